What follows belongs to an exercise in optimizing a design on an open flow for small area; a production flow would make more cautious choices.
Where RTL was checked, it was by simulation tests only, not by an equivalence proof against the original.
Order is by start time. A run may have started before the one above it ended, and the first run may already hold edits.
Some runs may be left out. An edit can pass the tests and still lose a function that they never use.
For run 2, only the layout was checked, not whether the RTL still works.

$ cat flow/design.v
module decode (input [31:0] instruction, output reg [5:0] op_code, output reg [5:0] func_code, output reg [4:0] rs, output reg [4:0] rt, output reg [4:0] rd, output reg [4:0] shamt, output reg [15:0] address);
    always @ (*) begin
        op_code = instruction [31:26];
        func_code = instruction [5:0];
        shamt = instruction [10:6];
        address = instruction [15:0];
        rs = instruction [25:21];
        rt = instruction [20:16];
        if (op_code == 0) begin  
            rd = instruction [15:11];
        end
        else begin  
            rd = instruction [20:16];
        end
    end
endmodule
module CPU (input clk, input rst, input [31:0] instr, output reg [4:0] pc, output reg [31:0] out);
    reg [31:0] data_memory [31:0];
    wire [5:0] op_code;
    wire [5:0] func_code;
    wire [4:0] rs;
    wire [4:0] rt;
    wire [4:0] rd;
    wire [4:0] shamt;
    wire [15:0] address;
    wire [31:0] op1;
    wire [31:0] op2;
    wire [31:0] cur;
    wire [31:0] maddr;
    wire m_in;
    wire [31:0] mval;
    reg [31:0] ans;
    reg [4:0] next_pc;
    reg jal_we;
    reg sw_we;
    integer i;
    decode d (instr, op_code, func_code, rs, rt, rd, shamt, address);
    assign op1 = data_memory[rs];
    assign op2 = data_memory[rt];
    assign cur = data_memory[rd];
    assign maddr = op1 + address;
    assign m_in = (maddr[31:5] == 27'd0);
    assign mval = m_in ? data_memory[maddr[4:0]] : 32'd0;
    always @ (*) begin
        ans = cur;
        next_pc = pc;
        jal_we = 1'b0;
        sw_we = 1'b0;
        if (op_code == 6'd0) begin  
            case(func_code)
                6'd1: ans = op1 + op2;  
                6'd2: ans = op1 - op2;  
                6'd3: ans = op1 + op2;  
                6'd4: ans = op1 - op2;  
                6'd5: ans = op1 & op2;  
                6'd6: ans = op1 | op2;  
                6'd9: ans = (op1<op2) ? 1 : 0;  
                default: ;
            endcase
            next_pc = pc + 5'b1;
        end
        if (op_code != 6'd0 && op_code != 6'd1) begin
            case(op_code)
                6'd2: begin ans = op1 + address; next_pc = pc + 5'b1; end  
                6'd3: begin ans = op1 + address; next_pc = pc + 5'b1; end  
                6'd4: begin ans = op1 & address; next_pc = pc + 5'b1; end  
                6'd5: begin ans = op1 | address; next_pc = pc + 5'b1; end  
                6'd6: begin ans = op1 << address; next_pc = pc + 5'b1; end  
                6'd7: begin ans = op1 >> address; next_pc = pc + 5'b1; end  
                6'd9: begin ans = mval; next_pc = pc + 5'b1; end  
                6'd8: begin ans = mval; sw_we = m_in; next_pc = pc + 5'b1; end  
                6'd10: next_pc = (op1 < op2) ? address[4:0] : pc + 5'b1;  
                6'd11: next_pc = (op1 != op2) ? address[4:0] : pc + 5'b1;  
                6'd12: next_pc = (op1 == op2) ? address[4:0] : pc + 5'b1;  
                6'd13: next_pc = (op1 > op2) ? address[4:0] : pc + 5'b1;  
                6'd14: next_pc = (op1 >= op2) ? address[4:0] : pc + 5'b1;  
                6'd15: next_pc = (op1 <= op2) ? address[4:0] : pc + 5'b1;  
                6'd16: begin ans = (op1 < address) ? 1 : 0; next_pc = pc + 5'b1; end  
                default: ;
            endcase
        end
        if (op_code == 6'd1) begin
            case(op1)
                32'd1: next_pc = address[4:0];  
                32'd2: begin jal_we = 1'b1; next_pc = address[4:0]; end  
                32'd3: next_pc = data_memory[22][4:0];  
                default: ;
            endcase
        end
    end
    always @ (posedge clk) begin
        if (rst) begin
            pc <= 5'd0;
            out <= 32'd0;
            for (i = 0; i < 32; i = i + 1) data_memory[i] <= 32'd0;
            data_memory[0] <= 32'd78;  
            data_memory[1] <= 32'd456;
            data_memory[2] <= 32'd1;
            data_memory[3] <= 32'd89;
            data_memory[4] <= 32'd13;
            data_memory[5] <= 32'd56;
            data_memory[6] <= 32'd267;
            data_memory[7] <= 32'd102;
            data_memory[8] <= 32'd3;
            data_memory[9] <= 32'd51;  
            data_memory[11] <= 32'd9;  
            data_memory[14] <= 32'd10;  
        end
        else begin
            pc <= next_pc;
            out <= ans;
            if (jal_we) data_memory[21] <= {27'd0, pc} + 32'd1;
            if (sw_we) data_memory[maddr[4:0]] <= cur;
            data_memory[rd] <= ans;
        end
    end
endmodule
$ cat flow/run.sh
#!/bin/bash
# synth_recipe.tcl (not shown) runs the flow's synth.tcl, then flattens the netlist and writes it again
# the make line also repeats each setting of config.mk as NAME=value (left out here)
make -C /OpenROAD-flow-scripts/flow DESIGN_CONFIG=/design/flow/config.mk WORK_HOME=/design/flow/orfs CLKGATE_MAP_FILE= SYNTH_SCRIPT=/design/flow/synth_recipe.tcl finish
$ cat flow/config.mk
export PLATFORM = sky130hd
export DESIGN_NAME = CPU
export DESIGN_NICKNAME = CPU
export VERILOG_FILES = /design/flow/design.v
export SDC_FILE = /design/flow/constraint.sdc
export NUM_CORES = 8
export LEC_CHECK = 0
export CAP_MARGIN = 20
export CORE_MARGIN = 2
export CORE_UTILIZATION = 40
export SLEW_MARGIN = 20
$ cat flow/constraint.sdc
create_clock -name core_clock -period 20.0 [get_ports {clk}]
set_input_delay 4.0000 -clock core_clock [delete_from_list [all_inputs] [get_ports {clk}]]
set_output_delay 4.0000 -clock core_clock [all_outputs]
set_load 0.01 [all_outputs]
==> summary.txt, run 1 <==
R2R Path Start - data_memory[22][0]
IO Port Bufs - 70
Vias/cell - 8.76
Die X - 470 um
CTS tree - yes
post-synthesis sequential area ratio - 0.363
measured slew at the worst slew-check pin - 1.37 ns
Startpoint Class - input pin
worst-path cell with the longest stage delay - nand3_2
final core utilization - 0.449
layout cells sized above 1 - 0.218
HP Start - pc[1]
# clock sinks - 1,061
routed length per instance - 58.0 um
Layout area overhead - 11.4%
Clk pin slew, worst setup/hold paths - 0.07 ns
Post-synth ARST share - 0
Num CTS Buffers - 132
FF-to-FF End - data_memory[27][26]
Slew headroom - 0.0632
top_reg_cell synth - edfxtp_1
die area - 0.221 mm^2
most frequent cells in the layout - 1,024 x edfxtp_1, 959 x o22ai_1, 759 x nand2_1
CTS Buffer Depth - 3
Syn Area/Cell - 10.8 um^2
number of global-route vias before repair - 86,000
post-CTS setup buffers - 0
WHS Path Cells - 3
top post-synthesis cells by area - edfxtp_1 35%, mux4_2 19%, o22ai_1 6.9%
slowest cell delay on critical path - 1.19 ns
Die H - 470 um
Worst path most repeated cell - buf_4
Core Area - 0.215 mm^2
synth unique cells - 98
HP Class - reg -> reg
Slew Limit Fails - 0
hold endpoint - pc[1]
total grt overflow - 0
crit share post-route - 0.729
worst path cell trace - buf_8 -> buf_12 -> buf_4 -> mux2i_1 -> a22oi_1 -> a21oi_1 -> nor4_4 -> buf_4 -> inv_1 -> ha_1 -> o21ai_0 -> nand2b_1 -> o211ai_1 -> a31oi_1 -> nand4b_1 -> nor4_2 -> mux2i_1 -> o2111ai_2 -> buf_4 -> nor4_4 -> nand3_2 -> buf_4 -> o22ai_1
Syn Inst Count - 8,000
FF-to-FF setup slack - 9.40 ns
Max Fclk - 68.6 MHz
First-pass DRT Iterations - 9
GRT Overall Usage - 0.549
Mapped Nets - 8,197
CP required - 20.67 ns
R2R cell count - 22
post-DP HPWL - 408,000 um
# nets final - 7,928
Antenna Nets Post-Route - 0
GPL Wtd Cong - 1.08
vias after detailed routing - 94,600
Initial Util - 0.403
Setup Crit Path Kind - in -> reg
first-pass GRT wire length - 814,000 um
Setup-failing EPs final - 0
post-synth top area cell - edfxtp_1
worst skew pair latency - 0.88 ns
WP data arrival - 15.25 ns
post-route setup TNS - 0 ns
EDFF count, synth - 1,024
endpoints failing hold - 0
largest net degree at the start of global routing - 103
Seq cells post-synth - 1,061
skew final - 0.0466 ns
leading cell type in the layout, fill and taps excluded - edfxtp_1
synth warn - 2
synthesized area - 0.0867 mm^2
Post-CTS Resized - 0
top cell type's share of synthesized area - 0.355
status - timing/DRC/antenna clean
DR iter-0 viols - 20,000
residual DRC count - 0
H-tree Lvls - 4
I/O pins - 71
clock root buffer - clkbuf_16
Crit Path Max Fanout - 71
Hold-fix buffers, CTS - 0
row count - 170
initial antenna violation count - 82
fill count - 20,000
Tmin final - 14.58 ns
drt total wl - 626,000 um
unrepaired setup endpoints after global routing - false
Max Cap Viol - 0
CP Capture Type - register
==> cells by family after synthesis <==
logic type | count (synthesis) | synth area share
AND/OR/NAND/NOR | 1850 | 0.0995
adder cells (fa/ha/maj) | 163 | 0.0238
AO/OA/AOI/OAI | 2474 | 0.199
flip-flops | 1061 | 0.363
multiplexers | 1319 | 0.258
buffers and inverters | 1097 | 0.0527
XOR/XNOR | 36 | 0.00364
==> final cells by class <==
cell class,instances,area [um^2],area share
Inverter,132,495,0.00513
Clock buffer,158,3560,0.0369
Timing Repair Buffer,562,4590,0.0475
Sequential cell,1061,31500,0.326
Antenna cell,119,298,0.00308
Clock inverter,82,821,0.00850
Multi-Input combinational cell,5842,51800,0.536
Tap cell,2838,3550,0.0368
==> sequential cells by signal (all words and copies together) (netlist names) <==
| register | cells |
|---|---|
| data_memory | 1024 |
| out | 32 |
| pc | 5 |
==> critical path: cells and delay by family <==
family                     cells  cell delay [ns]
and+or+nand+nor                6             4.13
buffers and inverters          7             3.44
AOI/OAI and AO/OA              7             2.13
muxes                          2             0.86
adders and majority gates      1             0.44
==> layer usage <==
layer / up-vias / global-route usage / routed length [um]
li1: 32600 / - / -
met1: 46600 / 0.593 / 193000
met2: 11700 / 0.736 / 246000
met3: 3669 / 0.327 / 112000
met4: 53 / 0.510 / 73800
met5: - / 0.0389 / 1430
==> stage by stage <==
| stage | cells | setup WS, ns | hold slack [ns] | area (um^2) |
|---|---|---|---|---|
| after floorplan | 8000 | 6.82 | 0.583 | 86700 |
| after global placement | 10400 | 5.35 | 0.736 | 91700 |
| after detailed placement | 10400 | 5.32 | 0.750 | 91800 |
| after CTS | 10700 | 6.16 | 0.766 | 96200 |
| after global routing | 10700 | 5.74 | 0.813 | 96400 |
| final | 10800 | 5.42 | 0.767 | 96600 |
==> cells in the mapped netlist (22+ instances only) <==
library cell,count
o22ai_1,960
nand4_1,73
inv_1,123
nor2_1,340
and3_1,72
edfxtp_1,1024
o211ai_1,85
a211oi_1,77
nor2b_1,22
mux4_2,731
or3_1,29
o221ai_1,40
buf_4,35
dfxtp_1,37
nand3_1,210
mux2i_1,570
a221oi_1,42
o32ai_1,73
xnor2_1,24
a21o_1,30
o311ai_0,22
buf_2,162
nor4_1,43
a21oi_1,232
nand2_1,790
or4_1,26
clkbuf_1,640
a22oi_1,168
o2bb2ai_1,66
a32oi_1,166
buf_1,112
nor3_1,116
or2_2,22
o31ai_1,24
a2111oi_0,41
ha_1,160
o21ai_0,153
a31oi_1,48
o2111ai_1,28
==> how the worst max path moves through the flow <==
stage	start	end	cells past startpoint
3_5_place_dp	instr[22]	data_memory[27][25]	23
5_1_grt	instr[22]	data_memory[27][27]	23
3_3_place_gp	instr[22]	data_memory[27][31]	23
6_report	instr[22]	data_memory[27][26]	23
4_1_cts	instr[22]	data_memory[27][26]	23
2_1_floorplan	instr[22]	data_memory[1][0]	27
Power of run 1 is not shown: the default activity estimate is doubtful for this run.
==> run 2, diff against run 1 <==
==> flow/design.v (replaced) <==
module decode (input [4:0] a, output [31:0] y);
    assign y = 32'd1 << a;
endmodule
module aoi222 (input a1, a2, b1, b2, c1, c2, output y);
    assign y = ~((a1 & a2) | (b1 & b2) | (c1 & c2));
endmodule
module aoi22 (input a1, a2, b1, b2, output y);
    assign y = ~((a1 & a2) | (b1 & b2));
endmodule
module rbit (input [31:0] s, input [31:0] d, output y);
    wire [10:0] t;
    genvar g;
    generate for (g = 0; g < 10; g = g + 1) begin : a
        aoi222 u (s[3*g], d[3*g], s[3*g+1], d[3*g+1], s[3*g+2], d[3*g+2], t[g]);
    end endgenerate
    aoi22 u10 (s[30], d[30], s[31], d[31], t[10]);
    assign y = ~&t;
endmodule
module stbit (input sa, a, sb, b, h, q, output d);
    assign d = (sa & a) | (sb & b) | (h & q);
endmodule
module fa (input a, b, ci, output s, co);
    assign s = a ^ b ^ ci;
    assign co = (a & b) | (ci & (a ^ b));
endmodule
module ha (input a, b, output s, co);
    assign s = a ^ b;
    assign co = a & b;
endmodule
module incseg #(parameter N = 11) (input [N-1:0] a, input [N-1:0] b, input ci, output [N-1:0] s, output co);
    wire [N:0] h;
    wire [N-1:0] s0;
    wire [N:0] p;
    ha u0 (a[0], b[0], s0[0], h[1]);
    genvar g;
    generate for (g = 1; g < N; g = g + 1) begin : r
        fa u (a[g], b[g], h[g], s0[g], h[g+1]);
    end endgenerate
    assign p[0] = 1'b1;
    generate for (g = 0; g < N; g = g + 1) begin : inc
        assign p[g+1] = p[g] & s0[g];
        assign s[g] = s0[g] ^ (ci & p[g]);
    end endgenerate
    assign co = h[N] | (ci & p[N]);
endmodule
module add32 (input [31:0] a, input [31:0] b, input ci, output [31:0] s, output co);
    wire [11:0] c;
    wire c22;
    assign c[0] = ci;
    genvar g;
    generate for (g = 0; g < 11; g = g + 1) begin : lo
        fa u (a[g], b[g], c[g], s[g], c[g+1]);
    end endgenerate
    incseg #(11) m1 (a[21:11], b[21:11], c[11], s[21:11], c22);
    incseg #(10) m2 (a[31:22], b[31:22], c22, s[31:22], co);
endmodule
module shr32 (input [31:0] a, input [4:0] n, output [31:0] y);
    assign y = a >> n;
endmodule
module CPU (input clk, input rst, input [31:0] instr, output reg [4:0] pc, output reg [31:0] out);
    reg [1023:0] m;
    wire [5:0]  op   = instr[31:26];
    wire [5:0]  func = instr[5:0];
    wire [4:0]  rs   = instr[25:21];
    wire [4:0]  rt   = instr[20:16];
    wire [15:0] imm  = instr[15:0];
    wire        is_r = (op == 6'd0);
    wire [4:0]  rd   = is_r ? instr[15:11] : rt;
    wire r_add = (func == 6'd1) | (func == 6'd3);
    wire r_sub = (func == 6'd2) | (func == 6'd4);
    wire r_and = (func == 6'd5);
    wire r_or  = (func == 6'd6);
    wire r_slt = (func == 6'd9);
    wire r_ok  = r_add | r_sub | r_and | r_or | r_slt;
    wire i_add = (op == 6'd2) | (op == 6'd3);
    wire i_and = (op == 6'd4);
    wire i_or  = (op == 6'd5);
    wire i_sll = (op == 6'd6);
    wire i_srl = (op == 6'd7);
    wire i_sw  = (op == 6'd8);
    wire i_lw  = (op == 6'd9);
    wire i_br  = (op[5:4] == 2'b00) & (op[3:1] == 3'b101 || op[3:2] == 2'b11);  
    wire i_slt = (op == 6'd16);
    wire i_j   = (op == 6'd1);
    wire [4:0] pb = (is_r & ~r_ok) ? instr[15:11] : rt;
    wire [31:0] sel_a, sel_b, sel_rd, sel_c;
    decode da (rs, sel_a);
    decode db (pb, sel_b);
    decode dd (rd, sel_rd);
    wire [31:0] op1, rb, mval;
    genvar b, k, i;
    generate
        for (b = 0; b < 32; b = b + 1) begin : rp
            wire [31:0] d;
            for (k = 0; k < 32; k = k + 1) begin : c
                assign d[k] = m[32*k + b];
            end
            rbit ua (sel_a, d, op1[b]);
            rbit ub (sel_b, d, rb[b]);
            rbit uc (sel_c, d, mval[b]);
        end
    endgenerate
    wire use_imm = i_add | i_and | i_or | i_sw | i_lw | i_slt;
    wire [31:0] x = use_imm ? {16'd0, imm} : rb;
    wire sub = (is_r & (r_sub | r_slt)) | i_slt | i_br;
    wire [31:0] sum;
    wire co;
    add32 ad (op1, x ^ {32{sub}}, sub, sum, co);
    wire lt = ~co;                   
    wire eq = (sum == 32'd0);        
    wire m_in = (sum[31:5] == 27'd0);
    decode dc (sum[4:0], sel_c);
    wire [31:0] op1_r, sh, sh_r;
    generate for (k = 0; k < 32; k = k + 1) begin : rv
        assign op1_r[k] = op1[31-k];
        assign sh_r[k] = sh[31-k];
    end endgenerate
    shr32 sr (i_sll ? op1_r : op1, imm[4:0], sh);
    wire sh_ok = (imm[15:5] == 11'd0);
    wire s_sum = (is_r & (r_add | r_sub)) | i_add;
    wire s_and = (is_r & r_and) | i_and;
    wire s_or  = (is_r & r_or) | i_or;
    wire s_slt = (is_r & r_slt) | i_slt;
    wire s_mem = (i_sw | i_lw) & m_in;
    wire s_cur = ~(s_sum | s_and | s_or | s_slt | i_sw | i_lw | i_sll | i_srl);
    wire [31:0] ans = ({32{s_sum}} & sum)
                    | ({32{s_and}} & (op1 & x))
                    | ({32{s_or}}  & (op1 | x))
                    | ({32{s_cur}} & x)
                    | {31'd0, s_slt & lt}
                    | ({32{i_sll & sh_ok}} & sh_r)
                    | ({32{i_srl & sh_ok}} & sh)
                    | ({32{s_mem}} & mval);
    wire [4:0] pc1 = pc + 5'd1;
    reg take;
    always @(*) begin
        case (op[2:0])
            3'd2: take = lt;           
            3'd3: take = ~eq;          
            3'd4: take = eq;           
            3'd5: take = ~lt & ~eq;    
            3'd6: take = ~lt;          
            default: take = lt | eq;   
        endcase
    end
    wire op1_lo = (op1[31:2] == 30'd0);
    wire j1 = op1_lo & (op1[1:0] == 2'd1);
    wire j2 = op1_lo & (op1[1:0] == 2'd2);
    wire j3 = op1_lo & (op1[1:0] == 2'd3);
    wire stay = (op > 6'd16) | (i_j & ~(j1 | j2 | j3));
    wire to_imm = (i_br & take) | (i_j & (j1 | j2));
    wire [4:0] next_pc = stay ? pc : to_imm ? imm[4:0] : (i_j & j3) ? m[32*22 +: 5] : pc1;
    wire [31:0] s_a = sel_rd | {32{rst}};
    wire [31:0] s_b = sel_c & {32{i_sw & m_in & ~rst}};
    wire s_j = i_j & j2 & ~rst & ~sel_rd[21];
    wire [31:0] a_z = ans & {32{~rst}};
    wire [31:0] a_o = ans | {32{rst}};
    wire [5:0] pcn = {1'b0, pc} + 6'd1;
    function [31:0] init_val(input integer w);
        case (w)
            0: init_val = 32'd78;   1: init_val = 32'd456; 2: init_val = 32'd1;
            3: init_val = 32'd89;   4: init_val = 32'd13;  5: init_val = 32'd56;
            6: init_val = 32'd267;  7: init_val = 32'd102; 8: init_val = 32'd3;
            9: init_val = 32'd51;   11: init_val = 32'd9;  14: init_val = 32'd10;
            default: init_val = 32'd0;
        endcase
    endfunction
    generate
        for (i = 0; i < 32; i = i + 1) begin : w
            wire [31:0] av = (a_z & ~init_val(i)) | (a_o & init_val(i));
            wire hold = ~(s_a[i] | s_b[i] | (i == 21 ? s_j : 1'b0));
            wire [31:0] jv = (i == 21) ? ({32{s_j}} & {26'd0, pcn}) : 32'd0;
            wire [31:0] nx;
            for (k = 0; k < 32; k = k + 1) begin : bt
                stbit u (s_a[i], av[k], s_b[i], rb[k], hold, m[32*i + k], nx[k]);
            end
            always @(posedge clk)
                m[32*i +: 32] <= nx | jv;
        end
    endgenerate
    always @(posedge clk) begin
        pc <= rst ? 5'd0 : next_pc;
        out <= a_z;
    end
endmodule
==> flow/config.mk (replaced) <==
export PLATFORM = sky130hd
export DESIGN_NAME = CPU
export DESIGN_NICKNAME = CPU
export VERILOG_FILES = /design/flow/design.v
export SDC_FILE = /design/flow/constraint.sdc
export NUM_CORES = 8
export LEC_CHECK = 0
export CAP_MARGIN = 0
export CELL_PAD_IN_SITES_DETAIL_PLACEMENT = 1
export CELL_PAD_IN_SITES_GLOBAL_PLACEMENT = 2
export CORE_MARGIN = 2
export CORE_UTILIZATION = 30
export PLACE_DENSITY = 0.35
export SLEW_MARGIN = 0
export SYNTH_HIERARCHICAL = 1
export SYNTH_MINIMUM_KEEP_SIZE = 0
==> run 2 against run 1 <==
- clock-buffer cell count grew 60
- highest routed layer unchanged
- register-to-register slack got worse by 1.1 ns
- sequential share of layout area decreased by 1.6 points
- final cell count fell by 18%
- largest cell class unchanged
- die area fell by 14%
- synthesized area decreased by 35%
==> summary.txt, run 2 <==
Crit Path Max Fanout - 33
die area - 0.191 mm^2
Max Fclk - 53.7 MHz
Post-synth ARST share - 0
WHS Path Cells - 2
synth warn - 7
vias after detailed routing - 71,500
largest net degree at the start of global routing - 51
synthesized area - 0.0561 mm^2
hold_ws - 0.540 ns
Slew Limit Fails - 0
CP Capture Type - register
max FFs per register - 1,024
First-pass DRT Iterations - 17
Tmin final - 18.62 ns
top post-synthesis cells by area - dfxtp_1 38%, a222oi_1 36%, inv_1 6.9%
synth unique cells - 81
measured slew at the worst slew-check pin - 1.43 ns
final core utilization - 0.369
DR iter-0 viols - 21,000
Seq cells post-synth - 1,061
Post-CTS Resized - 0
skew final - 0.0355 ns
Die H - 437 um
drt total wl - 474,000 um
status - timing/DRC/antenna clean
crit share post-route - 0.931
GRT Overall Usage - 0.472
# clock sinks - 1,061
Hold-fix buffers, CTS - 0
Syn Area/Cell - 9.91 um^2
# nets final - 6,191
worst-path cell with the longest stage delay - a41oi_1
post-DP HPWL - 308,000 um
Die X - 437 um
top-count cell post-synth - a222oi_1
IO Port Bufs - 70
I/O pins - 71
Largest Register - m
Slew headroom - 0.0466
Setup Crit Path Kind - in -> reg
post-synthesis sequential area ratio - 0.378
Mapped Nets - 5,733
Clk pin slew, worst setup/hold paths - 0.06 ns
WP data arrival - 19.35 ns
H-tree Lvls - 4
initial antenna violation count - 121
Core Area - 0.186 mm^2
fin area - 0.0685 mm^2
first-pass GRT wire length - 619,000 um
residual DRC count - 0
Setup-failing EPs final - 0
number of global-route vias before repair - 66,100
EDFF count, synth - 0
row count - 158
Startpoint Class - input pin
unrepaired setup endpoints after global routing - false
top cell type's share of synthesized area - 0.378
layout cells sized above 1 - 0.161
slowest cell delay on critical path - 1.05 ns
CTS tree - yes
Vias/cell - 8.13
Syn Inst Count - 5,664
post-route setup TNS - 0 ns
post-CTS setup buffers - 0
R2R cell count - 31
top_reg_cell synth - dfxtp_1
GPL Wtd Cong - 1.01
synth cell count leaders - 1,991 x a222oi_1, 1,061 x dfxtp_1, 1,033 x inv_1, 227 x nor2_1, 200 x nand4_1
worst skew pair latency - 0.86 ns
Worst path most repeated cell - fa_1
Initial Util - 0.302
Num CTS Buffers - 141
leading cell type in the layout, fill and taps excluded - a222oi_1
Placed Area - 0.0635 mm^2
Antenna Nets Post-Route - 0
Layout area overhead - 21.9%
endpoints failing hold - 0
most frequent cells in the layout - 1,991 x a222oi_1, 1,061 x dfxtp_1, 1,033 x inv_1
HP Class - reg -> reg
biggest regs - m x1024, out x32, pc x5
clock root buffer - clkbuf_16
Max Cap Viol - 0
post-synth top area cell - dfxtp_1
CTS Buffer Depth - 3
total grt overflow - 0
CP required - 20.72 ns
routed length per instance - 53.9 um
run 2: cell types whose count changed after synthesis, sizes merged, moves of 726 or more:
cell    change
mux4      -726
edfxtp   -1024
dfxtp    +1024
a222oi   +1989
inv       +907
o22ai     -952
run 2: cell families after synthesis:
family	Yosys count	share of synthesized area
flops	1061	0.378
simple gates	932	0.0905
buf+inv	1121	0.0768
fa+ha+maj	35	0.0118
xor+xnor	57	0.00889
compound gates	2334	0.408
mux	124	0.0254
run 2: Yosys stat by module, one instance, submodules excluded, a selection:
module,copies in the design,area [um^2]
CPU,1,25200
shr32,1,1840
rbit,96,23.8
fa,30,20.0
stbit,1024,13.8
ha,2,12.5
aoi22,96,12.5
aoi222,960,10.0
run 2: path summary, 6_finish.rpt:
| kind | from | end | slack, ns |
|---|---|---|---|
| setup / recovery | instr[27] | m[328] | 1.38 |
| hold / removal | m[716] | m[716] | 0.54 |
| setup reg to reg | m[97] | m[328] | 8.35 |
| hold reg to reg | m[716] | m[716] | 0.54 |
run 2: layout make-up:
cell class	count	area [um^2]
Fill cell	20600	117000
Multi-Input combinational cell	3482	32000
Sequential cell	1061	21200
Clock buffer	218	4330
Inverter	1033	3880
Timing Repair Buffer	403	3180
Tap cell	2480	3100
Clock inverter	29	438
Antenna cell	94	235
run 2: worst max-delay path, delay by kind of cell:
family	cells	cell delay [ns]
muxes	2	0.78
xor gates and xnor gates	2	0.29
adders and majority gates	11	4.31
and+or+nand+nor	14	4.76
buffers and inverters	6	2.70
AOI/OAI and AO/OA	4	2.34
run 2: layer usage:
metal  vias up  track usage  wire (um)
li1      26700            -          -
met1     36600        0.572     171000
met2      6550        0.656     190000
met3      1607        0.192      71300
met4        82        0.369      41900
met5         -       0.0116        578
run 2: per-stage QoR:
step                      std cells  setup WS [ns]
final                          8800           1.38
after global routing           8756           1.18
after CTS                      8706           2.05
after detailed placement       8459           1.24
after global placement         8459           1.41
after floorplan                5664           2.49
Power of run 2 is not shown: the default activity estimate is doubtful for this run.
==> run 3, diff against run 2 <==
--- a/flow/design.v
+++ b/flow/design.v
@@ -1,20 +1,35 @@
 module decode (input [4:0] a, output [31:0] y);
     assign y = 32'd1 << a;
 endmodule
+module aoi22 (input a1, a2, b1, b2, output y);
+    assign y = ~((a1 & a2) | (b1 & b2));
+endmodule
 module aoi222 (input a1, a2, b1, b2, c1, c2, output y);
     assign y = ~((a1 & a2) | (b1 & b2) | (c1 & c2));
 endmodule
-module aoi22 (input a1, a2, b1, b2, output y);
-    assign y = ~((a1 & a2) | (b1 & b2));
+module nand4m (input a, b, c, d, output y);
+    assign y = ~(a & b & c & d);
+endmodule
+module nand3m (input a, b, c, output y);
+    assign y = ~(a & b & c);
+endmodule
+module fin2 (input t8, t9, a1, a2, b1, b2, output y);
+    assign y = ~(t8 & t9) | (a1 & a2) | (b1 & b2);
+endmodule
+module or3m (input a, b, c, output y);
+    assign y = a | b | c;
 endmodule
 module rbit (input [31:0] s, input [31:0] d, output y);
-    wire [10:0] t;
+    wire [9:0] t;
+    wire [2:0] n;
     genvar g;
     generate for (g = 0; g < 10; g = g + 1) begin : a
         aoi222 u (s[3*g], d[3*g], s[3*g+1], d[3*g+1], s[3*g+2], d[3*g+2], t[g]);
     end endgenerate
-    aoi22 u10 (s[30], d[30], s[31], d[31], t[10]);
-    assign y = ~&t;
+    nand4m n0 (t[0], t[1], t[2], t[3], n[0]);
+    nand4m n1 (t[4], t[5], t[6], t[7], n[1]);
+    fin2 n2 (t[8], t[9], s[30], d[30], s[31], d[31], n[2]);
+    or3m o (n[0], n[1], n[2], y);
 endmodule
 module stbit (input sa, a, sb, b, h, q, output d);
     assign d = (sa & a) | (sb & b) | (h & q);
==> flow/flow/run.sh (new file) <==
#!/bin/bash
# The standard ORFS layout (standard.sh), with two changes passed to ORFS as variables:
#  - clock tree synthesis without dummy loads, with clkbuf_8 sink buffers and larger clusters
#  - input/output port buffers of type buf_2
# Every tool's output goes to make_finish.log here; ORFS's own per-step logs are under orfs/logs.
set -euo pipefail
export CTS_ARGS="-sink_clustering_enable -repair_clock_nets -dont_use_dummy_load -buf_list sky130_fd_sc_hd__clkbuf_8 -sink_clustering_size 20 -sink_clustering_max_diameter 70"
export BUFFER_PORTS_ARGS="-buffer_cell sky130_fd_sc_hd__buf_2"
bash standard.sh finish > make_finish.log 2>&1
==> flow/standard.sh (new file) <==
#!/bin/bash
# synth_recipe.tcl (not shown) runs the flow's synth.tcl, then flattens the netlist and writes it again
# the make line also repeats each setting of config.mk as NAME=value (left out here)
make -C /OpenROAD-flow-scripts/flow DESIGN_CONFIG=/design/flow/config.mk WORK_HOME=/design/flow/orfs CLKGATE_MAP_FILE= SYNTH_SCRIPT=/design/flow/synth_recipe.tcl "${@:-finish}"
removed: flow/run.sh
==> run 3 against run 2 <==
- now fails the layout checks on max-capacitance violations, max-slew violations
- clock-buffer cell count down 102
- clock skew up 0.11 ns
- worst setup slack better by 1.2 ns
- sequential share of layout area up 1.9 points
- synthesized cell count unchanged
- critical path type unchanged
- critical endpoint is now m[473]
==> summary.txt, run 3 <==
status - failed layout checks
failed layout checks - max-capacitance violations, max-slew violations
Num CTS Buffers - 116
Antenna Nets Post-Route - 0
GPL Wtd Cong - 0.969
Startpoint Class - input pin
Clk pin slew, worst setup/hold paths - 0.08 ns
IO Port Bufs - 70
endpoints failing hold - 0
# nets final - 6,164
top post-synthesis cells by area - dfxtp_1 38%, a222oi_1 36%, inv_1 7.0%
FF-to-FF setup slack - 8.18 ns
CTS tree - yes
Setup Crit Path Kind - in -> reg
routed length per instance - 54.1 um
most frequent cells in the layout - 1,991 x a222oi_1, 1,061 x dfxtp_1, 1,033 x inv_1
largest net degree at the start of global routing - 48
CTS Buffer Depth - 3
I/O pins - 71
R2R cell count - 29
Setup-failing EPs final - 0
Post-synth ARST share - 0
Worst path most repeated cell - fa_1
worst-path cell with the longest stage delay - a31oi_4
synth cell count leaders - 1,991 x a222oi_1, 1,061 x dfxtp_1, 1,033 x inv_1, 227 x nor2_1, 200 x nand4_1
Tmin final - 17.45 ns
skew final - 0.149 ns
clock root buffer - clkbuf_8
GRT Overall Usage - 0.468
Vias/cell - 8.16
FF-to-FF End - m[473]
die area - 0.189 mm^2
Mapped Nets - 5,733
first-pass GRT wire length - 612,000 um
Syn Area/Cell - 9.83 um^2
R2R Path Start - m[683]
residual DRC count - 0
Crit Path Max Fanout - 47
Slew Limit Fails - 27
post-route setup TNS - 0 ns
Die H - 435 um
post-CTS setup buffers - 0
row count - 158
crit share post-route - 0.873
unrepaired setup endpoints after global routing - false
top_reg_cell synth - dfxtp_1
synthesized area - 0.0557 mm^2
drt total wl - 468,000 um
Hold-fix buffers, CTS - 0
number of global-route vias before repair - 64,900
synth warn - 7
EDFF count, synth - 0
CP required - 20.89 ns
post-synth top area cell - dfxtp_1
measured slew at the worst slew-check pin - 1.52 ns
CP Capture Type - register
max FFs per register - 1,024
Critical Path Sink - m[473]
total grt overflow - 0
leading cell type in the layout, fill and taps excluded - a222oi_1
Layout area overhead - 15.8%
worst skew pair latency - 1.01 ns
DR iter-0 viols - 21,300
initial antenna violation count - 106
layout cells sized above 1 - 0.144
top-count cell post-synth - a222oi_1
Largest Register - m
Max Cap Viol - 1
slowest cell delay on critical path - 1.15 ns
vias after detailed routing - 70,700
Initial Util - 0.301
biggest regs - m x1024, out x32, pc x5
Core Area - 0.185 mm^2
Post-CTS Resized - 0
top cell type's share of synthesized area - 0.382
H-tree Lvls - 3
Die X - 435 um
Seq cells post-synth - 1,061
Syn Inst Count - 5,664
First-pass DRT Iterations - 17
post-DP HPWL - 302,000 um
# clock sinks - 1,061
beginning of the critical path - instr[0]
WP data arrival - 18.34 ns
post-synthesis sequential area ratio - 0.382
Max Fclk - 57.3 MHz
HP Class - reg -> reg
synth unique cells - 80
Slew headroom - -0.0115
## run 3: routing by layer
layer,routed length [um],share of wire,vias to the layer above,global-route usage
li1,-,-,26400,-
met5,401,0.00086,-,0.000756
met4,39500,0.084,54,0.350
met1,172000,0.37,36500,0.581
met2,188000,0.40,6321,0.652
met3,68000,0.15,1457,0.175
## run 3: layout make-up
type                    instances  area [um^2]
diodes                         91          228
flip-flops and latches       1061        21200
well taps                    2480         3100
inverters                    1033         3880
fillers                     20900       120000
multi-input cells            3482        31600
repair buffers                401         2840
clock buffers                 116         1600
## run 3: kinds of logic (layout without fill, tap and decap cells)
family                     Yosys count  count (layout)  share of synthesized area
xor gates and xnor gates            57              57                    0.00897
DFF                               1061            1061                      0.382
buffers and inverters             1121            1550                     0.0774
other                                0              91                          0
adders and majority gates           35              35                     0.0119
muxes                              124             124                     0.0256
and+or+nand+nor                    932             932                     0.0913
AOI/OAI and AO/OA                 2334            2334                      0.403
## run 3: worst min-delay path by stage
stage / endpoint / start / slack, ns / cells after the start
floorplan: m[0] / m[0] / 0.49 / 2
global placement: m[45] / m[45] / 0.51 / 2
detailed placement: m[576] / m[576] / 0.52 / 2
CTS: m[932] / m[932] / 0.54 / 2
global route: m[913] / m[913] / 0.57 / 2
finish: m[1016] / m[1016] / 0.55 / 2
## run 3: critical path: cells and delay by family
kind                       cells  cell delay (ns)
and+or+nand+nor               10             3.57
xor gates and xnor gates       2             0.29
AOI/OAI and AO/OA              7             2.77
muxes                          2             1.07
adders and majority gates     11             4.31
buffers and inverters          7             2.14
## run 3: through the flow
stage          instance area, um^2  setup slack [ns]   util  std cells  hold WS, ns
6_report                     64500              2.55  0.349       8664        0.546
5_1_grt                      64400              2.34  0.348       8625        0.569
4_1_cts                      64200              2.96  0.347       8573        0.539
3_5_place_dp                 62600              2.00  0.339       8457        0.523
3_3_place_gp                 62600              2.22  0.339       8457        0.508
2_1_floorplan                55700              3.07      -       5664        0.495
## run 3: modules after synthesis, one instance, submodules excluded, excerpt
module  times used  cells inside
fa              30             1
ha               2             1
CPU              1          1643
aoi222         960             1
decode           4            47
shr32            1           264
nand4m         192             1
or3m            96             1
Power of run 3 is not shown: the default activity estimate is doubtful for this run.
==> run 4, diff against run 3 <==
==> flow/flow/run.sh (replaced) <==
#!/bin/bash
# The standard ORFS layout (standard.sh), with two changes passed to ORFS as variables:
#  - clock tree synthesis without dummy loads, with clkbuf_4 buffers and clusters of at most 8 sinks
#  - input/output port buffers of type buf_2
# Every tool's output goes to make_finish.log here; ORFS's own per-step logs are under orfs/logs.
set -euo pipefail
export CTS_ARGS="-sink_clustering_enable -repair_clock_nets -dont_use_dummy_load -buf_list sky130_fd_sc_hd__clkbuf_4 -sink_clustering_size 8 -sink_clustering_max_diameter 50"
export BUFFER_PORTS_ARGS="-buffer_cell sky130_fd_sc_hd__buf_2"
bash standard.sh finish > make_finish.log 2>&1
==> flow/config.mk (replaced) <==
export PLATFORM = sky130hd
export DESIGN_NAME = CPU
export DESIGN_NICKNAME = CPU
export VERILOG_FILES = /design/flow/design.v
export SDC_FILE = /design/flow/constraint.sdc
export NUM_CORES = 8
export LEC_CHECK = 0
export CAP_MARGIN = 10
export CELL_PAD_IN_SITES_DETAIL_PLACEMENT = 1
export CELL_PAD_IN_SITES_GLOBAL_PLACEMENT = 2
export CORE_MARGIN = 2
export CORE_UTILIZATION = 30
export SLEW_MARGIN = 10
export SYNTH_HIERARCHICAL = 1
export SYNTH_MINIMUM_KEEP_SIZE = 0
==> run 4 against run 3 <==
- still fails the layout checks on max-capacitance violations, max-slew violations
- non-clock buffer count is 9 lower
- worst hold slack worse by 0.073 ns
- final area shrank 0.86%
- register-to-register slack gained 0.45 ns
- fmax rose by 5.0%
- highest routed layer unchanged
- via count down 1.8%
- clock-buffer cell count up 55
- sequential share of layout area increased by 0.28 points
- die area unchanged
- clock skew up 0.028 ns
- routed wire length is 11% lower
- critical path type unchanged
==> summary.txt, run 4 <==
status - failed layout checks
failed layout checks - max-capacitance violations, max-slew violations
area fraction in compound gates after synthesis - 0.403
synth unique cells - 80
synthesized area - 0.0557 mm^2
GPL Wtd Cong - 1.06
CP required - 21.14 ns
residual DRC count - 0
multiplexer share of the synthesized area - 0.0256
total grt overflow - 0
Die H - 435 um
Clk pin slew, worst setup/hold paths - 0.09 ns
CTS tree - yes
hold endpoint - m[672]
First-pass DRT Iterations - 15
area of the multi-input gates - 0.0315 mm^2
Post-Synth Adder-Cell Area - 0.0119
skew final - 0.177 ns
max FFs per register - 1,024
Post-Synth Simple-Gate Area - 0.0913
R2R cell count - 32
top_reg_cell synth - dfxtp_1
xor/xnor share of the synthesized area - 0.00897
worst-path cell with the longest stage delay - nand2b_1
IO Port Bufs - 70
post-route setup TNS - 0 ns
Seq cells post-synth - 1,061
Largest Register - m
routed length per instance - 48.4 um
Num CTS Buffers - 171
endpoints failing hold - 0
# nets final - 6,210
Core Area - 0.185 mm^2
synth warn - 7
FF-to-FF setup slack - 8.63 ns
hold_ws - 0.473 ns
Syn Area/Cell - 9.83 um^2
final core utilization - 0.346
initial antenna violation count - 37
post-DP HPWL - 269,000 um
measured slew at the worst slew-check pin - 1.50 ns
WP data arrival - 17.77 ns
Crit path max-delay family - simple AND/OR/NAND/NOR gates
top post-synthesis cells by area - dfxtp_1 38%, a222oi_1 36%, inv_1 7.0%
synth cell count leaders - 1,991 x a222oi_1, 1,061 x dfxtp_1, 1,033 x inv_1, 227 x nor2_1, 200 x nand4_1
post-CTS setup buffers - 0
Syn Inst Count - 5,664
GRT Overall Usage - 0.417
worst slack, placed - 2.45 ns
register area - 0.0212 mm^2
Antenna Nets Post-Route - 0
Slew headroom - -0.00374
EDFF count, synth - 0
setup ws final - 3.38 ns
Initial Util - 0.301
number of global-route vias before repair - 64,500
first-pass GRT wire length - 557,000 um
largest net degree at the start of global routing - 48
Startpoint Class - input pin
vias after detailed routing - 69,500
Worst path most repeated cell - fa_1
Die X - 435 um
leading cell type in the layout, fill and taps excluded - a222oi_1
Layout area overhead - 14.8%
CP Buf/Inv Count - 5
largest family of logic cells by synthesized area - compound AO/OA/AOI/OAI gates
top cell type's share of synthesized area - 0.382
slowest cell delay on critical path - 0.77 ns
Tmin final - 16.62 ns
R2R Path Start - m[192]
HP Start - pc[0]
Vias/cell - 8.03
Crit Path Max Fanout - 42
FF-to-FF End - m[32]
clock root buffer - clkbuf_4
H-tree Lvls - 4
Setup Crit Path Kind - in -> reg
Mapped Nets - 5,733
I/O pins - 71
Setup-failing EPs final - 0
Hold-fix buffers, CTS - 0
post-synthesis sequential area ratio - 0.382
row count - 158
HP Class - reg -> reg
fill count - 20,900
biggest regs - m x1024, out x32, pc x5
CTS Buffer Depth - 3
Max Cap Viol - 1
drt total wl - 418,000 um
die area - 0.189 mm^2
Post-synth ARST share - 0
Slew Limit Fails - 1
WHS Path Cells - 2
Post-CTS Resized - 0
CP Capture Type - register
crit share post-route - 0.831
# clock sinks - 1,061
most frequent cells in the layout - 1,991 x a222oi_1, 1,061 x dfxtp_1, 1,033 x inv_1
unrepaired setup endpoints after global routing - false
worst skew pair latency - 1.38 ns
layout cells sized above 1 - 0.146
top-count cell post-synth - a222oi_1
Max Fclk - 60.2 MHz
DR iter-0 viols - 21,300
post-synth top area cell - dfxtp_1
[run 4: changes by cell type in the layout (fill, tap and decap cells not counted), moves of 12 or more]
cell	change
buf_4	-12
clkbuf_4	+171
clkbuf_8	-116
diode_2	-64
or3_1	+28
or3_2	-28
[run 4: metal layers]
metal,vias to the layer above,part of all wire,track usage
met2,6239,0.40,0.585
met4,12,0.071,0.258
met3,1088,0.14,0.118
met1,35600,0.39,0.560
li1,26500,-,-
met5,-,0.00022,0
[run 4: modules after synthesis, one instance, submodules excluded, excerpt]
| module | cells | cell area [um^2] | times used | flops+latches |
|---|---|---|---|---|
| nand4m | 1 | 6.26 | 192 | 0 |
| or3m | 1 | 6.26 | 96 | 0 |
| decode | 47 | 214 | 4 | 0 |
| shr32 | 264 | 1840 | 1 | 0 |
| ha | 1 | 12.5 | 2 | 0 |
| aoi222 | 1 | 10.0 | 960 | 0 |
| fin2 | 2 | 12.5 | 96 | 0 |
| CPU | 1643 | 25200 | 1 | 1061 |
| stbit | 2 | 13.8 | 1024 | 0 |
| fa | 1 | 20.0 | 30 | 0 |
[run 4: cells by family after synthesis]
| group | count (synthesis) |
|---|---|
| xor gates and xnor gates | 57 |
| DFF | 1061 |
| AOI/OAI and AO/OA | 2334 |
| and+or+nand+nor | 932 |
| buffers and inverters | 1121 |
| adders and majority gates | 35 |
| muxes | 124 |
[run 4: worst reg2reg max path: cells and delay by family (launching register included)]
family | cells | cell delay (ns)
DFF | 1 | 0.35
AOI/OAI and AO/OA | 3 | 1.17
and+or+nand+nor | 12 | 3.50
muxes | 1 | 0.25
buffers and inverters | 3 | 1.06
xor gates and xnor gates | 2 | 0.24
adders and majority gates | 11 | 4.64
[run 4: how the worst max path moves through the flow]
stage | from | end | cells after the start
CTS | instr[1] | m[63] | 38
finish | instr[1] | m[32] | 39
detailed placement | instr[1] | m[677] | 39
global placement | instr[1] | m[677] | 40
floorplan | instr[27] | m[674] | 41
global route | instr[1] | m[32] | 39
[run 4: final cells by class]
| cell class | count | area share |
|---|---|---|
| Sequential cell | 1061 | 0.332 |
| Tap cell | 2480 | 0.0486 |
| Antenna cell | 27 | 0.00106 |
| Clock buffer | 171 | 0.0201 |
| Inverter | 1033 | 0.0607 |
| Timing Repair Buffer | 392 | 0.0439 |
| Multi-Input combinational cell | 3482 | 0.493 |
[run 4: per-stage QoR]
step                      cell area (um^2)  instances
after floorplan                      55700       5664
after global placement               62600       8448
after detailed placement             62600       8448
after CTS                            63800       8619
after global routing                 63900       8627
final                                63900       8646
Power of run 4 is not shown: the default activity estimate is doubtful for this run.
==> run 5, diff against run 4 <==
--- a/flow/design.v
+++ b/flow/design.v
@@ -32,7 +32,7 @@
     or3m o (n[0], n[1], n[2], y);
 endmodule
 module stbit (input sa, a, sb, b, h, q, output d);
-    assign d = (sa & a) | (sb & b) | (h & q);
+    assign d = ~((sa & a) | (sb & b) | (h & q));
 endmodule
 module fa (input a, b, ci, output s, co);
     assign s = a ^ b ^ ci;
@@ -74,6 +74,8 @@
 endmodule
 module CPU (input clk, input rst, input [31:0] instr, output reg [4:0] pc, output reg [31:0] out);
     reg [1023:0] m;
+    reg ph;
+    wire nph = ~ph & ~rst;   
     wire [5:0]  op   = instr[31:26];
     wire [5:0]  func = instr[5:0];
     wire [4:0]  rs   = instr[25:21];
@@ -102,7 +104,10 @@
     decode da (rs, sel_a);
     decode db (pb, sel_b);
     decode dd (rd, sel_rd);
-    wire [31:0] op1, rb, mval;
+    wire [31:0] op1_s, rb_s, mval_s;   
+    wire [31:0] op1 = op1_s ^ {32{ph}};
+    wire [31:0] rb = rb_s ^ {32{ph}};
+    wire [31:0] mval = mval_s ^ {32{ph}};
     genvar b, k, i;
     generate
         for (b = 0; b < 32; b = b + 1) begin : rp
@@ -110,9 +115,9 @@
             for (k = 0; k < 32; k = k + 1) begin : c
                 assign d[k] = m[32*k + b];
             end
-            rbit ua (sel_a, d, op1[b]);
-            rbit ub (sel_b, d, rb[b]);
-            rbit uc (sel_c, d, mval[b]);
+            rbit ua (sel_a, d, op1_s[b]);
+            rbit ub (sel_b, d, rb_s[b]);
+            rbit uc (sel_c, d, mval_s[b]);
         end
     endgenerate
     wire use_imm = i_add | i_and | i_or | i_sw | i_lw | i_slt;
@@ -164,12 +169,14 @@
     wire j3 = op1_lo & (op1[1:0] == 2'd3);
     wire stay = (op > 6'd16) | (i_j & ~(j1 | j2 | j3));
     wire to_imm = (i_br & take) | (i_j & (j1 | j2));
-    wire [4:0] next_pc = stay ? pc : to_imm ? imm[4:0] : (i_j & j3) ? m[32*22 +: 5] : pc1;
+    wire [4:0] next_pc = stay ? pc : to_imm ? imm[4:0] : (i_j & j3) ? (m[32*22 +: 5] ^ {5{ph}}) : pc1;
     wire [31:0] s_a = sel_rd | {32{rst}};
     wire [31:0] s_b = sel_c & {32{i_sw & m_in & ~rst}};
     wire s_j = i_j & j2 & ~rst & ~sel_rd[21];
     wire [31:0] a_z = ans & {32{~rst}};
     wire [31:0] a_o = ans | {32{rst}};
+    wire [31:0] bz = ~(a_z ^ {32{nph}});
+    wire [31:0] bo = ~(a_o ^ {32{nph}});
     wire [5:0] pcn = {1'b0, pc} + 6'd1;
     function [31:0] init_val(input integer w);
         case (w)
@@ -182,19 +189,20 @@
     endfunction
     generate
         for (i = 0; i < 32; i = i + 1) begin : w
-            wire [31:0] av = (a_z & ~init_val(i)) | (a_o & init_val(i));
+            wire [31:0] av = (bz & ~init_val(i)) | (bo & init_val(i));
             wire hold = ~(s_a[i] | s_b[i] | (i == 21 ? s_j : 1'b0));
-            wire [31:0] jv = (i == 21) ? ({32{s_j}} & {26'd0, pcn}) : 32'd0;
+            wire [31:0] jv = {26'd0, pcn} ^ {32{nph}};
             wire [31:0] nx;
             for (k = 0; k < 32; k = k + 1) begin : bt
-                stbit u (s_a[i], av[k], s_b[i], rb[k], hold, m[32*i + k], nx[k]);
+                stbit u (s_a[i], av[k], s_b[i], rb_s[k], hold, m[32*i + k], nx[k]);
             end
             always @(posedge clk)
-                m[32*i +: 32] <= nx | jv;
+                m[32*i +: 32] <= (i == 21 && s_j) ? jv : nx;
         end
     endgenerate
     always @(posedge clk) begin
         pc <= rst ? 5'd0 : next_pc;
         out <= a_z;
+        ph <= nph;
     end
 endmodule
--- a/flow/config.mk
+++ b/flow/config.mk
@@ -5,11 +5,11 @@
 export SDC_FILE = /design/flow/constraint.sdc
 export NUM_CORES = 8
 export LEC_CHECK = 0
-export CAP_MARGIN = 10
+export CAP_MARGIN = 20
 export CELL_PAD_IN_SITES_DETAIL_PLACEMENT = 1
 export CELL_PAD_IN_SITES_GLOBAL_PLACEMENT = 2
 export CORE_MARGIN = 2
 export CORE_UTILIZATION = 30
-export SLEW_MARGIN = 10
+export SLEW_MARGIN = 15
 export SYNTH_HIERARCHICAL = 1
 export SYNTH_MINIMUM_KEEP_SIZE = 0
==> run 5 against run 4 <==
- the run now finishes clean
- worst setup slack worse by 1.5 ns
- critical endpoint is now m[335]
- synthesized cell count is 14% lower
- register-to-register slack worse by 0.79 ns
- fmax is 8.1% lower
- first-iteration DRC count is 4.9% higher
- die area is 3.4% lower
- via count is 1.1% lower
- worst hold slack better by 0.046 ns
==> summary.txt, run 5 <==
CP Capture Type - register
Initial Util - 0.302
Core Area - 0.178 mm^2
status - timing/DRC/antenna clean
post-synthesis sequential area ratio - 0.396
Setup-failing EPs final - 0
vias after detailed routing - 68,700
top_reg_cell synth - dfxtp_1
fill count - 19,600
Layout area overhead - 15.8%
synth cell count leaders - 2,010 x a222oi_1, 1,062 x dfxtp_1, 279 x nor2_1, 203 x nand4_1, 118 x nand3_1
Max Used Layer - met5
Post-synth ARST share - 0
top-count cell post-synth - a222oi_1
initial antenna violation count - 25
synth unique cells - 86
top cell type's share of synthesized area - 0.396
synth warn - 7
I/O pins - 71
post-synth top area cell - dfxtp_1
CP required - 21.13 ns
met1 wire length - 148,000 um
WP data arrival - 19.23 ns
residual DRC count - 0
# clock sinks - 1,062
skew final - 0.143 ns
worst skew pair latency - 1.38 ns
GPL Wtd Cong - 1.07
max FFs per register - 1,024
CP Buf/Inv Count - 5
crit share post-route - 0.905
layout cells sized above 1 - 0.179
unrepaired setup endpoints after global routing - false
IO Port Bufs - 70
most frequent cells in the layout - 2,010 x a222oi_1, 1,061 x dfxtp_1, 379 x buf_4
R2R cell count - 33
Max Fclk - 55.3 MHz
biggest regs - m x1024, out x32, pc x5
Met2 Wirelength - 166,000 um
Worst path most repeated cell - fa_1
HP Class - reg -> reg
Antenna Nets Post-Route - 0
EDFF count, synth - 0
clock root buffer - clkbuf_4
first-pass GRT wire length - 558,000 um
number of global-route vias before repair - 62,700
First-pass DRT Iterations - 19
Mapped Nets - 4,948
CTS tree - yes
worst-path cell with the longest stage delay - mux2i_4
Slew Limit Fails - 0
Hold-fix buffers, CTS - 0
Crit path max-delay family - simple AND/OR/NAND/NOR gates
post-route setup TNS - 0 ns
WHS Path Cells - 1
met3 wire len - 66,900 um
post-DP HPWL - 263,000 um
top post-synthesis cells by area - dfxtp_1 40%, a222oi_1 37%, nand4_1 2.4%
drt total wl - 421,000 um
H-tree Lvls - 4
Critical Path Stages - 38
Seq cells post-synth - 1,062
largest net degree at the start of global routing - 53
leading cell type in the layout, fill and taps excluded - a222oi_1
routed length per instance - 54.2 um
Syn Inst Count - 4,879
synthesized area - 0.0537 mm^2
Syn Area/Cell - 11.0 um^2
Max Cap Viol - 0
CTS Buffer Depth - 3
die area - 0.183 mm^2
Num CTS Buffers - 172
Largest Register - m
Tmin final - 18.09 ns
Crit Path Max Fanout - 33
Clk pin slew, worst setup/hold paths - 0.09 ns
Die X - 427 um
Startpoint Class - input pin
Die H - 427 um
Setup Crit Path Kind - in -> reg
measured slew at the worst slew-check pin - 1.37 ns
total grt overflow - 0
GRT Overall Usage - 0.437
endpoints failing hold - 0
# nets final - 5,461
Post-CTS Resized - 0
Slew headroom - 0.0863
DR iter-0 viols - 22,400
Vias/cell - 8.85
slowest cell delay on critical path - 0.92 ns
post-CTS setup buffers - 0
row count - 155
==> run 5: cell families after synthesis <==
logic type      Yosys count  share of synthesized area
fa+ha+maj                35                     0.0123
mux                     168                     0.0349
compound gates         2324                      0.417
flops                  1062                      0.396
simple gates            985                      0.101
buf+inv                 135                     0.0114
xor+xnor                170                     0.0277
==> run 5: per-stage QoR <==
| stage | instances | worst slack, ns | cell area [um^2] | hold WS (ns) | utilization |
|---|---|---|---|---|---|
| 4_1_cts | 7742 | 2.61 | 62100 | 0.516 | 0.349 |
| 2_1_floorplan | 4879 | 2.36 | 53700 | 0.479 | - |
| 6_report | 7763 | 1.91 | 62200 | 0.519 | 0.349 |
| 5_1_grt | 7749 | 1.86 | 62200 | 0.529 | 0.349 |
| 3_5_place_dp | 7570 | 1.27 | 60800 | 0.504 | 0.341 |
| 3_3_place_gp | 7568 | 1.29 | 60800 | 0.487 | 0.341 |
==> run 5: per-layer routing <==
| metal | vias up | GRT usage |
|---|---|---|
| met5 | - | 0 |
| met4 | 12 | 0.340 |
| met3 | 1668 | 0.165 |
| met2 | 7129 | 0.609 |
| met1 | 34500 | 0.538 |
| li1 | 25400 | - |
==> run 5: path summary, 6_finish.rpt <==
check,from,end,slack (ns)
worst max-delay path,instr[27],m[335],1.91
worst min-delay path,m[68],m[68],0.52
worst max register to register,m[673],m[335],7.84
worst min register to register,m[68],m[68],0.52
==> run 5: Yosys stat by module (local to each module, per instance), excerpt <==
module / flops+latches / cell area, um^2 / copies in the design / cells inside
nand4m: 0 / 6.26 / 192 / 1
decode: 0 / 214 / 4 / 47
fin2: 0 / 12.5 / 96 / 2
or3m: 0 / 6.26 / 96 / 1
stbit: 0 / 10.0 / 1024 / 1
fa: 0 / 20.0 / 30 / 1
CPU: 1062 / 27100 / 1 / 1882
aoi222: 0 / 10.0 / 960 / 1
shr32: 0 / 1840 / 1 / 264
ha: 0 / 12.5 / 2 / 1
==> run 5: cell type report <==
cell class,instances,area [um^2],share of cell area
Clock buffer,172,1290,0.0207
Inverter,17,63.8,0.00103
Antenna cell,18,45.0,0.000724
Sequential cell,1062,21300,0.342
Timing Repair Buffer,457,3350,0.0538
Multi-Input combinational cell,3682,33300,0.535
Tap cell,2355,2950,0.0474
==> run 5: worst register-to-register path: cells and delay by family (launching register included) <==
| kind | cells | cell delay (ns) |
|---|---|---|
| XOR/XNOR | 3 | 0.60 |
| adder cells (fa/ha/maj) | 10 | 4.08 |
| buffers and inverters | 4 | 1.11 |
| flip-flops | 1 | 0.37 |
| multiplexers | 2 | 1.14 |
| AND/OR/NAND/NOR | 9 | 2.87 |
| AO/OA/AOI/OAI | 5 | 1.81 |
Power of run 5 is not shown: the default activity estimate is doubtful for this run.
==> run 6, diff against run 5 <==
--- a/flow/config.mk
+++ b/flow/config.mk
@@ -6,10 +6,11 @@
 export NUM_CORES = 8
 export LEC_CHECK = 0
 export CAP_MARGIN = 20
-export CELL_PAD_IN_SITES_DETAIL_PLACEMENT = 1
-export CELL_PAD_IN_SITES_GLOBAL_PLACEMENT = 2
+export CELL_PAD_IN_SITES_DETAIL_PLACEMENT = 3
+export CELL_PAD_IN_SITES_GLOBAL_PLACEMENT = 0
 export CORE_MARGIN = 2
 export CORE_UTILIZATION = 30
+export PLACE_DENSITY = 0.75
 export SLEW_MARGIN = 15
 export SYNTH_HIERARCHICAL = 1
 export SYNTH_MINIMUM_KEEP_SIZE = 0
==> run 6 against run 5 <==
- the run now fails in global routing
- synthesized cell count is the same
- synthesized area is the same
==> summary.txt, run 6 <==
top cell type's share of synthesized area - 0.396
synth cell count leaders - 2,010 x a222oi_1, 1,062 x dfxtp_1, 279 x nor2_1, 203 x nand4_1, 118 x nand3_1
top post-synthesis cells by area - dfxtp_1 40%, a222oi_1 37%, nand4_1 2.4%
EDFF count, synth - 0
largest net degree at the start of global routing - 56
Syn Inst Count - 4,879
CTS Buffer Depth - 3
Hold-fix buffers, CTS - 0
post-synth top area cell - dfxtp_1
status - did not finish
I/O pins - 71
clock root buffer - clkbuf_4
post-synthesis sequential area ratio - 0.396
number of global-route vias before repair - 93,600
synth warn - 7
post-CTS setup buffers - 0
Fail Step - global routing
synthesized area - 0.0537 mm^2
first-pass GRT wire length - 910,000 um
GRT Overall Usage - 0.721
Mapped Nets - 4,948
Num CTS Buffers - 166
Initial Util - 0.302
top_reg_cell synth - dfxtp_1
Post-CTS Resized - 0
row count - 155
Die H - 427 um
error msg - [ERROR GRT-0116] Global routing finished with congestion. Check the congestion regions in the DRC Viewer.
synth unique cells - 86
GPL Wtd Cong - 1.15
Die X - 427 um
top-count cell post-synth - a222oi_1
Post-synth ARST share - 0
IO Port Bufs - 70
# clock sinks - 1,062
H-tree Lvls - 4
post-DP HPWL - 337,000 um
Seq cells post-synth - 1,062
total grt overflow - 19
Syn Area/Cell - 11.0 um^2
-- run 6: cell counts after synthesis --
No cell type changed its count.
-- run 6: cells by family after synthesis --
kind of cell	after synthesis	synth area share
adder cells (fa/ha/maj)	35	0.0123
AO/OA/AOI/OAI	2324	0.417
flip-flops	1062	0.396
buffers and inverters	135	0.0114
AND/OR/NAND/NOR	985	0.101
XOR/XNOR	170	0.0277
multiplexers	168	0.0349
-- run 6: worst min-delay path by stage --
stage	from	endpoint	slack, ns
CTS	m[79]	m[79]	0.53
detailed placement	m[205]	m[205]	0.51
global placement	m[586]	m[586]	0.49
floorplan	m[0]	m[0]	0.48
-- run 6: layer usage --
layer | GRT usage | overflow
met1 | 0.707 | 0
met2 | 0.827 | 6
met3 | 0.669 | 1
met4 | 0.646 | 12
met5 | 0.563 | 0
-- run 6: through the flow --
step / instances / utilization / instance area [um^2] / worst slack, ns
2_1_floorplan: 4879 / - / 53700 / 2.36
3_3_place_gp: 7501 / 0.337 / 60100 / 1.79
3_5_place_dp: 7506 / 0.338 / 60200 / 0.257
4_1_cts: 7672 / 0.345 / 61400 / 0.916
-- run 6: modules after synthesis (local to each module, per instance), excerpt --
module  cells inside  times used  flops+latches
or3m               1          96              0
decode            47           4              0
aoi222             1         960              0
fin2               2          96              0
nand4m             1         192              0
ha                 1           2              0
shr32            264           1              0
stbit              1        1024              0
CPU             1882           1           1062
fa                 1          30              0
==> run 7, diff against run 6 <==
==> flow/flow/run.sh (replaced) <==
#!/bin/bash
# The standard ORFS layout (standard.sh), with these changes passed to ORFS as variables:
#  - clock tree synthesis without dummy loads, with clkbuf_4 buffers and clusters of at most 8 sinks
#  - input/output port buffers of type buf_2
#  - timing-driven global placement that reweights nets (and repairs the design) at
#    overflows 97, 90, 80, 70 and 60 %, while the cells are still close together
# Every tool's output goes to make_finish.log here; ORFS's own per-step logs are under orfs/logs.
set -euo pipefail
export CTS_ARGS="-sink_clustering_enable -repair_clock_nets -dont_use_dummy_load -buf_list sky130_fd_sc_hd__clkbuf_4 -sink_clustering_size 8 -sink_clustering_max_diameter 50"
export GLOBAL_PLACEMENT_ARGS="-timing_driven_net_reweight_overflow {97 90 80 70 60}"
export BUFFER_PORTS_ARGS="-buffer_cell sky130_fd_sc_hd__buf_2"
bash standard.sh finish > make_finish.log 2>&1
==> flow/config.mk (replaced) <==
export PLATFORM = sky130hd
export DESIGN_NAME = CPU
export DESIGN_NICKNAME = CPU
export VERILOG_FILES = /design/flow/design.v
export SDC_FILE = /design/flow/constraint.sdc
export NUM_CORES = 8
export LEC_CHECK = 0
export CAP_MARGIN = 20
export CELL_PAD_IN_SITES_DETAIL_PLACEMENT = 1
export CELL_PAD_IN_SITES_GLOBAL_PLACEMENT = 2
export CORE_MARGIN = 2
export CORE_UTILIZATION = 30
export SLEW_MARGIN = 15
export SYNTH_HIERARCHICAL = 1
export SYNTH_MINIMUM_KEEP_SIZE = 0
==> run 7 against run 6 <==
- now clean on timing, DRC and antenna
- synthesized area did not move
- synthesized cell count stayed put
==> summary.txt, run 7 <==
drt total wl - 418,000 um
status - timing/DRC/antenna clean
top post-synthesis cells by area - dfxtp_1 40%, a222oi_1 37%, nand4_1 2.4%
fill count - 19,600
First-pass DRT Iterations - 22
Crit Path Max Fanout - 32
CP required - 21.10 ns
synth warn - 7
post-route setup TNS - 0 ns
I/O pins - 71
GRT Overall Usage - 0.434
Vias/cell - 8.76
EDFF count, synth - 0
Seq cells post-synth - 1,062
register area - 0.0213 mm^2
Initial Util - 0.302
# clock sinks - 1,062
fin cells - 7,691
Worst path most repeated cell - fa_1
post-CTS setup buffers - 0
Num CTS Buffers - 171
CP Capture Type - register
GPL Wtd Cong - 1.01
beginning of the critical path - instr[27]
Max Cap Viol - 0
unrepaired setup endpoints after global routing - false
synth unique cells - 86
Largest Register - m
HP Start - m[139]
Die X - 427 um
measured slew at the worst slew-check pin - 1.37 ns
Tmin final - 17.48 ns
# nets final - 5,387
synth cell count leaders - 2,010 x a222oi_1, 1,062 x dfxtp_1, 279 x nor2_1, 203 x nand4_1, 118 x nand3_1
Clk pin slew, worst setup/hold paths - 0.09 ns
skew final - 0.133 ns
die area - 0.183 mm^2
Setup Crit Path Kind - in -> reg
most frequent cells in the layout - 2,010 x a222oi_1, 1,061 x dfxtp_1, 276 x buf_4
Slew headroom - 0.0806
crit share post-route - 0.874
top-count cell post-synth - a222oi_1
post-DP HPWL - 252,000 um
Layout area overhead - 13.5%
IO Port Bufs - 70
worst slack, placed - 1.79 ns
row count - 155
Setup-failing EPs final - 0
largest net degree at the start of global routing - 68
Hold-fix buffers, CTS - 0
Post-CTS Resized - 0
synthesized area - 0.0537 mm^2
CTS Buffer Depth - 3
residual DRC count - 0
slowest cell delay on critical path - 1.03 ns
clock root buffer - clkbuf_4
Syn Inst Count - 4,879
Syn Area/Cell - 11.0 um^2
Startpoint Class - input pin
WP data arrival - 18.58 ns
Die H - 427 um
CTS tree - yes
first-pass GRT wire length - 552,000 um
post-synthesis sequential area ratio - 0.396
leading cell type in the layout, fill and taps excluded - a222oi_1
routed length per instance - 54.4 um
Max Fclk - 57.2 MHz
total grt overflow - 0
DR iter-0 viols - 21,800
area of the multi-input gates - 0.0322 mm^2
number of global-route vias before repair - 62,200
max FFs per register - 1,024
layout cells sized above 1 - 0.142
Core Area - 0.178 mm^2
Slew Limit Fails - 0
dpl cells - 7,494
H-tree Lvls - 4
Antenna Nets Post-Route - 0
worst-path cell with the longest stage delay - nor2_1
endpoints failing hold - 0
R2R Path Start - m[395]
vias after detailed routing - 67,400
initial antenna violation count - 32
final core utilization - 0.342
worst skew pair latency - 1.39 ns
HP Class - reg -> reg
post-synth top area cell - dfxtp_1
setup ws final - 2.52 ns
Mapped Nets - 4,948
Post-synth ARST share - 0
top cell type's share of synthesized area - 0.396
top_reg_cell synth - dfxtp_1
biggest regs - m x1024, out x32, pc x5
==> run 7: cell counts after synthesis <==
Identical to the previous run, type by type.
==> run 7: layout make-up <==
class | instances | area share
Multi-Input combinational cell | 3682 | 0.528
Sequential cell | 1062 | 0.349
Tap cell | 2355 | 0.0483
Antenna cell | 20 | 0.000820
Timing Repair Buffer | 384 | 0.0523
Inverter | 17 | 0.00105
Clock buffer | 171 | 0.0210
==> run 7: kinds of logic after synthesis <==
logic type,after synthesis,share of synthesized area
compound gates,2324,0.417
flops,1062,0.396
simple gates,985,0.101
xor+xnor,170,0.0277
mux,168,0.0349
buf+inv,135,0.0114
fa+ha+maj,35,0.0123
==> run 7: worst max-delay path: cells and delay by family <==
family / cells / cell delay (ns)
and+or+nand+nor: 15 / 6.17
AOI/OAI and AO/OA: 3 / 1.01
adders and majority gates: 11 / 4.38
xor gates and xnor gates: 3 / 0.58
buffers and inverters: 4 / 1.51
muxes: 2 / 0.75
==> run 7: path summary, 6_finish.rpt <==
kind              depth (start not counted)  slack [ns]     end
hold / removal                            1        0.52  m[139]
setup reg to reg                         30        7.96  m[473]
hold reg to reg                           1        0.52  m[139]
setup / recovery                         38        2.52  m[473]
==> run 7: modules after synthesis, one instance, submodules excluded, excerpt <==
| module | cell area [um^2] | cells | flops+latches |
|---|---|---|---|
| CPU | 27100 | 1882 | 1062 |
| shr32 | 1840 | 264 | 0 |
| decode | 214 | 47 | 0 |
| fa | 20.0 | 1 | 0 |
| fin2 | 12.5 | 2 | 0 |
| ha | 12.5 | 1 | 0 |
| aoi222 | 10.0 | 1 | 0 |
| stbit | 10.0 | 1 | 0 |
| nand4m | 6.26 | 1 | 0 |
| or3m | 6.26 | 1 | 0 |
==> run 7: metal layers <==
layer,vias to the layer above,part of all wire,track usage
li1,25200,-,-
met1,34100,0.36,0.531
met2,6532,0.39,0.603
met3,1534,0.16,0.172
met4,18,0.094,0.336
met5,-,0.00044,0.00265
==> run 7: per-stage QoR <==
step                area (um^2)  hold slack (ns)
finish                    61000            0.519
global route              61000            0.535
CTS                       60800            0.516
detailed placement        59500            0.504
global placement          59100            0.489
floorplan                 53700            0.479
Power of run 7 is not shown: the default activity estimate is doubtful for this run.
==> run 8, diff against run 7 <==
--- a/flow/config.mk
+++ b/flow/config.mk
@@ -6,8 +6,8 @@
 export NUM_CORES = 8
 export LEC_CHECK = 0
 export CAP_MARGIN = 20
-export CELL_PAD_IN_SITES_DETAIL_PLACEMENT = 1
-export CELL_PAD_IN_SITES_GLOBAL_PLACEMENT = 2
+export CELL_PAD_IN_SITES_DETAIL_PLACEMENT = 2
+export CELL_PAD_IN_SITES_GLOBAL_PLACEMENT = 0
 export CORE_MARGIN = 2
 export CORE_UTILIZATION = 30
 export SLEW_MARGIN = 15
==> run 8 against run 7 <==
- still clean on timing, DRC and antenna
- fmax down 3.7%
- worst hold slack better by 0.0048 ns
- clock-buffer cell count down 10
- via count up 4.0%
- sequential share of layout area up 0.38 points
- critical path type unchanged
- highest routed layer unchanged
==> summary.txt, run 8 <==
most frequent cells in the layout - 2,010 x a222oi_1, 1,061 x dfxtp_1, 261 x nor2_1
Max Fclk - 55.1 MHz
First-pass DRT Iterations - 22
post-synth top area cell - dfxtp_1
WP data arrival - 19.28 ns
total grt overflow - 0
GPL Wtd Cong - 1.06
Slew Limit Fails - 0
CP required - 21.13 ns
vias after detailed routing - 70,100
endpoints failing hold - 0
beginning of the critical path - instr[27]
largest net degree at the start of global routing - 82
synth cell count leaders - 2,010 x a222oi_1, 1,062 x dfxtp_1, 279 x nor2_1, 203 x nand4_1, 118 x nand3_1
Largest Register - m
drt total wl - 396,000 um
Post-CTS Resized - 0
layout cells sized above 1 - 0.133
biggest regs - m x1024, out x32, pc x5
crit share post-route - 0.908
Startpoint Class - input pin
unrepaired setup endpoints after global routing - false
Clk pin slew, worst setup/hold paths - 0.09 ns
worst-path cell with the longest stage delay - a221oi_1
Setup-failing EPs final - 0
# clock sinks - 1,062
initial antenna violation count - 51
HP Class - reg -> reg
Post-synth ARST share - 0
post-CTS setup buffers - 0
CP Capture Type - register
H-tree Lvls - 4
met3 global-route usage - 0.215
Die H - 427 um
max FFs per register - 1,024
IO Port Bufs - 70
Seq cells post-synth - 1,062
Slew headroom - 0.0185
Tmin final - 18.16 ns
top post-synthesis cells by area - dfxtp_1 40%, a222oi_1 37%, nand4_1 2.4%
CTS Buffer Depth - 3
routed length per instance - 51.6 um
Num CTS Buffers - 161
Initial Util - 0.302
Setup Crit Path Kind - in -> reg
number of global-route vias before repair - 66,200
met2 usage - 0.564
fill count - 19,100
post-DP HPWL - 233,000 um
CTS tree - yes
GRT Max-Usage Layer - met2
HP Start - m[578]
clock root buffer - clkbuf_4
Die X - 427 um
first-pass GRT wire length - 538,000 um
row count - 155
residual DRC count - 0
slowest cell delay on critical path - 1.05 ns
R2R Path Start - m[288]
Crit Path Max Fanout - 32
Syn Area/Cell - 11.0 um^2
Core Area - 0.178 mm^2
GR Util met1 - 0.463
Layout area overhead - 12.3%
Crit path max-delay family - simple AND/OR/NAND/NOR gates
Worst path most repeated cell - fa_1
GRT Overall Usage - 0.412
EDFF count, synth - 0
Antenna Nets Post-Route - 0
Syn Inst Count - 4,879
Hold-fix buffers, CTS - 0
die area - 0.183 mm^2
synthesized area - 0.0537 mm^2
worst skew pair latency - 1.44 ns
synth warn - 7
Max Cap Viol - 0
post-synthesis sequential area ratio - 0.396
skew final - 0.145 ns
DR iter-0 viols - 23,500
leading cell type in the layout, fill and taps excluded - a222oi_1
post-route setup TNS - 0 ns
CP Buf/Inv Count - 4
top cell type's share of synthesized area - 0.396
synth unique cells - 86
Vias/cell - 9.13
top_reg_cell synth - dfxtp_1
status - timing/DRC/antenna clean
top-count cell post-synth - a222oi_1
Mapped Nets - 4,948
final core utilization - 0.339
I/O pins - 71
measured slew at the worst slew-check pin - 1.47 ns
# nets final - 5,342
run 8: cell count changes in the layout (fill, tap and decap cells not counted), sizes merged:
| cell | previous run | this run |
|---|---|---|
| buf | 384 | 349 |
| diode | 20 | 48 |
| clkbuf | 171 | 161 |
run 8: final timing paths:
check | cells past startpoint | slack (ns) | to
worst min register to register | 1 | 0.52 | m[578]
worst max-delay path | 40 | 1.84 | m[338]
worst max register to register | 32 | 7.20 | m[338]
worst min-delay path | 1 | 0.52 | m[578]
run 8: through the flow:
step	worst slack, ns	hold WS (ns)	cells	instance area [um^2]
after CTS	2.54	0.519	7616	60100
after detailed placement	1.30	0.507	7455	58800
final	1.84	0.523	7674	60300
after global routing	1.79	0.537	7644	60300
after floorplan	2.36	0.479	4879	53700
after global placement	0.776	0.487	7434	58500
run 8: per-layer routing:
layer,vias to the layer above,wire length (um),part of all wire
met4,30,44500,0.11
met2,7971,153000,0.39
li1,25200,-,-
met1,34500,127000,0.32
met3,2394,69900,0.18
met5,-,1080,0.0027
run 8: layout make-up:
type	count	area [um^2]	share of cell area
diodes	48	120	0.00199
repair buffers	349	2640	0.0438
clock buffers	161	1210	0.0200
inverters	17	63.8	0.00106
well taps	2355	2950	0.0488
flip-flops and latches	1062	21300	0.352
multi-input cells	3682	32100	0.532
run 8: cells by family after synthesis:
logic type | synth area share
buf+inv | 0.0114
simple gates | 0.101
mux | 0.0349
flops | 0.396
xor+xnor | 0.0277
fa+ha+maj | 0.0123
compound gates | 0.417
run 8: per-module statistics from Yosys, one instance, submodules excluded, excerpt:
module  times used  flip-flops and latches  cell area (um^2)
CPU              1                    1062             27100
nand4m         192                       0              6.26
shr32            1                       0              1840
decode           4                       0               214
aoi222         960                       0              10.0
or3m            96                       0              6.26
fin2            96                       0              12.5
Power of run 8 is not shown: the default activity estimate is doubtful for this run.
==> run 9, diff against run 8 <==
==> flow/config.mk (replaced) <==
export PLATFORM = sky130hd
export DESIGN_NAME = CPU
export DESIGN_NICKNAME = CPU
export VERILOG_FILES = /design/flow/design.v
export SDC_FILE = /design/flow/constraint.sdc
export NUM_CORES = 8
export LEC_CHECK = 0
export CAP_MARGIN = 15
export CELL_PAD_IN_SITES_DETAIL_PLACEMENT = 1
export CELL_PAD_IN_SITES_GLOBAL_PLACEMENT = 2
export CORE_MARGIN = 2
export CORE_UTILIZATION = 30
export SLEW_MARGIN = 10
export SYNTH_HIERARCHICAL = 1
export SYNTH_MINIMUM_KEEP_SIZE = 0
==> run 9 against run 8 <==
- worst hold slack worse by 0.0039 ns
- routed wire length rose by 5.2%
- via count decreased by 3.7%
- synthesized cell count unchanged
- worst setup slack better by 0.70 ns
- critical path type unchanged
- highest routed layer unchanged
==> summary.txt, run 9 <==
IO Port Bufs - 70
Mapped Nets - 4,948
Syn Inst Count - 4,879
top post-synthesis cells by area - dfxtp_1 40%, a222oi_1 37%, nand4_1 2.4%
Hold-fix buffers, CTS - 0
post-route setup TNS - 0 ns
multiplexer share of the synthesized area - 0.0349
Num CTS Buffers - 170
synth unique cells - 86
largest net degree at the start of global routing - 68
Worst path most repeated cell - fa_1
biggest regs - m x1024, out x32, pc x5
number of global-route vias before repair - 61,900
Slew headroom - 0.0506
slowest cell delay on critical path - 1.06 ns
GRT Max-Usage Layer - met2
fill count - 19,600
CP required - 21.29 ns
Syn Area/Cell - 11.0 um^2
status - timing/DRC/antenna clean
worst skew pair latency - 1.39 ns
WP data arrival - 18.75 ns
vias after detailed routing - 67,500
Largest Register - m
top_reg_cell synth - dfxtp_1
Clk pin slew, worst setup/hold paths - 0.10 ns
clock root buffer - clkbuf_4
GR Util met1 - 0.535
Setup-failing EPs final - 0
post-synth top area cell - dfxtp_1
I/O pins - 71
endpoints failing hold - 0
Max Cap Viol - 0
total grt overflow - 0
met2 usage - 0.600
Core Area - 0.178 mm^2
measured slew at the worst slew-check pin - 1.42 ns
crit share post-route - 0.873
Post-CTS Resized - 0
HP Class - reg -> reg
Post-Synth Adder-Cell Area - 0.0123
# clock sinks - 1,062
EDFF count, synth - 0
Post-Synth Simple-Gate Area - 0.101
post-DP HPWL - 250,000 um
CTS tree - yes
top-count cell post-synth - a222oi_1
drt total wl - 417,000 um
die area - 0.183 mm^2
synth warn - 7
Startpoint Class - input pin
first-pass GRT wire length - 550,000 um
post-synthesis sequential area ratio - 0.396
synthesized area - 0.0537 mm^2
skew final - 0.139 ns
row count - 155
leading cell type in the layout, fill and taps excluded - a222oi_1
most frequent cells in the layout - 2,010 x a222oi_1, 1,061 x dfxtp_1, 274 x buf_4
max FFs per register - 1,024
residual DRC count - 0
routed length per instance - 54.3 um
Die X - 427 um
worst-path cell with the longest stage delay - a221oi_1
area fraction in compound gates after synthesis - 0.417
Initial Util - 0.302
GPL Wtd Cong - 1.01
# nets final - 5,374
Post-synth ARST share - 0
First-pass DRT Iterations - 22
initial antenna violation count - 36
unrepaired setup endpoints after global routing - false
Seq cells post-synth - 1,062
Antenna Nets Post-Route - 0
layout cells sized above 1 - 0.140
Setup Crit Path Kind - in -> reg
Tmin final - 17.46 ns
synth cell count leaders - 2,010 x a222oi_1, 1,062 x dfxtp_1, 279 x nor2_1, 203 x nand4_1, 118 x nand3_1
largest family of logic cells by synthesized area - compound AO/OA/AOI/OAI gates
Max Fclk - 57.3 MHz
GRT Overall Usage - 0.433
post-CTS setup buffers - 0
CTS Buffer Depth - 3
H-tree Lvls - 4
top cell type's share of synthesized area - 0.396
Layout area overhead - 13.0%
FF-to-FF setup slack - 7.92 ns
DR iter-0 viols - 22,200
Vias/cell - 8.79
Crit Path Max Fanout - 32
xor/xnor share of the synthesized area - 0.0277
CP Capture Type - register
Slew Limit Fails - 0
Die H - 427 um
met3 global-route usage - 0.164
[run 9: cell count changes in the layout (fill, tap and decap cells not counted), sizes merged]
| cell | before | now |
|---|---|---|
| clkbuf | 161 | 171 |
| buf | 349 | 371 |
| diode | 48 | 19 |
[run 9: per-module statistics from Yosys, one instance, submodules excluded, excerpt]
module / cell area, um^2 / cells / copies in the design / flip-flops and latches
or3m: 6.26 / 1 / 96 / 0
CPU: 27100 / 1882 / 1 / 1062
fa: 20.0 / 1 / 30 / 0
aoi222: 10.0 / 1 / 960 / 0
ha: 12.5 / 1 / 2 / 0
shr32: 1840 / 264 / 1 / 0
fin2: 12.5 / 2 / 96 / 0
decode: 214 / 47 / 4 / 0
nand4m: 6.26 / 1 / 192 / 0
[run 9: logic make-up (layout without fill, tap and decap cells)]
family / after synthesis / count (layout)
muxes: 168 / 168
and+or+nand+nor: 985 / 985
AOI/OAI and AO/OA: 2324 / 2324
other: 0 / 19
adders and majority gates: 35 / 35
xor gates and xnor gates: 170 / 170
buffers and inverters: 135 / 559
DFF: 1062 / 1062
[run 9: area by class of cell]
type / count / area (um^2) / share of cell area
repair buffers: 372 / 2970 / 0.0488
inverters: 17 / 63.8 / 0.00105
multi-input cells: 3682 / 32200 / 0.530
clock buffers: 170 / 1280 / 0.0210
flip-flops and latches: 1062 / 21300 / 0.350
diodes: 19 / 47.5 / 0.000783
well taps: 2355 / 2950 / 0.0485
[run 9: metal layers]
| layer | vias to the layer above | wire (um) | part of all wire |
|---|---|---|---|
| met5 | - | 201 | 0.00048 |
| met4 | 26 | 38900 | 0.093 |
| met3 | 1546 | 63500 | 0.15 |
| met2 | 6463 | 165000 | 0.39 |
| met1 | 34300 | 150000 | 0.36 |
| li1 | 25200 | - | - |
[run 9: worst paths after layout]
kind                            startpoint     end  cells after the start
worst max-delay path             instr[27]  m[693]                     38
worst min-delay path                m[804]  m[804]                      1
worst max register to register      m[395]  m[693]                     30
worst min register to register      m[804]  m[804]                      1
[run 9: through the flow]
step                       util  instances  area (um^2)  hold slack, ns  setup WS (ns)
after global placement    0.332       7473        59100           0.489           1.49
final                     0.341       7677        60800           0.520           2.54
after CTS                 0.340       7654        60700           0.516           3.19
after floorplan               -       4879        53700           0.479           2.36
after detailed placement  0.333       7484        59400           0.504           1.76
after global routing      0.341       7663        60700           0.535           2.50
[run 9: critical path, delay by kind of cell]
family | cells | cell delay, ns
adders and majority gates | 11 | 4.37
muxes | 3 | 1.32
AOI/OAI and AO/OA | 6 | 2.54
xor gates and xnor gates | 3 | 0.62
buffers and inverters | 3 | 1.04
and+or+nand+nor | 12 | 4.71
Power of run 9 is not shown: the default activity estimate is doubtful for this run.
==> run 10, diff against run 9 <==
--- a/flow/config.mk
+++ b/flow/config.mk
@@ -6,8 +6,8 @@
 export NUM_CORES = 8
 export LEC_CHECK = 0
 export CAP_MARGIN = 15
-export CELL_PAD_IN_SITES_DETAIL_PLACEMENT = 1
-export CELL_PAD_IN_SITES_GLOBAL_PLACEMENT = 2
+export CELL_PAD_IN_SITES_DETAIL_PLACEMENT = 2
+export CELL_PAD_IN_SITES_GLOBAL_PLACEMENT = 0
 export CORE_MARGIN = 2
 export CORE_UTILIZATION = 30
 export SLEW_MARGIN = 10
==> run 10 against run 9 <==
- synthesized area stayed put
- clock skew is 0.0015 ns lower
- non-clock buffer count down 21
- highest routed layer unchanged
- fmax down 4.0%
- worst setup slack worse by 0.73 ns
==> summary.txt, run 10 <==
DR iter-0 viols - 24,000
endpoints failing hold - 0
layout cells sized above 1 - 0.131
I/O pins - 71
most frequent cells in the layout - 2,010 x a222oi_1, 1,061 x dfxtp_1, 265 x nor2_1
Setup Crit Path Kind - in -> reg
register area - 0.0213 mm^2
Slew Limit Fails - 0
Slew headroom - 0.0450
status - timing/DRC/antenna clean
max FFs per register - 1,024
Syn Inst Count - 4,879
unrepaired setup endpoints after global routing - false
post-synthesis sequential area ratio - 0.396
first-pass GRT wire length - 535,000 um
Crit Path Max Fanout - 32
Startpoint Class - input pin
area of the multi-input gates - 0.0321 mm^2
CP Capture Type - register
top cell type's share of synthesized area - 0.396
top-count cell post-synth - a222oi_1
routed length per instance - 51.3 um
Core Area - 0.178 mm^2
residual DRC count - 0
synthesized area - 0.0537 mm^2
post-DP HPWL - 232,000 um
Antenna Nets Post-Route - 0
number of global-route vias before repair - 66,000
synth warn - 7
HP Class - reg -> reg
vias after detailed routing - 70,100
post-synth top area cell - dfxtp_1
CTS Buffer Depth - 3
CP Buf/Inv Count - 3
Largest Register - m
top post-synthesis cells by area - dfxtp_1 40%, a222oi_1 37%, nand4_1 2.4%
Worst path most repeated cell - fa_1
synth cell count leaders - 2,010 x a222oi_1, 1,062 x dfxtp_1, 279 x nor2_1, 203 x nand4_1, 118 x nand3_1
IO Port Bufs - 70
EDFF count, synth - 0
worst-path cell with the longest stage delay - a221oi_1
Layout area overhead - 12.2%
crit share post-route - 0.910
H-tree Lvls - 4
Crit path max-delay family - simple AND/OR/NAND/NOR gates
skew final - 0.138 ns
biggest regs - m x1024, out x32, pc x5
Initial Util - 0.302
Die X - 427 um
# nets final - 5,342
hold_ws - 0.523 ns
Max Cap Viol - 0
Setup-failing EPs final - 0
Max Fclk - 55.0 MHz
First-pass DRT Iterations - 29
drt total wl - 394,000 um
Vias/cell - 9.13
Post-synth ARST share - 0
die area - 0.183 mm^2
Tmin final - 18.19 ns
Post-CTS Resized - 0
Syn Area/Cell - 11.0 um^2
measured slew at the worst slew-check pin - 1.43 ns
top_reg_cell synth - dfxtp_1
fill count - 19,100
Hold-fix buffers, CTS - 0
worst skew pair latency - 1.42 ns
clock root buffer - clkbuf_4
Mapped Nets - 4,948
initial antenna violation count - 42
CP required - 21.24 ns
Num CTS Buffers - 159
row count - 155
Clk pin slew, worst setup/hold paths - 0.09 ns
WP data arrival - 19.43 ns
synth unique cells - 86
Die H - 427 um
post-CTS setup buffers - 0
GRT Overall Usage - 0.408
leading cell type in the layout, fill and taps excluded - a222oi_1
GPL Wtd Cong - 1.06
Seq cells post-synth - 1,062
CTS tree - yes
largest net degree at the start of global routing - 82
# clock sinks - 1,062
slowest cell delay on critical path - 1.15 ns
total grt overflow - 0
post-route setup TNS - 0 ns
## run 10: layer usage
| metal | part of all wire | vias up | track usage | wire (um) |
|---|---|---|---|---|
| li1 | - | 25200 | - | - |
| met1 | 0.32 | 34500 | 0.464 | 127000 |
| met2 | 0.39 | 7933 | 0.559 | 152000 |
| met3 | 0.17 | 2488 | 0.196 | 67300 |
| met4 | 0.12 | 30 | 0.365 | 47300 |
| met5 | 0.0026 | - | 0.0347 | 1020 |
## run 10: area by class of cell
class                           instances  share of cell area
Antenna cell                           50             0.00208
Clock buffer                          159              0.0198
Inverter                               17             0.00106
Multi-Input combinational cell       3682               0.532
Sequential cell                      1062               0.353
Tap cell                             2355              0.0489
Timing Repair Buffer                  351              0.0435
## run 10: worst register-to-register path: cells and delay by family (launching register included)
family / cells / cell delay, ns
AND/OR/NAND/NOR: 7 / 2.95
multiplexers: 2 / 0.77
adder cells (fa/ha/maj): 11 / 4.51
AO/OA/AOI/OAI: 6 / 2.77
flip-flops: 1 / 0.35
buffers and inverters: 1 / 0.53
XOR/XNOR: 3 / 0.75
## run 10: cell families (layout without fill, tap and decap cells)
logic type      count (synthesis)  count (layout)  synth area share
compound gates               2324            2324             0.417
xor+xnor                      170             170            0.0277
fa+ha+maj                      35              35            0.0123
buf+inv                       135             527            0.0114
flops                        1062            1062             0.396
mux                           168             168            0.0349
other cells                     0              50                 0
simple gates                  985             985             0.101
## run 10: per-module statistics from Yosys, one instance, submodules excluded, excerpt
| module | cells | cell area (um^2) | times used | flops+latches |
|---|---|---|---|---|
| stbit | 1 | 10.0 | 1024 | 0 |
| decode | 47 | 214 | 4 | 0 |
| nand4m | 1 | 6.26 | 192 | 0 |
| fin2 | 2 | 12.5 | 96 | 0 |
| fa | 1 | 20.0 | 30 | 0 |
| CPU | 1882 | 27100 | 1 | 1062 |
| shr32 | 264 | 1840 | 1 | 0 |
| ha | 1 | 12.5 | 2 | 0 |
| aoi222 | 1 | 10.0 | 960 | 0 |
| or3m | 1 | 6.26 | 96 | 0 |
## run 10: stage by stage
stage	std cells	setup slack (ns)	util	cell area [um^2]
finish	7676	1.81	0.338	60300
global route	7638	1.50	0.338	60200
CTS	7613	2.39	0.336	60000
detailed placement	7454	1.17	0.330	58800
global placement	7434	0.776	0.328	58500
floorplan	4879	2.36	-	53700
## run 10: worst paths after layout
check | startpoint | to | slack, ns | depth (start not counted)
worst max register to register | m[107] | m[701] | 7.28 | 30
worst min register to register | m[814] | m[814] | 0.52 | 1
worst min-delay path | m[814] | m[814] | 0.52 | 1
worst max-delay path | instr[27] | m[701] | 1.81 | 38
Power of run 10 is not shown: the default activity estimate is doubtful for this run.

-- what the ideal ports hide --
No port has a modelled driver above. Below, the same layouts with a new extraction and two added sets of constraints. Step 1 (the two cells are an assumption about what drives the block):
set clk [get_ports {clk}]
set_driving_cell -lib_cell sky130_fd_sc_hd__clkbuf_16 $clk
set_driving_cell -lib_cell sky130_fd_sc_hd__buf_2 [delete_from_list [all_inputs] $clk]
Step 2 moves the port delays by t, midway between the first and last clock arrival at a register: inputs arrive t later, outputs are due t later. That takes back most of the time a late clock gives input paths. Three values: no drivers, after step 1, after step 2; two values: the first two.
run | t (ns) | setup WS [ns] | latest minus earliest clock arrival (ns) | slew at the worst register clock pin (ns)
run 1 | 0.958 | 5.422 / 5.477 / 4.519 | 0.047 / 0.047 | 0.09 / 0.09
run 2 | 0.935 | 1.376 / 1.442 / 0.506 | 0.035 / 0.035 | 0.06 / 0.06
run 3 | 1.038 | 2.549 / 2.598 / 1.559 | 0.149 / 0.149 | 0.12 / 0.12
run 4 | 1.373 | 3.378 / 3.435 / 2.061 | 0.177 / 0.177 | 0.11 / 0.11
run 5 | 1.381 | 1.908 / 1.964 / 0.583 | 0.143 / 0.143 | 0.11 / 0.11
run 7 | 1.407 | 2.516 / 2.574 / 1.168 | 0.133 / 0.133 | 0.11 / 0.11
run 8 | 1.441 | 1.843 / 1.895 / 0.455 | 0.145 / 0.145 | 0.11 / 0.11
run 9 | 1.401 | 2.540 / 2.596 / 1.196 | 0.139 / 0.139 | 0.12 / 0.12
run 10 | 1.417 | 1.807 / 1.851 / 0.434 | 0.138 / 0.138 | 0.12 / 0.12
For run 8, which loses most, drivers alone change the setup slack by +0.052 ns; drivers and shift together by -1.388 ns.
